Source: an optimization exercise on an open RTL-to-GDS flow (aim: small area). Production flows keep margins and buffers that such runs may drop. At most, simulation tests tie the RTL to the original design; equivalence was not proved. The runs stand in the order in which they began. Some may have run side by side, so a run need not build on the results above it, and the first need not be the original design. Not every run is shown, and edits may drop behaviour that the tests do not exercise. The RTL of run 3 was laid out without a check of its function. The clock port is modelled as an ideal driver; clocking choices that lean on that would not hold on a real chip. No activity file was given, so power comes from the tool's default toggle rates.

File: flow/config.mk
export PLATFORM = sky130hd
export DESIGN_NAME = PWM_WRAPPER
export DESIGN_NICKNAME = PWM_WRAPPER
export VERILOG_FILES = /design/flow/design.v
export SDC_FILE = /design/flow/constraint.sdc
export NUM_CORES = 4
export LEC_CHECK = 0
export CAP_MARGIN = 20
export CORE_MARGIN = 2
export CORE_UTILIZATION = 40
export SLEW_MARGIN = 20
File: flow/constraint.sdc
create_clock -name core_clock -period 6.0 [get_ports {clk}]
set_input_delay 1.2000 -clock core_clock [delete_from_list [all_inputs] [get_ports {clk}]]
set_output_delay 1.2000 -clock core_clock [all_outputs]
set_load 0.01 [all_outputs]
File: flow/design.v
module minus_one(
input	[15:0]i_operand,
output	[15:0]o_result,
output	o_borrow
);
wire	[15:0]G_0;
assign	G_0=~i_operand;
wire	[15:0]G_1;
assign	G_1[1]=G_0[1]&G_0[0];
assign	G_1[3]=G_0[3]&G_0[2];
assign	G_1[5]=G_0[5]&G_0[4];
assign	G_1[7]=G_0[7]&G_0[6];
assign	G_1[9]=G_0[9]&G_0[8];
assign	G_1[11]=G_0[11]&G_0[10];
assign	G_1[13]=G_0[13]&G_0[12];
assign	G_1[15]=G_0[15]&G_0[14];
assign	G_1[0]=G_0[0];
assign	G_1[2]=G_0[2];
assign	G_1[4]=G_0[4];
assign	G_1[6]=G_0[6];
assign	G_1[8]=G_0[8];
assign	G_1[10]=G_0[10];
assign	G_1[12]=G_0[12];
assign	G_1[14]=G_0[14];
wire	[15:0]G_2;
assign	G_2[3]=G_1[3]&G_1[1];
assign	G_2[5]=G_1[5]&G_1[3];
assign	G_2[7]=G_1[7]&G_1[5];
assign	G_2[9]=G_1[9]&G_1[7];
assign	G_2[11]=G_1[11]&G_1[9];
assign	G_2[13]=G_1[13]&G_1[11];
assign	G_2[15]=G_1[15]&G_1[13];
assign	G_2[0]=G_1[0];
assign	G_2[2]=G_1[2];
assign	G_2[1]=G_1[1];
assign	G_2[4]=G_1[4];
assign	G_2[6]=G_1[6];
assign	G_2[8]=G_1[8];
assign	G_2[10]=G_1[10];
assign	G_2[12]=G_1[12];
assign	G_2[14]=G_1[14];
wire	[15:0]G_3;
assign	G_3[5]=G_2[5]&G_2[1];
assign	G_3[7]=G_2[7]&G_2[3];
assign	G_3[9]=G_2[9]&G_2[5];
assign	G_3[11]=G_2[11]&G_2[7];
assign	G_3[13]=G_2[13]&G_2[9];
assign	G_3[15]=G_2[15]&G_2[11];
assign	G_3[0]=G_2[0];
assign	G_3[2]=G_2[2];
assign	G_3[1]=G_2[1];
assign	G_3[4]=G_2[4];
assign	G_3[3]=G_2[3];
assign	G_3[6]=G_2[6];
assign	G_3[8]=G_2[8];
assign	G_3[10]=G_2[10];
assign	G_3[12]=G_2[12];
assign	G_3[14]=G_2[14];
wire	[15:0]G_4;
assign	G_4[9]=G_3[9]&G_3[1];
assign	G_4[11]=G_3[11]&G_3[3];
assign	G_4[13]=G_3[13]&G_3[5];
assign	G_4[15]=G_3[15]&G_3[7];
assign	G_4[0]=G_3[0];
assign	G_4[2]=G_3[2];
assign	G_4[1]=G_3[1];
assign	G_4[4]=G_3[4];
assign	G_4[3]=G_3[3];
assign	G_4[6]=G_3[6];
assign	G_4[5]=G_3[5];
assign	G_4[8]=G_3[8];
assign	G_4[7]=G_3[7];
assign	G_4[10]=G_3[10];
assign	G_4[12]=G_3[12];
assign	G_4[14]=G_3[14];
wire	[15:0]G_5;
assign	G_5[2]=G_4[2]&G_4[1];
assign	G_5[4]=G_4[4]&G_4[3];
assign	G_5[6]=G_4[6]&G_4[5];
assign	G_5[8]=G_4[8]&G_4[7];
assign	G_5[10]=G_4[10]&G_4[9];
assign	G_5[12]=G_4[12]&G_4[11];
assign	G_5[14]=G_4[14]&G_4[13];
assign	G_5[1]=G_4[1];
assign	G_5[3]=G_4[3];
assign	G_5[5]=G_4[5];
assign	G_5[7]=G_4[7];
assign	G_5[9]=G_4[9];
assign	G_5[11]=G_4[11];
assign	G_5[13]=G_4[13];
assign	G_5[15]=G_4[15];
assign	G_5[0]=G_4[0];
assign	o_result[0]=~i_operand[0];
assign	o_result[15:1]=(G_5[14:0]&(~i_operand[15:1]))|((~G_5[14:0])&i_operand[15:1]);
assign	o_borrow=G_5[15];
endmodule
module	prescaler_tick(
input	i_clk,
input	i_rst,
input	[15:0]i_divisor,
output	o_tick
);
wire	[15:0]divisor;
wire	borrow;
minus_one	minus_one_0(
i_divisor,
divisor,
borrow
);
wire	[15:0]limit;
assign	limit=borrow?16'd0:divisor;
reg	[15:0]ct;
assign	o_tick=(ct>=limit);
always@(posedge i_clk or negedge i_rst)
	if(!i_rst)
		ct<=0;
	else if(o_tick)
		ct<=0;
	else
		ct<=ct+1;
endmodule
module PWM_CORE(
    input           clk,
    input           reset,
    input   [15:0]  period,
    input   [15:0]  duty_cycle,
    input   [15:0]  prescaler,
    input           enable,
    output          pwm_running,
    output          pwm_out
);
wire    tick;
prescaler_tick prescaler_tick_0(
    clk,
    (!reset),
    prescaler,
    tick
);
reg [15:0] counter;
wire [15:0] period_minus_1;
assign period_minus_1 = (period == 0) ? 0 : (period - 1);
assign pwm_running = enable;
assign pwm_out = (counter < duty_cycle) && enable;
always@(posedge clk or posedge reset)
    if(reset) begin
        counter <= 0;
    end
    else begin
        if(enable && tick) begin
            if(counter >= period_minus_1) 
                counter <= 0;
            else 
                counter <= counter + 1;
        end
    end
endmodule
module PWM_CSR(
    input           clk,
    input           reset,
    input           chipselect,
    input           write,
    input           read,
    input   [2:0]   address,
    input   [31:0]  writedata,
    output  [31:0]  readdata,
    output          enable,
    output  [15:0]  period,
    output  [15:0]  duty_cycle,
    output  [15:0]  prescaler,
    input           pwm_running
);
parameter   ADDR_CONTROL=3'd0,
            ADDR_STATUS=3'd1,
            ADDR_PERIOD=3'd2,
            ADDR_DUTY_CYCLE=3'd3,
            ADDR_DIVISOR=3'd4;
reg [31:0]  data_reg;
reg [31:0]  control_reg;
reg [31:0]  status_reg;
reg [15:0]  period_reg;
reg [15:0]  duty_cycle_reg;
reg [15:0]  divisor_reg;
assign enable = control_reg[0];
assign period = period_reg;
assign duty_cycle = duty_cycle_reg;
assign prescaler = divisor_reg;
assign readdata = data_reg;
always @(posedge clk or posedge reset) begin
    if (reset) begin
        control_reg <= 32'h0;
        period_reg <= 16'h0;
        duty_cycle_reg <= 16'h0;
        divisor_reg <= 16'h0;
    end else if (chipselect & write) begin
        case (address)
            ADDR_CONTROL: control_reg <= writedata;
            ADDR_PERIOD: period_reg <= writedata[15:0];
            ADDR_DUTY_CYCLE: duty_cycle_reg <= writedata[15:0];
            ADDR_DIVISOR: divisor_reg <= writedata[15:0];
        endcase
    end else begin
        control_reg <= control_reg;
        period_reg <= period_reg;
        duty_cycle_reg <= duty_cycle_reg;
        divisor_reg <= divisor_reg;
    end
end
always @(posedge clk or posedge reset) begin
    if (reset) begin
        data_reg <= 32'h0;
    end else if (chipselect & read) begin
        case (address)
            ADDR_CONTROL: data_reg <= control_reg;
            ADDR_STATUS: data_reg <= {31'h0, pwm_running};
            ADDR_PERIOD: data_reg <= {16'h0, period_reg};
            ADDR_DUTY_CYCLE: data_reg <= {16'h0, duty_cycle_reg};
            ADDR_DIVISOR: data_reg <= {16'h0, divisor_reg};
            default: data_reg <= 32'h0;
        endcase
    end else begin
        data_reg <= data_reg;
    end
end
endmodule
module PWM_WRAPPER(
    input           clk,
    input           reset,
    input           chipselect,
    input           write,
    input           read,
    input   [2:0]   address,
    input   [31:0]  writedata,
    output  [31:0]  readdata,
    output          pwm_out
);
wire        enable;
wire [15:0] period;
wire [15:0] duty_cycle;
wire [15:0] prescaler;
wire        pwm_running;
PWM_CSR csr_inst (
    .clk            (clk),
    .reset          (reset),
    .chipselect     (chipselect),
    .write          (write),
    .read           (read),
    .address        (address),
    .writedata      (writedata),
    .readdata       (readdata),
    .enable         (enable),
    .period         (period),
    .duty_cycle     (duty_cycle),
    .prescaler      (prescaler),
    .pwm_running    (pwm_running)
);
PWM_CORE core_inst (
    .clk            (clk),
    .reset          (reset),
    .period         (period),
    .duty_cycle     (duty_cycle),
    .prescaler      (prescaler),
    .enable         (enable),
    .pwm_running    (pwm_running),
    .pwm_out        (pwm_out)
);
endmodule
File: flow/run.sh
#!/bin/bash
# synth_recipe.tcl (not shown) runs the flow's synth.tcl, then flattens the netlist and writes it again
# the make line also repeats each setting of config.mk as NAME=value (left out here)
make -C /OpenROAD-flow-scripts/flow DESIGN_CONFIG=/design/flow/config.mk WORK_HOME=/design/flow/orfs CLKGATE_MAP_FILE= SYNTH_SCRIPT=/design/flow/synth_recipe.tcl finish
==> results.txt, run 1 <==
# TYPE chip_impl_metric gauge
chip_impl_info{name="run_status",value="timing/DRC/antenna clean"} 1
chip_impl_metric{name="power.ir.vdd_worst",unit="mV"} 0.191
chip_impl_metric{name="yosysWarnings",unit=""} 3
chip_impl_metric{name="detailroute.via_count",unit=""} 5869
chip_impl_metric{name="maxSlewHeadroom",unit="%"} 34.3
chip_impl_metric{name="via_density_per_instance",unit=""} 5.35
chip_impl_metric{name="cts-buffers-inserted",unit=""} 17
chip_impl_metric{name="routabilityCongestion",unit=""} 0.849
chip_impl_metric{name="clock_power_share",unit="%"} 32.8
chip_impl_metric{name="syn_area",unit="µm²"} 7970
chip_impl_info{name="top_layer",value="met4"} 1
chip_impl_info{name="critical_path.endpoint_type",value="flip-flop"} 1
chip_impl_metric{name="critPathArrivalTime",unit="ns"} 4.74
chip_impl_metric{name="finClkSkew",unit="ns"} 0.0104
chip_impl_info{name="most_frequently_used_flop_master_after_synthesis",value="sky130_fd_sc_hd__dfrtp_1"} 1
chip_impl_info{name="r2r_end",value="core_inst.counter[0]"} 1
chip_impl_metric{name="clock_latency",unit="ns"} 0.43
chip_impl_metric{name="antenna_cells_inserted",unit=""} 0
chip_impl_metric{name="grt_use_total",unit="%"} 18.9
chip_impl_metric{name="area_used_by_multi_input_combinational_logic",unit="µm²"} 4110
chip_impl_info{name="rsz0062_at_grt",value="no"} 1
chip_impl_metric{name="p_int",unit="mW"} 2.10
chip_impl_metric{name="core-area",unit="µm²"} 19500
chip_impl_metric{name="syn-instance-count",unit=""} 749
chip_impl_metric{name="min_path_cells",unit=""} 2
chip_impl_metric{name="route.final.wire_length",unit="mm"} 19.1
chip_impl_metric{name="reg2regPathDepth",unit=""} 15
chip_impl_info{name="critical_path_slowest_stage_cell",value="sky130_fd_sc_hd__nor3b_4"} 1
chip_impl_metric{name="fmax",unit="MHz"} 228
chip_impl_metric{name="drt_first_pass_iters",unit=""} 4
chip_impl_metric{name="initialDrtViolationCount",unit=""} 278
chip_impl_info{name="timing.hold.worst_endpoint",value="csr_inst.data_reg[6]"} 1
chip_impl_metric{name="post-cts-setup-buffer-count",unit=""} 0
chip_impl_metric{name="p_sw",unit="mW"} 1.02
chip_impl_metric{name="clk_pin_slew",unit="ns"} 0.07
chip_impl_info{name="tritoncts",value="done"} 1
chip_impl_metric{name="power_frac_comb",unit="%"} 24.9
chip_impl_metric{name="reg2reg_setup_slack",unit="ns"} 1.62
chip_impl_metric{name="switching_share",unit="%"} 32.6
chip_impl_metric{name="ioPinCount",unit=""} 73
chip_impl_metric{name="post-layout-total-power",unit="mW"} 3.12
chip_impl_metric{name="postSynth.asyncResetShare",unit="%"} 100
chip_impl_info{name="clock-root-buffer",value="sky130_fd_sc_hd__clkbuf_16"} 1
chip_impl_info{name="worst_hold_startpoint",value="csr_inst.data_reg[6]"} 1
chip_impl_metric{name="rows",unit=""} 51
chip_impl_metric{name="final-hold-violation-count",unit=""} 0
chip_impl_metric{name="synth_fp_nets",unit=""} 848
chip_impl_metric{name="fin_cells",unit=""} 1096
chip_impl_metric{name="wl_met1",unit="mm"} 9.14
chip_impl_metric{name="place.port_buffers",unit=""} 72
chip_impl_metric{name="syn_avg_cell_area",unit="µm²"} 10.6
chip_impl_metric{name="cts.sink_count",unit=""} 144
chip_impl_metric{name="final_antenna_net_count",unit=""} 0
chip_impl_metric{name="drive_gt1_share",unit="%"} 17.2
chip_impl_info{name="timing.critical_path.from_type",value="flip-flop"} 1
chip_impl_metric{name="regArea",unit="µm²"} 3600
chip_impl_metric{name="leakage_power_total",unit="nW"} 4.39
chip_impl_metric{name="pwr-share-seq",unit="%"} 42.3
chip_impl_metric{name="synthToLayoutAreaGrowth",unit="%"} 19.8
chip_impl_metric{name="post-route-drc-count",unit=""} 0
chip_impl_metric{name="post_cts_resize_count",unit=""} 0
chip_impl_metric{name="crit_fanout",unit=""} 18
chip_impl_metric{name="power_density",unit="nW/µm²"} 326
chip_impl_info{name="worst_r2r_startpoint",value="csr_inst.divisor_reg[0]"} 1
chip_impl_metric{name="drv.max_cap_violation_count",unit=""} 0
chip_impl_metric{name="cts-htree-levels",unit=""} 4
chip_impl_metric{name="floorplan.initialDensity",unit="%"} 40.8
chip_impl_info{name="min_path_type",value="flip-flop to flip-flop"} 1
chip_impl_metric{name="die_h",unit="µm"} 145
chip_impl_metric{name="wl_met3",unit="µm"} 586
chip_impl_metric{name="timing.final.max_slew_violations",unit=""} 0
chip_impl_info{name="crit_top_cell",value="sky130_fd_sc_hd__ha_1"} 1
chip_impl_metric{name="slowest_delay",unit="ns"} 0.67
chip_impl_metric{name="grt_start_max_net_pins",unit=""} 107
chip_impl_metric{name="fin_nets",unit=""} 917
chip_impl_metric{name="setup_tns",unit="ns"} 0
chip_impl_metric{name="cp.required",unit="ns"} 6.36
chip_impl_metric{name="synth_edf_count",unit=""} 0
chip_impl_metric{name="synth-seq-cells",unit=""} 144
chip_impl_metric{name="die_w",unit="µm"} 145
chip_impl_metric{name="hpwlAfterDp",unit="mm"} 13.7
chip_impl_metric{name="placed_cells",unit=""} 1064
chip_impl_metric{name="grt_pass1_vias",unit=""} 6069
chip_impl_info{name="crit_chain",value="inv_1, ha_1, nor3b_2, and3_2, nand3_2, or3_1, or3_4, and2_4, ha_1, nand2b_1, a31oi_1, o21ai_1, a211o_1, nor3b_4, mux2_2"} 1
chip_impl_metric{name="grt.overflow.total",unit=""} 0
chip_impl_metric{name="grt_antenna_before_repair",unit=""} 0
chip_impl_metric{name="wl_met2",unit="mm"} 9.12
chip_impl_metric{name="fillerInstances",unit=""} 1795
chip_impl_metric{name="clock_tree.buffer_depth",unit=""} 2
chip_impl_metric{name="finalWorstPathRequiredPeriod",unit="ns"} 4.38
chip_impl_metric{name="synth_seq_area_share",unit="%"} 45.2
chip_impl_metric{name="yosys.cell_types.count",unit=""} 53
chip_impl_metric{name="timing.final.setup_violations",unit=""} 0
chip_impl_info{name="path_class",value="flip-flop to flip-flop"} 1
chip_impl_metric{name="dieArea",unit="µm²"} 21100
chip_impl_metric{name="grt_pass1_wl",unit="mm"} 32.1
chip_impl_metric{name="ctsHoldBuffers",unit=""} 0
chip_impl_metric{name="worst_pin_slew",unit="ns"} 0.983
chip_impl_metric{name="post_drt_wl_per_cell",unit="µm"} 17.4
chip_impl_metric{name="post-route-period-util",unit="%"} 73.0
==> synthesized netlist by cell type, types with 6 or more instances <==
cell type                    n  area share (%)
sky130_fd_sc_hd__nor2_1     63             3.0
sky130_fd_sc_hd__nor2b_1     8            0.63
sky130_fd_sc_hd__clkbuf_1   19            0.89
sky130_fd_sc_hd__xnor2_1     7            0.77
sky130_fd_sc_hd__nor4_1      7            0.55
sky130_fd_sc_hd__a21o_1      8            0.75
sky130_fd_sc_hd__a31oi_1    16             1.3
sky130_fd_sc_hd__nor3_1      9            0.57
sky130_fd_sc_hd__nand2_1    56             2.6
sky130_fd_sc_hd__dfrtp_1   144              45
sky130_fd_sc_hd__and3_1      6            0.47
sky130_fd_sc_hd__nand3_1    13            0.82
sky130_fd_sc_hd__o21ai_0    40             2.5
sky130_fd_sc_hd__a22o_1     29             3.2
sky130_fd_sc_hd__a21oi_1    19             1.2
sky130_fd_sc_hd__ha_1       59             9.3
sky130_fd_sc_hd__buf_2       6            0.38
sky130_fd_sc_hd__xor2_1     23             2.5
sky130_fd_sc_hd__nand2b_1    7            0.55
sky130_fd_sc_hd__a22oi_1    10            0.94
sky130_fd_sc_hd__mux2_2     90              13
sky130_fd_sc_hd__mux2i_1     9             1.1
sky130_fd_sc_hd__or2b_1      6            0.57
sky130_fd_sc_hd__inv_1      37             1.7
sky130_fd_sc_hd__nand4_1    14             1.1
==> metal layers <==
| layer | global-route usage [%] | vias to the layer above |
|---|---|---|
| li1 | - | 2821 |
| met1 | 25.7 | 2922 |
| met2 | 30.9 | 104 |
| met3 | 3.77 | 22 |
| met4 | 5.15 | 0 |
| met5 | 0 | - |
==> critical path: cells and delay by family (launching register included) <==
family                     cells  cell delay [ns]
adders and majority gates      2             0.41
and+or+nand+nor                8             2.26
buffers and inverters          1             0.08
AOI/OAI and AO/OA              3             0.90
DFF                            1             0.39
muxes                          1             0.27
==> placed cells by master, fill, tap and decap left out, types with 9 or more instances in the layout <==
cell	netlist	layout
sky130_fd_sc_hd__ha_1	59	59
sky130_fd_sc_hd__mux2i_1	9	9
sky130_fd_sc_hd__a31oi_1	16	16
sky130_fd_sc_hd__mux2_2	90	90
sky130_fd_sc_hd__nor3_1	9	9
sky130_fd_sc_hd__clkbuf_16	0	17
sky130_fd_sc_hd__a22o_1	29	29
sky130_fd_sc_hd__clkdlybuf4s50_1	0	72
sky130_fd_sc_hd__nand4_1	14	14
sky130_fd_sc_hd__inv_1	37	36
sky130_fd_sc_hd__a21oi_1	19	19
sky130_fd_sc_hd__o21ai_0	40	40
sky130_fd_sc_hd__nand3_1	13	13
sky130_fd_sc_hd__nor2_1	63	63
sky130_fd_sc_hd__dfrtp_1	144	144
sky130_fd_sc_hd__buf_4	1	9
sky130_fd_sc_hd__nand2_1	56	56
sky130_fd_sc_hd__a22oi_1	10	10
sky130_fd_sc_hd__xor2_1	23	23
==> final cells by class <==
| cell class | instances | share of cell area [%] |
|---|---|---|
| clock buffer | 17 | 4.45 |
| clock inverter | 15 | 1.52 |
| inverter | 37 | 1.51 |
| multi-input combinational | 537 | 43.1 |
| sequential | 144 | 37.7 |
| tap | 265 | 3.47 |
| timing repair buffer | 81 | 8.25 |
==> power by group through the flow <==
| stage | clock network, mW | logic (mW) | registers [mW] |
|---|---|---|---|
| CTS | 1.04 | 0.785 | 1.32 |
| global route | 1.09 | 0.874 | 1.35 |
| global placement | 0 | 0.745 | 1.33 |
| floorplan | 0 | 0.545 | 1.29 |
| finish | 1.02 | 0.775 | 1.32 |
| detailed placement | 0 | 0.778 | 1.33 |
==> kinds of logic after synthesis <==
kind of cell    Yosys count  synth area share [%]
xor+xnor                 30                  3.30
buf+inv                  68                  3.44
mux                      99                  13.8
flops                   144                  45.2
fa+ha+maj                59                  9.26
compound gates          137                  11.4
simple gates            212                  13.5
==> how the worst max path moves through the flow <==
stage,start,endpoint
after floorplan,reset,core_inst.counter[0]
after global placement,csr_inst.divisor_reg[0],core_inst.counter[0]
after detailed placement,csr_inst.divisor_reg[0],core_inst.counter[0]
after CTS,csr_inst.divisor_reg[0],core_inst.counter[0]
after global routing,csr_inst.divisor_reg[0],core_inst.counter[0]
final,csr_inst.divisor_reg[0],core_inst.counter[0]
==> stage by stage <==
step	util, %	worst slack, ns	cell area, µm²	hold WS (ns)
2_1_floorplan	-	0.934	7970	0.462
3_3_place_gp	46.0	1.80	8980	0.466
3_5_place_dp	46.0	1.60	8980	0.471
4_1_cts	48.9	1.58	9550	0.488
5_1_grt	48.9	1.26	9550	0.499
6_report	48.9	1.62	9550	0.480
==> inputs of run 2 (changes only) <==
==> flow/design.v (replaced) <==
module PWM_WRAPPER(
    input           clk,
    input           reset,
    input           chipselect,
    input           write,
    input           read,
    input   [2:0]   address,
    input   [31:0]  writedata,
    output  [31:0]  readdata,
    output          pwm_out
);
reg [31:0] control_reg;
reg [15:0] period_reg;
reg [15:0] duty_reg;
reg [15:0] div_reg;
reg [31:0] data_reg;
reg [15:0] ct1;
reg [15:0] cnt1;
wire enable = control_reg[0];
function ge16;
    input [15:0] a;
    input [15:0] b;
    integer i;
    reg g;
    begin
        g = 1'b1;
        for (i = 0; i < 16; i = i + 1)
            g = (a[i] & ~b[i]) | ((a[i] | ~b[i]) & g);
        ge16 = g;
    end
endfunction
wire tick = ge16(ct1, div_reg);
wire adv = enable & tick;
wire wrap = ge16(cnt1, period_reg);
assign pwm_out = ge16(duty_reg, cnt1) && enable;
assign readdata = data_reg;
always @(posedge clk or posedge reset)
    if (reset) begin
        control_reg <= 32'h0;
        period_reg  <= 16'h0;
        duty_reg    <= 16'h0;
        div_reg     <= 16'h0;
    end else if (chipselect & write) begin
        case (address)
            3'd0: control_reg <= writedata;
            3'd2: period_reg  <= writedata[15:0];
            3'd3: duty_reg    <= writedata[15:0];
            3'd4: div_reg     <= writedata[15:0];
            default: ;
        endcase
    end
always @(posedge clk or posedge reset)
    if (reset)
        data_reg <= 32'h0;
    else if (chipselect & read)
        case (address)
            3'd0: data_reg <= control_reg;
            3'd1: data_reg <= {31'h0, enable};
            3'd2: data_reg <= {16'h0, period_reg};
            3'd3: data_reg <= {16'h0, duty_reg};
            3'd4: data_reg <= {16'h0, div_reg};
            default: data_reg <= 32'h0;
        endcase
always @(posedge clk or posedge reset)
    if (reset)
        ct1 <= 16'h1;
    else if (tick)
        ct1 <= 16'h1;
    else
        ct1 <= ct1 + 16'h1;
always @(posedge clk or posedge reset)
    if (reset)
        cnt1 <= 16'h1;
    else if (adv) begin
        if (wrap)
            cnt1 <= 16'h1;
        else
            cnt1 <= cnt1 + 16'h1;
    end
endmodule
==> results.txt, run 2 <==
# TYPE chip_impl_metric gauge
chip_impl_info{name="run_status",value="timing/DRC/antenna clean"} 1
chip_impl_metric{name="place.port_buffers",unit=""} 72
chip_impl_info{name="clock-root-buffer",value="sky130_fd_sc_hd__clkbuf_16"} 1
chip_impl_metric{name="final_antenna_net_count",unit=""} 0
chip_impl_metric{name="post-synth-top-area-fraction",unit="%"} 51.7
chip_impl_metric{name="power_density",unit="nW/µm²"} 359
chip_impl_metric{name="ioPinCount",unit=""} 73
chip_impl_metric{name="finClkSkew",unit="ns"} 0.00935
chip_impl_metric{name="detailroute.via_count",unit=""} 5326
chip_impl_metric{name="via_density_per_instance",unit=""} 5.57
chip_impl_info{name="critical_path.endpoint_type",value="output pin"} 1
chip_impl_metric{name="syn_avg_cell_area",unit="µm²"} 10.4
chip_impl_metric{name="clk_pin_slew",unit="ns"} 0.06
chip_impl_metric{name="rows",unit=""} 47
chip_impl_metric{name="grt_pass1_wl",unit="mm"} 28.3
chip_impl_info{name="most_frequently_used_flop_master_after_synthesis",value="sky130_fd_sc_hd__dfrtp_1"} 1
chip_impl_metric{name="grt_antenna_before_repair",unit=""} 0
chip_impl_metric{name="dieArea",unit="µm²"} 18200
chip_impl_metric{name="fin_nets",unit=""} 767
chip_impl_info{name="path_class",value="flip-flop to output pin"} 1
chip_impl_metric{name="antenna_cells_inserted",unit=""} 0
chip_impl_metric{name="synth_edf_count",unit=""} 0
chip_impl_info{name="layout_commonest_cell",value="sky130_fd_sc_hd__dfrtp_1"} 1
chip_impl_metric{name="die_w",unit="µm"} 135
chip_impl_metric{name="syn-instance-count",unit=""} 659
chip_impl_metric{name="post-cts-setup-buffer-count",unit=""} 0
chip_impl_metric{name="yosys.cell_types.count",unit=""} 59
chip_impl_metric{name="synth-seq-cells",unit=""} 144
chip_impl_metric{name="grt_pass1_vias",unit=""} 5201
chip_impl_metric{name="crit_fanout",unit=""} 4
chip_impl_metric{name="die_h",unit="µm"} 135
chip_impl_metric{name="synth_seq_area_share",unit="%"} 52.5
chip_impl_metric{name="post_placement_worst_setup_slack",unit="ns"} 1.95
chip_impl_info{name="yosysTopAreaCell",value="sky130_fd_sc_hd__dfrtp_1"} 1
chip_impl_metric{name="grt.overflow.total",unit=""} 0
chip_impl_info{name="min_path_type",value="flip-flop to flip-flop"} 1
chip_impl_metric{name="postSynth.asyncResetShare",unit="%"} 100
chip_impl_metric{name="post-route-period-util",unit="%"} 67.2
chip_impl_metric{name="ctsHoldBuffers",unit=""} 0
chip_impl_metric{name="clock_tree.buffer_depth",unit=""} 2
chip_impl_info{name="timing.critical_path.from_type",value="flip-flop"} 1
chip_impl_metric{name="least_setup_slack_across_all_paths_after_layout",unit="ns"} 1.97
chip_impl_metric{name="worst_pin_slew",unit="ns"} 1.11
chip_impl_metric{name="post-layout-total-power",unit="mW"} 3.05
chip_impl_metric{name="power.ir.vdd_worst",unit="mV"} 0.225
chip_impl_info{name="yosys.cell_count.top_type",value="sky130_fd_sc_hd__dfrtp_1"} 1
chip_impl_metric{name="floorplan.initialDensity",unit="%"} 41.1
chip_impl_info{name="synth_top_cells_by_area",value="sky130_fd_sc_hd__dfrtp_1 (52%), sky130_fd_sc_hd__mux2_2 (11%), sky130_fd_sc_hd__o21ai_0 (4.4%)"} 1
chip_impl_metric{name="timing.final.max_slew_violations",unit=""} 0
chip_impl_metric{name="cts.sink_count",unit=""} 144
chip_impl_metric{name="hpwlAfterDp",unit="mm"} 12.6
chip_impl_metric{name="clock_latency",unit="ns"} 0.42
chip_impl_info{name="rsz0062_at_grt",value="no"} 1
chip_impl_metric{name="cp.required",unit="ns"} 4.80
chip_impl_metric{name="routabilityCongestion",unit=""} 0.906
chip_impl_metric{name="core-area",unit="µm²"} 16700
chip_impl_metric{name="leakage_power_total",unit="nW"} 3.47
chip_impl_metric{name="final-hold-violation-count",unit=""} 0
chip_impl_metric{name="post_cts_resize_count",unit=""} 0
chip_impl_metric{name="grt_start_max_net_pins",unit=""} 100
chip_impl_metric{name="synthToLayoutAreaGrowth",unit="%"} 23.4
chip_impl_metric{name="fmax",unit="MHz"} 248
chip_impl_info{name="most-common-layout-cells",value="sky130_fd_sc_hd__dfrtp_1 (142), sky130_fd_sc_hd__nand2_1 (76), sky130_fd_sc_hd__clkdlybuf4s50_1 (72)"} 1
chip_impl_metric{name="drv.max_cap_violation_count",unit=""} 0
chip_impl_metric{name="post-route-drc-count",unit=""} 0
chip_impl_metric{name="drive_gt1_share",unit="%"} 15.6
chip_impl_metric{name="timing.final.setup_violations",unit=""} 0
chip_impl_metric{name="route.final.wire_length",unit="mm"} 17.5
chip_impl_metric{name="grt_use_total",unit="%"} 20.2
chip_impl_metric{name="yosysWarnings",unit=""} 1
chip_impl_metric{name="setup_tns",unit="ns"} 0
chip_impl_metric{name="cts-htree-levels",unit=""} 4
chip_impl_info{name="synthTopCellsByCount",value="sky130_fd_sc_hd__dfrtp_1 (142), sky130_fd_sc_hd__nand2_1 (76), sky130_fd_sc_hd__mux2_2 (65)"} 1
chip_impl_metric{name="synth_fp_nets",unit=""} 701
chip_impl_info{name="tritoncts",value="done"} 1
chip_impl_metric{name="finalWorstPathRequiredPeriod",unit="ns"} 4.03
chip_impl_metric{name="critPathArrivalTime",unit="ns"} 2.83
chip_impl_metric{name="cts-buffers-inserted",unit=""} 17
chip_impl_metric{name="maxSlewHeadroom",unit="%"} 25.7
chip_impl_metric{name="drt_first_pass_iters",unit=""} 5
chip_impl_metric{name="initialDrtViolationCount",unit=""} 462
chip_impl_metric{name="post_drt_wl_per_cell",unit="µm"} 18.3
chip_impl_metric{name="syn_area",unit="µm²"} 6870
## run 2: cell count changes after synthesis, moves of 20 or more
| cell | before | now |
|---|---|---|
| sky130_fd_sc_hd__nand2_1 | 56 | 76 |
| sky130_fd_sc_hd__o21ai_0 | 40 | 61 |
| sky130_fd_sc_hd__ha_1 | 59 | 2 |
| sky130_fd_sc_hd__mux2_2 | 90 | 65 |
| sky130_fd_sc_hd__xor2_1 | 23 | 3 |
| sky130_fd_sc_hd__nor2_1 | 63 | 37 |
## run 2: worst max-delay path, cell delays in order, from the launching register on
cell	delay, ns
sky130_fd_sc_hd__dfrtp_1	0.43
sky130_fd_sc_hd__nor2b_1	0.16
sky130_fd_sc_hd__maj3_1	0.35
sky130_fd_sc_hd__maj3_1	0.36
sky130_fd_sc_hd__o21a_1	0.11
sky130_fd_sc_hd__a31oi_1	0.16
sky130_fd_sc_hd__o2111ai_1	0.15
sky130_fd_sc_hd__o211ai_1	0.12
sky130_fd_sc_hd__nand2_1	0.08
sky130_fd_sc_hd__clkdlybuf4s50_1	0.50
## run 2: layer usage
layer	part of all wire [%]	vias to the layer above	wire, µm	global-route usage, %
li1	-	2514	-	-
met1	48	2622	8470	28.4
met2	46	169	7990	31.6
met3	4.6	21	814	3.90
met4	1.4	0	245	6.71
met5	0	-	0	0
## run 2: metrics by stage
step                hold slack (ns)  instance area, µm²  cells  utilization, %
finish                        0.475                8480    957            50.7
global route                  0.511                8480    957            50.7
global placement              0.463                7810    926            46.8
floorplan                     0.458                6870    659               -
detailed placement            0.471                7810    926            46.8
CTS                           0.484                8480    957            50.7
## run 2: cell families after synthesis
| family | count (synthesis) | share of synthesized area [%] |
|---|---|---|
| buf+inv | 66 | 3.66 |
| mux | 67 | 10.9 |
| flops | 144 | 52.5 |
| fa+ha+maj | 7 | 1.09 |
| xor+xnor | 14 | 1.78 |
| compound gates | 169 | 16.8 |
| simple gates | 192 | 13.3 |
## run 2: area by class of cell
class	instances	area [µm²]
fillers	1499	8230
flip-flops and latches	144	3610
multi-input cells	449	3030
repair buffers	77	758
clock buffers	17	425
well taps	220	275
clock inverters	14	239
inverters	36	140
## run 2: power by group
part           switching [mW]  internal (mW)
clock network           0.411          0.777
logic                   0.249          0.277
registers               0.181           1.15
total                   0.841           2.21
## run 2: worst paths after layout
path                               from           end  slack [ns]  cells past startpoint
setup / recovery            duty_reg[7]       pwm_out        1.97                      9
hold / removal             data_reg[31]  data_reg[31]        0.48                      2
setup reg to reg                 ct1[0]       cnt1[9]        2.85                      8
hold reg to reg            data_reg[31]  data_reg[31]        0.48                      2
max in group asynchronous         reset       cnt1[5]        3.48                      3
min in group asynchronous         reset  data_reg[27]        1.32                      2
==> inputs of run 3 (changes only) <==
==> flow/design.v (replaced) <==
module PWM_WRAPPER(
    input           clk,
    input           reset,
    input           chipselect,
    input           write,
    input           read,
    input   [2:0]   address,
    input   [31:0]  writedata,
    output  [31:0]  readdata,
    output          pwm_out
);
reg        enable;           
reg [31:1] control_hi;
reg [15:0] period_reg;
reg [15:0] duty_reg;
reg [15:0] div_reg;
reg        control_v, period_v, duty_v, div_v;
reg [31:0] data_reg;
reg [15:0] ct1;
reg [15:0] cnt1;
function ge16;
    input [15:0] a;
    input [15:0] b;
    integer i;
    reg g;
    begin
        g = 1'b1;
        for (i = 0; i < 16; i = i + 1)
            g = (a[i] & ~b[i]) | ((a[i] | ~b[i]) & g);
        ge16 = g;
    end
endfunction
wire tick = ~div_v | ge16(ct1, div_reg);
wire adv = enable & tick;
wire wrap = ~period_v | ge16(cnt1, period_reg);
assign pwm_out = enable & duty_v & ge16(duty_reg, cnt1);
assign readdata = data_reg;
wire wr = chipselect & write;
wire rd = chipselect & read;
always @(posedge clk or posedge reset)
    if (reset) begin
        enable    <= 1'b0;
        control_v <= 1'b0;
        period_v  <= 1'b0;
        duty_v    <= 1'b0;
        div_v     <= 1'b0;
    end else if (wr) begin
        case (address)
            3'd0: begin enable <= writedata[0]; control_v <= 1'b1; end
            3'd2: period_v <= 1'b1;
            3'd3: duty_v   <= 1'b1;
            3'd4: div_v    <= 1'b1;
            default: ;
        endcase
    end
always @(posedge clk)
    if (wr) begin
        case (address)
            3'd0: control_hi <= writedata[31:1];
            3'd2: period_reg <= writedata[15:0];
            3'd3: duty_reg   <= writedata[15:0];
            3'd4: div_reg    <= writedata[15:0];
            default: ;
        endcase
    end
always @(posedge clk or posedge reset)
    if (reset)
        data_reg <= 32'h0;
    else if (rd)
        case (address)
            3'd0: data_reg <= {control_v ? control_hi : 31'h0, enable};
            3'd1: data_reg <= {31'h0, enable};
            3'd2: data_reg <= {16'h0, period_v ? period_reg : 16'h0};
            3'd3: data_reg <= {16'h0, duty_v ? duty_reg : 16'h0};
            3'd4: data_reg <= {16'h0, div_v ? div_reg : 16'h0};
            default: data_reg <= 32'h0;
        endcase
always @(posedge clk or posedge reset)
    if (reset)
        ct1 <= 16'h1;
    else if (tick)
        ct1 <= 16'h1;
    else
        ct1 <= ct1 + 16'h1;
always @(posedge clk or posedge reset)
    if (reset)
        cnt1 <= 16'h1;
    else if (adv) begin
        if (wrap)
            cnt1 <= 16'h1;
        else
            cnt1 <= cnt1 + 16'h1;
    end
endmodule
==> flow/flow/run.sh (new file) <==
#!/bin/bash
# Standard layout with two changes: the port buffers are the smallest buffer
# (buf_1 instead of the resizer's default pick), and CTS uses clkbuf_8 only
# and inserts no dummy loads.
set -euo pipefail
export BUFFER_PORTS_ARGS="-buffer_cell sky130_fd_sc_hd__buf_1"
export CTS_ARGS="-sink_clustering_enable -repair_clock_nets -buf_list sky130_fd_sc_hd__clkbuf_8 -dont_use_dummy_load"
bash standard.sh > standard.log 2>&1
==> flow/standard.sh (new file) <==
#!/bin/bash
# synth_recipe.tcl (not shown) runs the flow's synth.tcl, then flattens the netlist and writes it again
# the make line also repeats each setting of config.mk as NAME=value (left out here)
make -C /OpenROAD-flow-scripts/flow DESIGN_CONFIG=/design/flow/config.mk WORK_HOME=/design/flow/orfs CLKGATE_MAP_FILE= SYNTH_SCRIPT=/design/flow/synth_recipe.tcl "${@:-finish}"
removed: flow/run.sh
==> results.txt, run 3 <==
# TYPE chip_impl_metric gauge
chip_impl_metric{name="post-route-period-util",unit="%"} 61.2
chip_impl_metric{name="fraction_of_met1_tracks_used_by_global_routing",unit="%"} 23.8
chip_impl_metric{name="grt_pass1_wl",unit="mm"} 25.0
chip_impl_metric{name="final_antenna_net_count",unit=""} 0
chip_impl_metric{name="floorplan.initialDensity",unit="%"} 40.5
chip_impl_info{name="run_status",value="timing/DRC/antenna clean"} 1
chip_impl_metric{name="cts.sink_count",unit=""} 148
chip_impl_info{name="most-common-layout-cells",value="sky130_fd_sc_hd__nand2_1 (79), sky130_fd_sc_hd__edfxtp_1 (79), sky130_fd_sc_hd__buf_1 (72)"} 1
chip_impl_metric{name="synth_seq_area_share",unit="%"} 61.7
chip_impl_metric{name="ioPinCount",unit=""} 73
chip_impl_metric{name="grtUsageMet3",unit="%"} 4.25
chip_impl_metric{name="postPlaceCellArea",unit="µm²"} 7130
chip_impl_metric{name="post_drt_wl_per_cell",unit="µm"} 17.7
chip_impl_metric{name="synth-seq-cells",unit=""} 148
chip_impl_metric{name="clk_pin_slew",unit="ns"} 0.08
chip_impl_metric{name="fmax",unit="MHz"} 272
chip_impl_info{name="min_path_type",value="flip-flop to flip-flop"} 1
chip_impl_metric{name="crit_fanout",unit=""} 5
chip_impl_metric{name="routabilityCongestion",unit=""} 0.845
chip_impl_metric{name="fin_nets",unit=""} 686
chip_impl_metric{name="placed_cells",unit=""} 845
chip_impl_metric{name="post-layout-total-power",unit="mW"} 2.01
chip_impl_metric{name="final-hold-violation-count",unit=""} 0
chip_impl_metric{name="cts-buffers-inserted",unit=""} 17
chip_impl_metric{name="detailroute.via_count",unit=""} 4711
chip_impl_metric{name="dieArea",unit="µm²"} 17700
chip_impl_metric{name="clock_latency",unit="ns"} 0.45
chip_impl_metric{name="drt_first_pass_iters",unit=""} 5
chip_impl_info{name="tritoncts",value="done"} 1
chip_impl_metric{name="critPathArrivalTime",unit="ns"} 2.47
chip_impl_metric{name="post-synth-top-area-fraction",unit="%"} 35.7
chip_impl_metric{name="worst-path-buf-inv",unit=""} 1
chip_impl_metric{name="reg2reg_setup_slack",unit="ns"} 3.37
chip_impl_metric{name="route.final.wire_length",unit="mm"} 15.3
chip_impl_metric{name="initialDrtViolationCount",unit=""} 520
chip_impl_metric{name="antenna_cells_inserted",unit=""} 0
chip_impl_metric{name="setup_tns",unit="ns"} 0
chip_impl_info{name="worst_hold_startpoint",value="data_reg[22]"} 1
chip_impl_metric{name="maxSlewHeadroom",unit="%"} 38.1
chip_impl_metric{name="timing.final.setup_violations",unit=""} 0
chip_impl_info{name="path_class",value="flip-flop to output pin"} 1
chip_impl_metric{name="finClkSkew",unit="ns"} 0.0279
chip_impl_info{name="critical_path.startpoint",value="cnt1[0]"} 1
chip_impl_metric{name="fin_cells",unit=""} 862
chip_impl_metric{name="grt_pass1_vias",unit=""} 4780
chip_impl_metric{name="grt_antenna_before_repair",unit=""} 0
chip_impl_metric{name="post-cts-setup-buffer-count",unit=""} 0
chip_impl_metric{name="postSynth.asyncResetShare",unit="%"} 46.6
chip_impl_info{name="critical_path_slowest_stage_cell",value="sky130_fd_sc_hd__dfstp_2"} 1
chip_impl_metric{name="place.port_buffers",unit=""} 72
chip_impl_info{name="synthTopCellsByCount",value="sky130_fd_sc_hd__edfxtp_1 (79), sky130_fd_sc_hd__nand2_1 (79), sky130_fd_sc_hd__dfrtp_1 (67)"} 1
chip_impl_metric{name="yosysWarnings",unit=""} 1
chip_impl_metric{name="post_cts_resize_count",unit=""} 0
chip_impl_metric{name="power.ir.vdd_worst",unit="mV"} 0.134
chip_impl_metric{name="power_density",unit="nW/µm²"} 272
chip_impl_metric{name="slowest_delay",unit="ns"} 0.57
chip_impl_info{name="worst_r2r_startpoint",value="ct1[14]"} 1
chip_impl_metric{name="rows",unit=""} 47
chip_impl_info{name="most_frequently_used_flop_master_after_synthesis",value="sky130_fd_sc_hd__edfxtp_1"} 1
chip_impl_metric{name="finalWorstPathRequiredPeriod",unit="ns"} 3.67
chip_impl_info{name="crit_chain",value="nand2b_1, maj3_1, maj3_1, a2bb2oi_1, o2111ai_1, nand2_1, o2111ai_1, nand2_1, buf_1"} 1
chip_impl_metric{name="grt.overflow.total",unit=""} 0
chip_impl_metric{name="hpwlAfterDp",unit="mm"} 10.8
chip_impl_metric{name="leakage_power_total",unit="nW"} 2.67
chip_impl_metric{name="drive_gt1_share",unit="%"} 8.57
chip_impl_metric{name="fin_util",unit="%"} 44.9
chip_impl_metric{name="grt_start_max_net_pins",unit=""} 70
chip_impl_metric{name="regArea",unit="µm²"} 4100
chip_impl_metric{name="worst_pin_slew",unit="ns"} 0.928
chip_impl_info{name="clock-root-buffer",value="sky130_fd_sc_hd__clkbuf_8"} 1
chip_impl_metric{name="via_density_per_instance",unit=""} 5.47
chip_impl_metric{name="die_h",unit="µm"} 133
chip_impl_info{name="critical_path.endpoint_type",value="output pin"} 1
chip_impl_info{name="globalRoute.busiestLayer",value="met2"} 1
chip_impl_metric{name="area_used_by_multi_input_combinational_logic",unit="µm²"} 2290
chip_impl_metric{name="ctsHoldBuffers",unit=""} 0
chip_impl_metric{name="cp.required",unit="ns"} 4.80
chip_impl_metric{name="largest_register_ffs",unit=""} 32
chip_impl_metric{name="syn-instance-count",unit=""} 570
chip_impl_info{name="yosysTopAreaCell",value="sky130_fd_sc_hd__edfxtp_1"} 1
chip_impl_metric{name="synth_fp_nets",unit=""} 612
chip_impl_metric{name="fillerInstances",unit=""} 1541
chip_impl_metric{name="synthToLayoutAreaGrowth",unit="%"} 10.9
chip_impl_metric{name="post-route-drc-count",unit=""} 0
chip_impl_info{name="path_delay_family",value="adder cells"} 1
chip_impl_info{name="timing.critical_path.from_type",value="flip-flop"} 1
chip_impl_metric{name="core-area",unit="µm²"} 16400
chip_impl_metric{name="syn_area",unit="µm²"} 6650
chip_impl_metric{name="die_w",unit="µm"} 133
chip_impl_metric{name="grt_use_total",unit="%"} 18.3
chip_impl_metric{name="syn_avg_cell_area",unit="µm²"} 11.7
chip_impl_metric{name="drv.max_cap_violation_count",unit=""} 0
chip_impl_metric{name="area_of_all_placed_cells_without_fillers",unit="µm²"} 7370
chip_impl_metric{name="yosys.cell_types.count",unit=""} 71
chip_impl_metric{name="grt_util_met2",unit="%"} 29.8
chip_impl_metric{name="timing.final.max_slew_violations",unit=""} 0
chip_impl_info{name="synth_top_cells_by_area",value="sky130_fd_sc_hd__edfxtp_1 (36%), sky130_fd_sc_hd__dfrtp_1 (25%), sky130_fd_sc_hd__nand2_1 (4.5%)"} 1
chip_impl_info{name="rsz0062_at_grt",value="no"} 1
chip_impl_metric{name="cts-htree-levels",unit=""} 4
chip_impl_metric{name="clock_tree.buffer_depth",unit=""} 2
chip_impl_metric{name="synth_edf_count",unit=""} 79
## run 3: cell count changes after synthesis, sizes merged, moves of 6 or more
cell,change
clkbuf,-9
edfxtp,+79
nor2,-8
a21boi,+17
a22o,-16
nor3,-6
dfrtp,-75
mux2,-63
o21ai,-10
a221oi,-14
a222oi,+18
## run 3: final timing paths
kind / cells after the start / endpoint
hold reg to reg: 2 / data_reg[22]
min in group asynchronous: 3 / data_reg[2]
setup reg to reg: 8 / cnt1[14]
hold / removal: 2 / data_reg[22]
max in group asynchronous: 3 / control_v
setup / recovery: 9 / pwm_out
## run 3: cell families after synthesis
| family | Yosys count | share of synthesized area, % |
|---|---|---|
| simple gates | 185 | 13.4 |
| mux | 4 | 0.640 |
| buf+inv | 62 | 4.09 |
| compound gates | 140 | 15.7 |
| xor+xnor | 19 | 2.50 |
| flops | 148 | 61.7 |
| fa+ha+maj | 12 | 1.94 |
## run 3: area by class of cell
class | instances | area share (%)
Sequential cell | 148 | 55.7
Inverter | 38 | 1.94
Clock buffer | 17 | 3.18
Tap cell | 220 | 3.74
Multi-Input combinational cell | 360 | 31.1
Timing Repair Buffer | 79 | 4.38
## run 3: report_power, final
group | internal, mW | switching (mW) | leakage, nW | total, mW
combinational | 0.100 | 0.150 | 0.905 | 0.251
sequential | 1.14 | 0.0574 | 1.64 | 1.19
clock | 0.249 | 0.311 | 0.122 | 0.561
total | 1.49 | 0.519 | 2.67 | 2.01
## run 3: worst reg2reg max path: cells and delay by family, from the launching register on
family | cells | cell delay (ns)
AOI/OAI and AO/OA | 4 | 1.16
xor gates and xnor gates | 1 | 0.23
DFF | 1 | 0.40
and+or+nand+nor | 3 | 0.70
## run 3: stage by stage
stage / worst slack, ns / hold slack, ns
floorplan: 0.773 / 0.430
global placement: 2.79 / 0.449
detailed placement: 2.79 / 0.465
CTS: 2.27 / 0.487
global route: 2.18 / 0.502
finish: 2.33 / 0.482
## run 3: per-layer routing
layer	wire, µm	up-vias	share of wire, %
met3	643	29	4.2
met2	7230	132	47
met5	0	-	0
li1	-	2209	-
met4	346	0	2.3
met1	7030	2341	46
==> inputs of run 4 (changes only) <==
--- a/flow/design.v
+++ b/flow/design.v
@@ -26,7 +26,7 @@
     begin
         g = 1'b1;
         for (i = 0; i < 16; i = i + 1)
-            g = (a[i] & ~b[i]) | ((a[i] | ~b[i]) & g);
+            g = (a[i] ~^ b[i]) ? g : a[i];
         ge16 = g;
     end
 endfunction
==> results.txt, run 4 <==
# TYPE chip_impl_metric gauge
chip_impl_metric{name="place.port_buffers",unit=""} 72
chip_impl_metric{name="post-cts-setup-buffer-count",unit=""} 0
chip_impl_metric{name="drv.max_cap_violation_count",unit=""} 0
chip_impl_metric{name="area_used_by_multi_input_combinational_logic",unit="µm²"} 2250
chip_impl_metric{name="leakage_power_total",unit="nW"} 2.70
chip_impl_metric{name="floorplan.initialDensity",unit="%"} 41.1
chip_impl_metric{name="reg2regPathDepth",unit=""} 8
chip_impl_metric{name="least_setup_slack_across_all_paths_after_layout",unit="ns"} 2.18
chip_impl_metric{name="grt_antenna_before_repair",unit=""} 0
chip_impl_metric{name="drive_gt1_share",unit="%"} 6.46
chip_impl_metric{name="worst-path-buf-inv",unit=""} 1
chip_impl_metric{name="postPlaceCellArea",unit="µm²"} 7050
chip_impl_metric{name="clk_pin_slew",unit="ns"} 0.07
chip_impl_info{name="run_status",value="timing/DRC/antenna clean"} 1
chip_impl_metric{name="ioPinCount",unit=""} 73
chip_impl_metric{name="fillerInstances",unit=""} 1491
chip_impl_info{name="synth_top_cells_by_area",value="sky130_fd_sc_hd__edfxtp_1 (36%), sky130_fd_sc_hd__dfrtp_1 (26%), sky130_fd_sc_hd__nand2_1 (4.0%)"} 1
chip_impl_metric{name="largest_register_ffs",unit=""} 32
chip_impl_info{name="yosys.cell_count.top_type",value="sky130_fd_sc_hd__edfxtp_1"} 1
chip_impl_metric{name="final-hold-violation-count",unit=""} 0
chip_impl_metric{name="post-synth-top-area-fraction",unit="%"} 36.2
chip_impl_info{name="path_delay_family",value="compound AO/OA/AOI/OAI gates"} 1
chip_impl_metric{name="critPathArrivalTime",unit="ns"} 2.62
chip_impl_metric{name="die_w",unit="µm"} 132
chip_impl_metric{name="initialDrtViolationCount",unit=""} 304
chip_impl_metric{name="finalWorstPathRequiredPeriod",unit="ns"} 3.82
chip_impl_info{name="globalRoute.busiestLayer",value="met2"} 1
chip_impl_metric{name="power_density",unit="nW/µm²"} 274
chip_impl_metric{name="synthToLayoutAreaGrowth",unit="%"} 11.1
chip_impl_metric{name="finClkSkew",unit="ns"} 0.0124
chip_impl_metric{name="post-route-drc-count",unit=""} 0
chip_impl_metric{name="route.final.wire_length",unit="mm"} 15.4
chip_impl_metric{name="power.ir.vdd_worst",unit="mV"} 0.145
chip_impl_metric{name="synth_seq_area_share",unit="%"} 62.5
chip_impl_metric{name="cts-htree-levels",unit=""} 4
chip_impl_metric{name="maxSlewHeadroom",unit="%"} 38.9
chip_impl_metric{name="grt_start_max_net_pins",unit=""} 70
chip_impl_metric{name="routabilityCongestion",unit=""} 0.845
chip_impl_info{name="crit_top_cell",value="sky130_fd_sc_hd__maj3_1"} 1
chip_impl_metric{name="post_cts_resize_count",unit=""} 0
chip_impl_metric{name="antenna_cells_inserted",unit=""} 0
chip_impl_info{name="layout_commonest_cell",value="sky130_fd_sc_hd__edfxtp_1"} 1
chip_impl_metric{name="synth_fp_nets",unit=""} 608
chip_impl_metric{name="detailroute.via_count",unit=""} 4576
chip_impl_metric{name="yosysWarnings",unit=""} 1
chip_impl_metric{name="cts-buffers-inserted",unit=""} 17
chip_impl_info{name="yosysTopAreaCell",value="sky130_fd_sc_hd__edfxtp_1"} 1
chip_impl_metric{name="finalHoldWorstSlack",unit="ns"} 0.480
chip_impl_metric{name="area_of_all_placed_cells_without_fillers",unit="µm²"} 7290
chip_impl_metric{name="cp.required",unit="ns"} 4.80
chip_impl_info{name="rsz0062_at_grt",value="no"} 1
chip_impl_info{name="timing.critical_path.from_type",value="flip-flop"} 1
chip_impl_metric{name="worst_pin_slew",unit="ns"} 0.916
chip_impl_metric{name="crit_fanout",unit=""} 7
chip_impl_metric{name="clock_tree.buffer_depth",unit=""} 2
chip_impl_metric{name="post_drt_wl_per_cell",unit="µm"} 18.1
chip_impl_info{name="critical_path.endpoint_type",value="output pin"} 1
chip_impl_metric{name="ctsHoldBuffers",unit=""} 0
chip_impl_info{name="path_class",value="flip-flop to output pin"} 1
chip_impl_metric{name="synth_edf_count",unit=""} 79
chip_impl_metric{name="dieArea",unit="µm²"} 17400
chip_impl_metric{name="post-route-period-util",unit="%"} 63.7
chip_impl_metric{name="min_path_cells",unit=""} 1
chip_impl_metric{name="crit_cells",unit=""} 8
chip_impl_metric{name="grt_pass1_vias",unit=""} 4499
chip_impl_metric{name="syn-instance-count",unit=""} 566
chip_impl_metric{name="syn_avg_cell_area",unit="µm²"} 11.6
chip_impl_metric{name="syn_area",unit="µm²"} 6560
chip_impl_metric{name="timing.final.setup_violations",unit=""} 0
chip_impl_metric{name="timing.final.max_slew_violations",unit=""} 0
chip_impl_info{name="crit_chain",value="nand2b_1, maj3_1, a211o_1, a31oi_1, maj3_1, and3_1, o31ai_1, buf_1"} 1
chip_impl_info{name="critical_path_slowest_stage_cell",value="sky130_fd_sc_hd__dfstp_2"} 1
chip_impl_metric{name="grt_util_met2",unit="%"} 29.2
chip_impl_info{name="most_frequently_used_flop_master_after_synthesis",value="sky130_fd_sc_hd__edfxtp_1"} 1
chip_impl_metric{name="rows",unit=""} 46
chip_impl_metric{name="hpwlAfterDp",unit="mm"} 10.6
chip_impl_metric{name="grtUsageMet3",unit="%"} 4.15
chip_impl_metric{name="fin_cells",unit=""} 851
chip_impl_metric{name="setup_tns",unit="ns"} 0
chip_impl_info{name="most-common-layout-cells",value="sky130_fd_sc_hd__edfxtp_1 (79), sky130_fd_sc_hd__buf_1 (72), sky130_fd_sc_hd__nand2_1 (70)"} 1
chip_impl_metric{name="drt_first_pass_iters",unit=""} 5
chip_impl_info{name="tritoncts",value="done"} 1
chip_impl_metric{name="clock_latency",unit="ns"} 0.45
chip_impl_metric{name="cts.sink_count",unit=""} 148
chip_impl_metric{name="fmax",unit="MHz"} 262
chip_impl_metric{name="post_placement_worst_setup_slack",unit="ns"} 2.67
chip_impl_metric{name="fin_nets",unit=""} 679
chip_impl_metric{name="slowest_delay",unit="ns"} 0.60
chip_impl_metric{name="final_antenna_net_count",unit=""} 0
chip_impl_metric{name="fraction_of_met1_tracks_used_by_global_routing",unit="%"} 25.3
chip_impl_metric{name="grt_use_total",unit="%"} 18.4
chip_impl_metric{name="die_h",unit="µm"} 132
chip_impl_metric{name="grt.overflow.total",unit=""} 0
chip_impl_metric{name="grt_pass1_wl",unit="mm"} 24.6
chip_impl_metric{name="postSynth.asyncResetShare",unit="%"} 46.6
chip_impl_metric{name="fin_util",unit="%"} 45.7
chip_impl_metric{name="placed_cells",unit=""} 834
chip_impl_info{name="min_path_type",value="flip-flop to flip-flop"} 1
chip_impl_metric{name="regArea",unit="µm²"} 4100
chip_impl_metric{name="via_density_per_instance",unit=""} 5.38
chip_impl_metric{name="core-area",unit="µm²"} 15900
chip_impl_metric{name="synth-seq-cells",unit=""} 148
chip_impl_info{name="clock-root-buffer",value="sky130_fd_sc_hd__clkbuf_8"} 1
chip_impl_metric{name="post-layout-total-power",unit="mW"} 2.00
chip_impl_metric{name="yosys.cell_types.count",unit=""} 58
chip_impl_info{name="synthTopCellsByCount",value="sky130_fd_sc_hd__edfxtp_1 (79), sky130_fd_sc_hd__nand2_1 (70), sky130_fd_sc_hd__dfrtp_1 (67)"} 1
[run 4: cell types whose count changed in the layout (fill, tap and decap cells not counted), sizes merged, moves of 6 or more]
| cell | change |
|---|---|
| nand3 | -6 |
| a21boi | -16 |
| a221oi | +16 |
| a22o | +26 |
| a222oi | -18 |
| nand2 | -10 |
| inv | -9 |
| xnor2 | -9 |
| nor2b | +12 |
[run 4: layer usage]
| layer | wire [µm] | share of wire, % |
|---|---|---|
| met4 | 172 | 1.1 |
| met5 | 0 | 0 |
| met1 | 7070 | 46 |
| met3 | 818 | 5.3 |
| met2 | 7340 | 48 |
[run 4: worst paths after layout]
| kind | startpoint | end | slack, ns |
|---|---|---|---|
| min in group asynchronous | reset | data_reg[29] | 1.02 |
| max | cnt1[0] | pwm_out | 2.18 |
| max in group asynchronous | reset | div_v | 4.39 |
| max reg2reg | div_reg[13] | cnt1[7] | 3.15 |
| min | control_v | control_v | 0.48 |
| min reg2reg | control_v | control_v | 0.48 |
[run 4: layout make-up]
cell class,count,area share (%)
timing repair buffer,79,4.43
inverter,29,1.49
clock buffer,17,3.21
tap,216,3.71
sequential,148,56.3
multi-input combinational,362,30.9
[run 4: power by group]
part           switching [mW]  internal, mW  total (mW)  leakage (nW)
logic                   0.136        0.0992       0.235         0.936
registers              0.0638          1.14        1.20          1.64
clock network           0.311         0.249       0.561         0.122
total                   0.511          1.48        2.00          2.70
[run 4: logic make-up (layout without fill, tap and decap cells)]
logic type | Yosys count | after routing | share of synthesized area (%)
flops | 148 | 148 | 62.5
mux | 1 | 1 | 0.172
buf+inv | 56 | 125 | 3.47
compound gates | 145 | 145 | 15.6
fa+ha+maj | 14 | 14 | 2.23
xor+xnor | 13 | 13 | 1.74
simple gates | 189 | 189 | 14.2
==> inputs of run 5 (changes only) <==
==> flow/flow/run.sh (replaced) <==
#!/bin/bash
# Standard layout with three changes:
#  - after the standard synthesis, its combinational logic is mapped again by
#    ABC for area (resyn.abc); every flip-flop cell keeps its name and type;
#  - the port buffers are the smallest buffer (buf_1);
#  - CTS uses clkbuf_8 only and inserts no dummy loads.
set -euo pipefail
export BUFFER_PORTS_ARGS="-buffer_cell sky130_fd_sc_hd__buf_1"
export CTS_ARGS="-sink_clustering_enable -repair_clock_nets -buf_list sky130_fd_sc_hd__clkbuf_8 -dont_use_dummy_load"

bash standard.sh synth > synth.log 2>&1

RES=orfs/results/$FLOW_PLATFORM/PWM_WRAPPER/base
LIB=$FLOW_HOME/platforms/$FLOW_PLATFORM/lib/sky130_fd_sc_hd__tt_025C_1v80.lib
cp $RES/1_2_yosys.v 1_2_yosys.standard.v
DONT_USE=""
for c in $(sed -n '/^export DONT_USE_CELLS/,/^$/p' $FLOW_HOME/platforms/$FLOW_PLATFORM/config.mk | grep -o 'sky130_fd_sc_hd__[a-z0-9_]*'); do
  DONT_USE="$DONT_USE -dont_use $c"
done
cat > resyn.ys <<EOS
read_liberty -ignore_miss_func $LIB
read_verilog 1_2_yosys.standard.v
hierarchy -top $FLOW_TOP
setattr -mod -set keep_hierarchy 1 sky130_fd_sc_hd__df* sky130_fd_sc_hd__edf* sky130_fd_sc_hd__sdf* sky130_fd_sc_hd__dl* sky130_fd_sc_hd__conb*
flatten
rename -hide $FLOW_TOP/w:*.*
opt_clean -purge
abc -liberty $LIB -script flow/resyn.abc $DONT_USE
opt_clean -purge
splitnets
opt_clean -purge
hilomap -singleton -hicell sky130_fd_sc_hd__conb_1 HI -locell sky130_fd_sc_hd__conb_1 LO
insbuf -buf sky130_fd_sc_hd__buf_4 A X
rename -hide $FLOW_TOP/w:_*
stat -liberty $LIB
select $FLOW_TOP
write_verilog -noattr -noexpr -nohex -nodec -selected 1_2_yosys.resyn.v
EOS
yosys -s resyn.ys > resyn.log 2>&1
cp 1_2_yosys.resyn.v $RES/1_2_yosys.v
rm -f $RES/1_synth.odb $RES/1_synth.sdc

bash standard.sh > finish.log 2>&1
==> flow/flow/resyn.abc (new file) <==
strash
&get -n
&deepsyn -T 20
&put
dch -f
map -a
==> results.txt, run 5 <==
# TYPE chip_impl_metric gauge
chip_impl_metric{name="initialDrtViolationCount",unit=""} 242
chip_impl_metric{name="least_setup_slack_across_all_paths_after_layout",unit="ns"} 1.04
chip_impl_metric{name="worst_pin_slew",unit="ns"} 0.995
chip_impl_metric{name="floorplan.initialDensity",unit="%"} 40.5
chip_impl_metric{name="power.ir.vdd_worst",unit="mV"} 0.183
chip_impl_metric{name="post-route-drc-count",unit=""} 0
chip_impl_metric{name="route.final.wire_length",unit="mm"} 13.6
chip_impl_info{name="min_path_type",value="flip-flop to flip-flop"} 1
chip_impl_info{name="path_delay_family",value="simple AND/OR/NAND/NOR gates"} 1
chip_impl_metric{name="timing.final.setup_violations",unit=""} 0
chip_impl_metric{name="post-layout-total-power",unit="mW"} 1.86
chip_impl_metric{name="clk_pin_slew",unit="ns"} 0.07
chip_impl_metric{name="timing.final.max_slew_violations",unit=""} 0
chip_impl_metric{name="reg2regPathDepth",unit=""} 31
chip_impl_info{name="endpoint",value="cnt1[14]"} 1
chip_impl_metric{name="grt_use_total",unit="%"} 18.3
chip_impl_info{name="clock-root-buffer",value="sky130_fd_sc_hd__clkbuf_8"} 1
chip_impl_metric{name="place.port_buffers",unit=""} 72
chip_impl_metric{name="fin_nets",unit=""} 621
chip_impl_metric{name="ctsHoldBuffers",unit=""} 0
chip_impl_metric{name="die_w",unit="µm"} 125
chip_impl_info{name="run_status",value="timing/DRC/antenna clean"} 1
chip_impl_metric{name="setup_tns",unit="ns"} 0
chip_impl_metric{name="pwr-share-seq",unit="%"} 62.2
chip_impl_metric{name="yosysWarnings",unit=""} 1
chip_impl_metric{name="cts-buffers-inserted",unit=""} 17
chip_impl_metric{name="crit_cells",unit=""} 31
chip_impl_metric{name="power_frac_comb",unit="%"} 7.7
chip_impl_metric{name="syn_avg_cell_area",unit="µm²"} 12.2
chip_impl_metric{name="grt.overflow.total",unit=""} 0
chip_impl_info{name="timing.critical_path.from_type",value="flip-flop"} 1
chip_impl_metric{name="fmax",unit="MHz"} 202
chip_impl_metric{name="power_density",unit="nW/µm²"} 279
chip_impl_metric{name="final_antenna_net_count",unit=""} 0
chip_impl_metric{name="fillerInstances",unit=""} 1330
chip_impl_metric{name="cts.sink_count",unit=""} 148
chip_impl_metric{name="dieArea",unit="µm²"} 15600
chip_impl_metric{name="crit_fanout",unit=""} 15
chip_impl_info{name="path_class",value="flip-flop to flip-flop"} 1
chip_impl_metric{name="post_placement_worst_setup_slack",unit="ns"} 1.07
chip_impl_metric{name="rows",unit=""} 44
chip_impl_metric{name="post-cts-setup-buffer-count",unit=""} 0
chip_impl_info{name="critical_path.endpoint_type",value="flip-flop"} 1
chip_impl_metric{name="finalWorstPathRequiredPeriod",unit="ns"} 4.96
chip_impl_info{name="tritoncts",value="done"} 1
chip_impl_metric{name="post_cts_resize_count",unit=""} 0
chip_impl_metric{name="post-route-period-util",unit="%"} 82.6
chip_impl_metric{name="die_h",unit="µm"} 125
chip_impl_metric{name="p_int",unit="mW"} 1.43
chip_impl_metric{name="syn-instance-count",unit=""} 481
chip_impl_metric{name="drv.max_cap_violation_count",unit=""} 0
chip_impl_info{name="worst_r2r_startpoint",value="ct1[0]"} 1
chip_impl_info{name="rsz0062_at_grt",value="no"} 1
chip_impl_info{name="critical_path_slowest_stage_cell",value="sky130_fd_sc_hd__dfstp_2"} 1
chip_impl_metric{name="slowest_delay",unit="ns"} 0.55
chip_impl_metric{name="synthToLayoutAreaGrowth",unit="%"} 14.1
chip_impl_metric{name="ioPinCount",unit=""} 73
chip_impl_metric{name="reg2reg_setup_slack",unit="ns"} 1.04
chip_impl_metric{name="via_density_per_instance",unit=""} 5.37
chip_impl_metric{name="finClkSkew",unit="ns"} 0.0223
chip_impl_metric{name="routabilityCongestion",unit=""} 0.851
chip_impl_metric{name="clock_tree.buffer_depth",unit=""} 2
chip_impl_info{name="most-common-layout-cells",value="sky130_fd_sc_hd__edfxtp_1 (79), sky130_fd_sc_hd__buf_1 (72), sky130_fd_sc_hd__dfrtp_1 (67)"} 1
chip_impl_info{name="layout_commonest_cell",value="sky130_fd_sc_hd__edfxtp_1"} 1
chip_impl_metric{name="clock_power_share",unit="%"} 30.1
chip_impl_metric{name="drt_first_pass_iters",unit=""} 4
chip_impl_metric{name="final-hold-violation-count",unit=""} 0
chip_impl_metric{name="detailroute.via_count",unit=""} 4094
chip_impl_metric{name="grt_pass1_vias",unit=""} 4090
chip_impl_metric{name="core-area",unit="µm²"} 14400
chip_impl_metric{name="syn_area",unit="µm²"} 5850
chip_impl_metric{name="maxSlewHeadroom",unit="%"} 33.4
chip_impl_metric{name="largest_register_ffs",unit=""} 32
chip_impl_metric{name="grt_antenna_before_repair",unit=""} 0
chip_impl_info{name="critical_path.startpoint",value="ct1[0]"} 1
chip_impl_metric{name="grt_pass1_wl",unit="mm"} 21.8
chip_impl_metric{name="antenna_cells_inserted",unit=""} 0
chip_impl_metric{name="post_drt_wl_per_cell",unit="µm"} 17.9
chip_impl_info{name="crit_top_cell",value="sky130_fd_sc_hd__nand2_1"} 1
chip_impl_metric{name="drive_gt1_share",unit="%"} 9.50
chip_impl_metric{name="clock_latency",unit="ns"} 0.44
chip_impl_metric{name="grt_start_max_net_pins",unit=""} 70
chip_impl_metric{name="critPathArrivalTime",unit="ns"} 5.23
chip_impl_info{name="r2r_end",value="cnt1[14]"} 1
chip_impl_metric{name="p_sw",unit="µW"} 433
chip_impl_metric{name="hpwlAfterDp",unit="mm"} 9.14
chip_impl_metric{name="cp.required",unit="ns"} 6.27
chip_impl_metric{name="synth_fp_nets",unit=""} 521
chip_impl_metric{name="switching_share",unit="%"} 23.3
chip_impl_metric{name="cts-htree-levels",unit=""} 4
chip_impl_metric{name="worst-path-buf-inv",unit=""} 2
chip_impl_metric{name="leakage_power_total",unit="nW"} 2.43
==> run 5: through the flow <==
stage	std cells	hold WS, ns	util, %	cell area, µm²
floorplan	481	0.440	-	5850
global placement	746	0.451	44.6	6430
detailed placement	746	0.455	44.6	6430
CTS	763	0.472	46.2	6670
global route	763	0.488	46.2	6670
finish	763	0.468	46.2	6670
==> run 5: layout make-up <==
cell class / count / area [µm²] / area share (%)
multi-input combinational: 268 / 1520 / 22.8
inverter: 65 / 245 / 3.68
clock buffer: 17 / 234 / 3.51
tap: 184 / 230 / 3.45
sequential: 148 / 4100 / 61.5
timing repair buffer: 81 / 338 / 5.07
==> run 5: power by group through the flow <==
stage	Combinational [mW]	Sequential, mW	Clock, mW
2_1_floorplan	0.0810	1.18	0
3_3_place_gp	0.142	1.17	0
3_5_place_dp	0.146	1.18	0
4_1_cts	0.147	1.16	0.578
5_1_grt	0.162	1.16	0.618
6_report	0.143	1.16	0.561
==> run 5: layer usage <==
metal | global-route usage [%] | vias to the layer above | routed length (µm)
li1 | - | 1954 | -
met1 | 24.4 | 2006 | 6280
met2 | 29.2 | 121 | 6520
met3 | 4.77 | 13 | 647
met4 | 6.41 | 0 | 197
met5 | 0 | - | 0
==> run 5: worst reg2reg max path: cells and delay by family, from the launching register on <==
kind            cells  cell delay [ns]
compound gates      9             1.12
buf+inv             2             0.32
flops               1             0.55
simple gates       20             2.82
==> run 5: worst min path at each step <==
stage | from | end | cells past startpoint
2_1_floorplan | control_v | control_v | 1
3_3_place_gp | control_hi[17] | data_reg[17] | 1
3_5_place_dp | control_hi[28] | data_reg[28] | 1
4_1_cts | control_hi[26] | data_reg[26] | 1
5_1_grt | control_hi[23] | data_reg[23] | 1
6_report | control_hi[26] | data_reg[26] | 1
==> inputs of run 6 (changes only) <==
==> flow/design.v (replaced) <==
module PWM_WRAPPER(
    input           clk,
    input           reset,
    input           chipselect,
    input           write,
    input           read,
    input   [2:0]   address,
    input   [31:0]  writedata,
    output  [31:0]  readdata,
    output          pwm_out
);
reg [31:0] control_reg;
reg [15:0] period_reg;
reg [15:0] duty_reg;
reg [15:0] div_reg;
reg        control_v, period_v, duty_v, div_v;
reg [31:0] data_reg;
reg [15:0] ct1;
reg [15:0] cnt1;
wire enable = control_v & control_reg[0];
function ge16;
    input [15:0] a;
    input [15:0] b;
    integer i;
    reg g;
    begin
        g = 1'b1;
        for (i = 0; i < 16; i = i + 1)
            g = (a[i] ~^ b[i]) ? g : a[i];
        ge16 = g;
    end
endfunction
wire tick = ~div_v | ge16(ct1, div_reg);
wire adv = enable & tick;
wire wrap = ~period_v | ge16(cnt1, period_reg);
assign pwm_out = enable & duty_v & ge16(duty_reg, cnt1);
assign readdata = data_reg;
wire wr = chipselect & write;
wire rd = chipselect & read;
always @(posedge clk or posedge reset)
    if (reset) begin
        control_v <= 1'b0;
        period_v  <= 1'b0;
        duty_v    <= 1'b0;
        div_v     <= 1'b0;
    end else if (wr) begin
        case (address)
            3'd0: control_v <= 1'b1;
            3'd2: period_v  <= 1'b1;
            3'd3: duty_v    <= 1'b1;
            3'd4: div_v     <= 1'b1;
            default: ;
        endcase
    end
always @(posedge clk)
    if (wr) begin
        case (address)
            3'd0: control_reg <= writedata;
            3'd2: period_reg  <= writedata[15:0];
            3'd3: duty_reg    <= writedata[15:0];
            3'd4: div_reg     <= writedata[15:0];
            default: ;
        endcase
    end
always @(posedge clk or posedge reset)
    if (reset)
        data_reg <= 32'h0;
    else if (rd)
        case (address)
            3'd0: data_reg <= control_v ? control_reg : 32'h0;
            3'd1: data_reg <= {31'h0, enable};
            3'd2: data_reg <= {16'h0, period_v ? period_reg : 16'h0};
            3'd3: data_reg <= {16'h0, duty_v ? duty_reg : 16'h0};
            3'd4: data_reg <= {16'h0, div_v ? div_reg : 16'h0};
            default: data_reg <= 32'h0;
        endcase
always @(posedge clk)
    if (tick)
        ct1 <= 16'h1;
    else
        ct1 <= ct1 + 16'h1;
always @(posedge clk)
    if (~control_v | (adv & wrap))
        cnt1 <= 16'h1;
    else if (adv)
        cnt1 <= cnt1 + 16'h1;
endmodule
==> flow/flow/resyn.abc (replaced) <==
strash
&get -n
&deepsyn -T 60
&put
dch -f
&get -n
&nf -a -R 1000
&put
==> results.txt, run 6 <==
# TYPE chip_impl_metric gauge
chip_impl_metric{name="area_of_all_placed_cells_without_fillers",unit="µm²"} 6410
chip_impl_metric{name="routabilityCongestion",unit=""} 0.815
chip_impl_info{name="path_class",value="flip-flop to flip-flop"} 1
chip_impl_metric{name="clock_latency",unit="ns"} 0.43
chip_impl_metric{name="crit_fanout",unit=""} 18
chip_impl_info{name="rsz0062_at_grt",value="no"} 1
chip_impl_metric{name="final_antenna_net_count",unit=""} 0
chip_impl_metric{name="power_density",unit="nW/µm²"} 295
chip_impl_metric{name="least_setup_slack_across_all_paths_after_layout",unit="ns"} 1.20
chip_impl_metric{name="switching_share",unit="%"} 23.4
chip_impl_metric{name="floorplan.initialDensity",unit="%"} 40.7
chip_impl_metric{name="cts-htree-levels",unit=""} 4
chip_impl_metric{name="finalWorstPathRequiredPeriod",unit="ns"} 4.80
chip_impl_metric{name="final-hold-violation-count",unit=""} 0
chip_impl_info{name="critical_path.endpoint_type",value="flip-flop"} 1
chip_impl_metric{name="regArea",unit="µm²"} 3940
chip_impl_metric{name="finClkSkew",unit="ns"} 0.0256
chip_impl_metric{name="grt_use_total",unit="%"} 17.3
chip_impl_metric{name="fin_util",unit="%"} 46.5
chip_impl_metric{name="pwr-share-seq",unit="%"} 61.6
chip_impl_metric{name="syn-instance-count",unit=""} 423
chip_impl_metric{name="die_h",unit="µm"} 122
chip_impl_metric{name="antenna_cells_inserted",unit=""} 0
chip_impl_metric{name="die_w",unit="µm"} 122
chip_impl_info{name="timing.hold.worst_endpoint",value="data_reg[27]"} 1
chip_impl_metric{name="drv.max_cap_violation_count",unit=""} 0
chip_impl_metric{name="detailroute.via_count",unit=""} 3808
chip_impl_metric{name="yosysWarnings",unit=""} 1
chip_impl_info{name="tritoncts",value="done"} 1
chip_impl_metric{name="area_used_by_multi_input_combinational_logic",unit="µm²"} 1550
chip_impl_metric{name="place.port_buffers",unit=""} 72
chip_impl_metric{name="grt_start_max_net_pins",unit=""} 37
chip_impl_metric{name="fraction_of_met1_tracks_used_by_global_routing",unit="%"} 23.2
chip_impl_info{name="timing.critical_path.from_type",value="flip-flop"} 1
chip_impl_info{name="critical_path.startpoint",value="ct1[1]"} 1
chip_impl_metric{name="post-cts-setup-buffer-count",unit=""} 0
chip_impl_metric{name="finalHoldWorstSlack",unit="ns"} 0.459
chip_impl_metric{name="grt.overflow.total",unit=""} 0
chip_impl_metric{name="fmax",unit="MHz"} 209
chip_impl_metric{name="syn_avg_cell_area",unit="µm²"} 13.3
chip_impl_metric{name="ioPinCount",unit=""} 73
chip_impl_metric{name="power_frac_comb",unit="%"} 9.6
chip_impl_info{name="layout_commonest_cell",value="sky130_fd_sc_hd__edfxtp_1"} 1
chip_impl_metric{name="leakage_power_total",unit="nW"} 2.30
chip_impl_metric{name="rows",unit=""} 43
chip_impl_metric{name="synthToLayoutAreaGrowth",unit="%"} 14.3
chip_impl_info{name="worst_r2r_startpoint",value="ct1[1]"} 1
chip_impl_metric{name="cts.sink_count",unit=""} 148
chip_impl_metric{name="p_int",unit="mW"} 1.45
chip_impl_metric{name="drive_gt1_share",unit="%"} 5.18
chip_impl_metric{name="worst_pin_slew",unit="ns"} 1.01
chip_impl_metric{name="min_path_cells",unit=""} 1
chip_impl_metric{name="syn_area",unit="µm²"} 5610
chip_impl_metric{name="synth_fp_nets",unit=""} 463
chip_impl_metric{name="p_sw",unit="µW"} 444
chip_impl_metric{name="grt_util_met2",unit="%"} 27.4
chip_impl_metric{name="fillerInstances",unit=""} 1251
chip_impl_metric{name="power.ir.vdd_worst",unit="mV"} 0.110
chip_impl_metric{name="ctsHoldBuffers",unit=""} 0
chip_impl_metric{name="postPlaceCellArea",unit="µm²"} 6180
chip_impl_metric{name="clock_power_share",unit="%"} 28.8
chip_impl_metric{name="cts-buffers-inserted",unit=""} 17
chip_impl_metric{name="post-route-drc-count",unit=""} 0
chip_impl_metric{name="drt_first_pass_iters",unit=""} 5
chip_impl_metric{name="post_cts_resize_count",unit=""} 0
chip_impl_info{name="clock-root-buffer",value="sky130_fd_sc_hd__clkbuf_8"} 1
chip_impl_metric{name="maxSlewHeadroom",unit="%"} 33.0
chip_impl_metric{name="reg2regPathDepth",unit=""} 25
chip_impl_metric{name="grt_pass1_wl",unit="mm"} 19.5
chip_impl_info{name="worst_hold_startpoint",value="control_reg[27]"} 1
chip_impl_metric{name="grtUsageMet3",unit="%"} 4.18
chip_impl_metric{name="post_placement_worst_setup_slack",unit="ns"} 1.30
chip_impl_metric{name="core-area",unit="µm²"} 13800
chip_impl_metric{name="clk_pin_slew",unit="ns"} 0.08
chip_impl_metric{name="via_density_per_instance",unit=""} 5.43
chip_impl_metric{name="initialDrtViolationCount",unit=""} 303
chip_impl_metric{name="post-route-period-util",unit="%"} 79.9
chip_impl_metric{name="critPathArrivalTime",unit="ns"} 5.14
chip_impl_info{name="globalRoute.busiestLayer",value="met2"} 1
chip_impl_metric{name="fin_nets",unit=""} 563
chip_impl_metric{name="clock_tree.buffer_depth",unit=""} 2
chip_impl_metric{name="timing.final.setup_violations",unit=""} 0
chip_impl_metric{name="hpwlAfterDp",unit="mm"} 8.36
chip_impl_info{name="most-common-layout-cells",value="sky130_fd_sc_hd__edfxtp_1 (80), sky130_fd_sc_hd__buf_1 (72), sky130_fd_sc_hd__dfrtp_1 (36)"} 1
chip_impl_metric{name="dieArea",unit="µm²"} 15000
chip_impl_info{name="min_path_type",value="flip-flop to flip-flop"} 1
chip_impl_metric{name="cp.required",unit="ns"} 6.35
chip_impl_metric{name="post_drt_wl_per_cell",unit="µm"} 17.7
chip_impl_metric{name="setup_tns",unit="ns"} 0
chip_impl_metric{name="grt_antenna_before_repair",unit=""} 0
chip_impl_info{name="r2r_end",value="cnt1[15]"} 1
chip_impl_metric{name="timing.final.max_slew_violations",unit=""} 0
chip_impl_metric{name="grt_pass1_vias",unit=""} 3798
chip_impl_info{name="run_status",value="timing/DRC/antenna clean"} 1
chip_impl_metric{name="reg2reg_setup_slack",unit="ns"} 1.20
chip_impl_metric{name="route.final.wire_length",unit="mm"} 12.4
## run 6: through the flow
stage	instances	total power, mW
detailed placement	684	1.37
global route	701	1.98
floorplan	423	1.30
finish	701	1.89
CTS	701	1.92
global placement	684	1.36
## run 6: critical path, stage by stage, from the launching register on
cell	delay, ns
sky130_fd_sc_hd__dfxtp_1	0.37
sky130_fd_sc_hd__clkinv_1	0.12
sky130_fd_sc_hd__o211ai_1	0.18
sky130_fd_sc_hd__a21oi_1	0.10
sky130_fd_sc_hd__o2bb2ai_1	0.13
sky130_fd_sc_hd__o221ai_1	0.12
sky130_fd_sc_hd__a31oi_1	0.16
sky130_fd_sc_hd__a221oi_1	0.07
sky130_fd_sc_hd__o2bb2ai_1	0.15
sky130_fd_sc_hd__a221oi_1	0.09
sky130_fd_sc_hd__o2bb2ai_1	0.15
sky130_fd_sc_hd__a221oi_1	0.09
sky130_fd_sc_hd__o221ai_1	0.18
sky130_fd_sc_hd__buf_4	0.26
sky130_fd_sc_hd__nand2_1	0.13
sky130_fd_sc_hd__nor4_1	0.38
sky130_fd_sc_hd__and2_0	0.30
sky130_fd_sc_hd__and3_1	0.23
sky130_fd_sc_hd__and2_0	0.25
sky130_fd_sc_hd__and3_1	0.22
sky130_fd_sc_hd__and2_0	0.24
sky130_fd_sc_hd__and3_1	0.23
sky130_fd_sc_hd__and2_0	0.25
sky130_fd_sc_hd__and3_1	0.21
sky130_fd_sc_hd__nor2_1	0.04
sky130_fd_sc_hd__nor2_1	0.07
## run 6: how the worst max path moves through the flow
stage | slack, ns | endpoint | cells past startpoint
floorplan | 1.04 | control_reg[0] | 1
global placement | 1.44 | cnt1[15] | 25
detailed placement | 1.30 | cnt1[15] | 25
CTS | 1.23 | cnt1[15] | 25
global route | 0.53 | cnt1[15] | 25
finish | 1.20 | cnt1[15] | 25
## run 6: routing by layer
metal	wire, µm	vias up
met2	6080	94
li1	-	1827
met1	5580	1876
met4	165	0
met5	0	-
met3	583	11
## run 6: cell type report
type	count	area share [%]
inverters	33	1.93
multi-input cells	242	24.1
repair buffers	81	5.27
clock buffers	17	3.65
flip-flops and latches	148	61.5
well taps	180	3.51
## run 6: power groups by stage
stage	combinational, mW	sequential [mW]	clock (mW)
3_5_place_dp	0.183	1.19	0
3_3_place_gp	0.179	1.18	0
5_1_grt	0.205	1.17	0.601
2_1_floorplan	0.111	1.18	0
6_report	0.182	1.17	0.546
4_1_cts	0.184	1.17	0.568
==> inputs of run 7 (changes only) <==
--- a/flow/flow/run.sh
+++ b/flow/flow/run.sh
@@ -6,7 +6,7 @@
 #  - CTS uses clkbuf_8 only and inserts no dummy loads.
 set -euo pipefail
 export BUFFER_PORTS_ARGS="-buffer_cell sky130_fd_sc_hd__buf_1"
-export CTS_ARGS="-sink_clustering_enable -repair_clock_nets -buf_list sky130_fd_sc_hd__clkbuf_8 -dont_use_dummy_load"
+export CTS_ARGS="-sink_clustering_enable -repair_clock_nets -buf_list {sky130_fd_sc_hd__clkbuf_4 sky130_fd_sc_hd__clkbuf_8} -sink_clustering_max_diameter 40 -dont_use_dummy_load"
 
 bash standard.sh synth > synth.log 2>&1
 
--- a/flow/config.mk
+++ b/flow/config.mk
@@ -5,7 +5,7 @@
 export SDC_FILE = /design/flow/constraint.sdc
 export NUM_CORES = 4
 export LEC_CHECK = 0
-export CAP_MARGIN = 20
+export CAP_MARGIN = 0
 export CORE_MARGIN = 2
 export CORE_UTILIZATION = 40
-export SLEW_MARGIN = 20
+export SLEW_MARGIN = 0
==> results.txt, run 7 <==
# TYPE chip_impl_metric gauge
chip_impl_metric{name="clock_tree.buffer_depth",unit=""} 2
chip_impl_metric{name="post-layout-total-power",unit="mW"} 1.89
chip_impl_info{name="rsz0062_at_grt",value="no"} 1
chip_impl_metric{name="worst_pin_slew",unit="ns"} 1.01
chip_impl_metric{name="finClkSkew",unit="ns"} 0.0256
chip_impl_info{name="min_path_type",value="flip-flop to flip-flop"} 1
chip_impl_info{name="timing.critical_path.from_type",value="flip-flop"} 1
chip_impl_metric{name="yosysWarnings",unit=""} 1
chip_impl_metric{name="critPathArrivalTime",unit="ns"} 5.14
chip_impl_info{name="worst_hold_startpoint",value="control_reg[27]"} 1
chip_impl_metric{name="grt_use_total",unit="%"} 17.3
chip_impl_metric{name="crit_fanout",unit=""} 18
chip_impl_metric{name="power_density",unit="nW/µm²"} 295
chip_impl_metric{name="rows",unit=""} 43
chip_impl_info{name="clock-root-buffer",value="sky130_fd_sc_hd__clkbuf_8"} 1
chip_impl_metric{name="drt_first_pass_iters",unit=""} 5
chip_impl_metric{name="syn_area",unit="µm²"} 5610
chip_impl_metric{name="power.ir.vdd_worst",unit="mV"} 0.110
chip_impl_metric{name="via_density_per_instance",unit=""} 5.43
chip_impl_info{name="layout_commonest_cell",value="sky130_fd_sc_hd__edfxtp_1"} 1
chip_impl_metric{name="route.final.wire_length",unit="mm"} 12.4
chip_impl_info{name="run_status",value="timing/DRC/antenna clean"} 1
chip_impl_metric{name="syn-instance-count",unit=""} 423
chip_impl_metric{name="clk_pin_slew",unit="ns"} 0.08
chip_impl_metric{name="fmax",unit="MHz"} 209
chip_impl_metric{name="ctsHoldBuffers",unit=""} 0
chip_impl_metric{name="final_antenna_net_count",unit=""} 0
chip_impl_metric{name="cts-buffers-inserted",unit=""} 17
chip_impl_metric{name="initialDrtViolationCount",unit=""} 303
chip_impl_metric{name="timing.final.max_slew_violations",unit=""} 0
chip_impl_metric{name="leakage_power_total",unit="nW"} 2.30
chip_impl_metric{name="detailroute.via_count",unit=""} 3808
chip_impl_metric{name="cp.required",unit="ns"} 6.35
chip_impl_metric{name="place.port_buffers",unit=""} 72
chip_impl_metric{name="fin_nets",unit=""} 563
chip_impl_metric{name="ioPinCount",unit=""} 73
chip_impl_info{name="r2r_end",value="cnt1[15]"} 1
chip_impl_metric{name="floorplan.initialDensity",unit="%"} 40.7
chip_impl_metric{name="antenna_cells_inserted",unit=""} 0
chip_impl_metric{name="drv.max_cap_violation_count",unit=""} 0
chip_impl_metric{name="drive_gt1_share",unit="%"} 5.18
chip_impl_metric{name="hpwlAfterDp",unit="mm"} 8.36
chip_impl_metric{name="cts-htree-levels",unit=""} 4
chip_impl_info{name="worst_r2r_startpoint",value="ct1[1]"} 1
chip_impl_metric{name="grt_pass1_wl",unit="mm"} 19.5
chip_impl_metric{name="clock_latency",unit="ns"} 0.43
chip_impl_metric{name="maxSlewHeadroom",unit="%"} 33.0
chip_impl_metric{name="post-route-drc-count",unit=""} 0
chip_impl_info{name="most-common-layout-cells",value="sky130_fd_sc_hd__edfxtp_1 (80), sky130_fd_sc_hd__buf_1 (72), sky130_fd_sc_hd__dfrtp_1 (36)"} 1
chip_impl_metric{name="routabilityCongestion",unit=""} 0.815
chip_impl_metric{name="grt.overflow.total",unit=""} 0
chip_impl_metric{name="die_w",unit="µm"} 122
chip_impl_metric{name="post_drt_wl_per_cell",unit="µm"} 17.7
chip_impl_metric{name="reg2regPathDepth",unit=""} 25
chip_impl_metric{name="grt_start_max_net_pins",unit=""} 37
chip_impl_metric{name="finalWorstPathRequiredPeriod",unit="ns"} 4.80
chip_impl_metric{name="final-hold-violation-count",unit=""} 0
chip_impl_metric{name="post-cts-setup-buffer-count",unit=""} 0
chip_impl_metric{name="core-area",unit="µm²"} 13800
chip_impl_metric{name="synthToLayoutAreaGrowth",unit="%"} 14.3
chip_impl_metric{name="synth_fp_nets",unit=""} 463
chip_impl_metric{name="timing.final.setup_violations",unit=""} 0
chip_impl_metric{name="cts.sink_count",unit=""} 148
chip_impl_metric{name="dieArea",unit="µm²"} 15000
chip_impl_metric{name="min_path_cells",unit=""} 1
chip_impl_metric{name="grt_antenna_before_repair",unit=""} 0
chip_impl_metric{name="post_cts_resize_count",unit=""} 0
chip_impl_info{name="path_class",value="flip-flop to flip-flop"} 1
chip_impl_info{name="timing.hold.worst_endpoint",value="data_reg[27]"} 1
chip_impl_metric{name="post-route-period-util",unit="%"} 79.9
chip_impl_info{name="critical_path.endpoint_type",value="flip-flop"} 1
chip_impl_metric{name="die_h",unit="µm"} 122
chip_impl_metric{name="reg2reg_setup_slack",unit="ns"} 1.20
chip_impl_metric{name="syn_avg_cell_area",unit="µm²"} 13.3
chip_impl_info{name="tritoncts",value="done"} 1
chip_impl_metric{name="grt_pass1_vias",unit=""} 3798
chip_impl_metric{name="setup_tns",unit="ns"} 0
-- run 7: cell counts in the layout (fill, tap and decap cells not counted) --
Identical to the previous run, type by type.
-- run 7: report_power, final --
part	total [mW]	leakage [nW]	internal, mW	switching (mW)
combinational	0.182	0.719	0.0737	0.108
sequential	1.17	1.46	1.13	0.0397
clock	0.546	0.122	0.250	0.296
total	1.89	2.30	1.45	0.444
-- run 7: worst max path at each step --
stage / cells past startpoint / startpoint / slack [ns] / to
6_report: 25 / ct1[1] / 1.20 / cnt1[15]
5_1_grt: 25 / ct1[1] / 0.53 / cnt1[15]
4_1_cts: 25 / ct1[1] / 1.23 / cnt1[15]
3_5_place_dp: 25 / ct1[1] / 1.30 / cnt1[15]
3_3_place_gp: 25 / ct1[1] / 1.44 / cnt1[15]
2_1_floorplan: 1 / address[0] / 1.04 / control_reg[0]
-- run 7: area by class of cell --
type                    instances  area [µm²]
clock buffers                  17         234
inverters                      33         124
multi-input cells             242        1550
flip-flops and latches        148        3940
well taps                     180         225
repair buffers                 81         338
fillers                      1251        7360
-- run 7: worst max-delay path: stages (launching register included) --
cell                        delay, ns
sky130_fd_sc_hd__dfxtp_1         0.37
sky130_fd_sc_hd__clkinv_1        0.12
sky130_fd_sc_hd__o211ai_1        0.18
sky130_fd_sc_hd__a21oi_1         0.10
sky130_fd_sc_hd__o2bb2ai_1       0.13
sky130_fd_sc_hd__o221ai_1        0.12
sky130_fd_sc_hd__a31oi_1         0.16
sky130_fd_sc_hd__a221oi_1        0.07
sky130_fd_sc_hd__o2bb2ai_1       0.15
sky130_fd_sc_hd__a221oi_1        0.09
sky130_fd_sc_hd__o2bb2ai_1       0.15
sky130_fd_sc_hd__a221oi_1        0.09
sky130_fd_sc_hd__o221ai_1        0.18
sky130_fd_sc_hd__buf_4           0.26
sky130_fd_sc_hd__nand2_1         0.13
sky130_fd_sc_hd__nor4_1          0.38
sky130_fd_sc_hd__and2_0          0.30
sky130_fd_sc_hd__and3_1          0.23
sky130_fd_sc_hd__and2_0          0.25
sky130_fd_sc_hd__and3_1          0.22
sky130_fd_sc_hd__and2_0          0.24
sky130_fd_sc_hd__and3_1          0.23
sky130_fd_sc_hd__and2_0          0.25
sky130_fd_sc_hd__and3_1          0.21
sky130_fd_sc_hd__nor2_1          0.04
sky130_fd_sc_hd__nor2_1          0.07
-- run 7: routing by layer --
metal	up-vias	GRT usage [%]	part of all wire (%)
met5	-	0	0
met4	0	6.82	1.3
met3	11	4.18	4.7
met2	94	27.4	49
met1	1876	23.2	45
li1	1827	-	-
-- run 7: through the flow --
| stage | hold WS [ns] | utilization, % | area (µm²) | setup slack, ns | std cells |
|---|---|---|---|---|---|
| 2_1_floorplan | 0.443 | - | 5610 | 1.04 | 423 |
| 3_3_place_gp | 0.448 | 44.8 | 6180 | 1.44 | 684 |
| 3_5_place_dp | 0.451 | 44.8 | 6180 | 1.30 | 684 |
| 4_1_cts | 0.459 | 46.5 | 6410 | 1.23 | 701 |
| 5_1_grt | 0.478 | 46.5 | 6410 | 0.525 | 701 |
| 6_report | 0.459 | 46.5 | 6410 | 1.20 | 701 |
==> inputs of run 8 (changes only) <==
--- a/flow/design.v
+++ b/flow/design.v
@@ -15,8 +15,10 @@
 reg [15:0] div_reg;
 reg        control_v, period_v, duty_v, div_v;
 reg [31:0] data_reg;
-reg [15:0] ct1;
-reg [15:0] cnt1;
+reg [15:0] ct1_n;
+reg [15:0] cnt1_n;
+wire [15:0] ct1 = ~ct1_n;
+wire [15:0] cnt1 = ~cnt1_n;
 wire enable = control_v & control_reg[0];
 function ge16;
     input [15:0] a;
@@ -76,12 +78,12 @@
         endcase
 always @(posedge clk)
     if (tick)
-        ct1 <= 16'h1;
+        ct1_n <= ~16'h1;
     else
-        ct1 <= ct1 + 16'h1;
+        ct1_n <= ~(ct1 + 16'h1);
 always @(posedge clk)
     if (~control_v | (adv & wrap))
-        cnt1 <= 16'h1;
+        cnt1_n <= ~16'h1;
     else if (adv)
-        cnt1 <= cnt1 + 16'h1;
+        cnt1_n <= ~(cnt1 + 16'h1);
 endmodule
==> flow/flow/run.sh (replaced) <==
#!/bin/bash
# Standard layout with these changes:
#  - after the standard synthesis, its combinational logic is mapped again by
#    ABC for area (resyn.abc, run with four random seeds; the smallest result
#    is kept); every flip-flop cell keeps its name and type;
#  - the port buffers are the smallest buffer (buf_1);
#  - CTS builds the tree from clkbuf_4 without dummy loads, then post_cts.tcl
#    upsizes to clkbuf_8 the clock buffers whose flip-flop clock pins have the
#    slowest slew.
set -euo pipefail
export BUFFER_PORTS_ARGS="-buffer_cell sky130_fd_sc_hd__buf_1"
export CTS_ARGS="-sink_clustering_enable -repair_clock_nets -buf_list sky130_fd_sc_hd__clkbuf_4 -dont_use_dummy_load"
export POST_CTS_TCL=$PWD/flow/post_cts.tcl

bash standard.sh synth > synth.log 2>&1

RES=orfs/results/$FLOW_PLATFORM/PWM_WRAPPER/base
LIB=$FLOW_HOME/platforms/$FLOW_PLATFORM/lib/sky130_fd_sc_hd__tt_025C_1v80.lib
YOSYS=yosys
cp $RES/1_2_yosys.v 1_2_yosys.standard.v
DONT_USE=""
for c in $(sed -n '/^export DONT_USE_CELLS/,/^$/p' $FLOW_HOME/platforms/$FLOW_PLATFORM/config.mk | grep -o 'sky130_fd_sc_hd__[a-z0-9_]*'); do
  DONT_USE="$DONT_USE -dont_use $c"
done
for S in 1 2 3 4; do
  sed "s/&deepsyn -T 60/\&deepsyn -T 60 -S $S/" flow/resyn.abc > resyn_$S.abc
  cat > resyn_$S.ys <<EOS
read_liberty -ignore_miss_func $LIB
read_verilog 1_2_yosys.standard.v
hierarchy -top $FLOW_TOP
setattr -mod -set keep_hierarchy 1 sky130_fd_sc_hd__df* sky130_fd_sc_hd__edf* sky130_fd_sc_hd__sdf* sky130_fd_sc_hd__dl* sky130_fd_sc_hd__conb*
flatten
rename -hide $FLOW_TOP/w:*.*
opt_clean -purge
abc -liberty $LIB -script resyn_$S.abc $DONT_USE
opt_clean -purge
splitnets
opt_clean -purge
hilomap -singleton -hicell sky130_fd_sc_hd__conb_1 HI -locell sky130_fd_sc_hd__conb_1 LO
insbuf -buf sky130_fd_sc_hd__buf_4 A X
rename -hide $FLOW_TOP/w:_*
stat -liberty $LIB
select $FLOW_TOP
write_verilog -noattr -noexpr -nohex -nodec -selected 1_2_yosys.resyn_$S.v
EOS
  $YOSYS -s resyn_$S.ys > resyn_$S.log 2>&1 &
done
wait
best=""; best_area=""
for S in 1 2 3 4; do
  a=$(grep "Chip area for top module" resyn_$S.log | awk '{print $NF}' || true)
  echo "seed $S: area $a" >> resyn_pick.log
  if [[ -n "$a" && -s 1_2_yosys.resyn_$S.v ]]; then
    if [[ -z "$best" ]] || awk -v a="$a" -v b="$best_area" 'BEGIN{exit !(a < b)}'; then best=$S; best_area=$a; fi
  fi
done
echo "picked seed $best ($best_area)" >> resyn_pick.log
if [[ -n "$best" ]]; then
  cp 1_2_yosys.resyn_$best.v $RES/1_2_yosys.v
  rm -f $RES/1_synth.odb $RES/1_synth.sdc
fi

bash standard.sh > finish.log 2>&1
==> flow/flow/post_cts.tcl (new file) <==
# Upsize the clock buffers whose flip-flop clock pins see the slowest slew.
estimate_parasitics -placement
set limit 0.110
for {set pass 0} {$pass < 3} {incr pass} {
  set bufs {}
  foreach inst [get_cells *] {
    if {[string match "*__df*" [get_property $inst ref_name]] || [string match "*__edf*" [get_property $inst ref_name]]} {
      set pin [get_pins [get_full_name $inst]/CLK]
      if {[get_property $pin slew_max] > $limit} {
        set net [get_nets -of_objects $pin]
        foreach drv [get_pins -of_objects $net -filter "direction==output"] {
          set c [get_cells -of_objects $drv]
          if {[get_property $c ref_name] eq "sky130_fd_sc_hd__clkbuf_4"} { lappend bufs [get_full_name $c] }
        }
      }
    }
  }
  set bufs [lsort -unique $bufs]
  puts "post_cts pass $pass: upsizing [llength $bufs] clock buffers"
  if {[llength $bufs] == 0} { break }
  foreach b $bufs { replace_cell [get_cells $b] [get_lib_cells sky130_fd_sc_hd__clkbuf_8] }
  detailed_placement
  estimate_parasitics -placement
}
--- a/flow/config.mk
+++ b/flow/config.mk
@@ -5,7 +5,7 @@
 export SDC_FILE = /design/flow/constraint.sdc
 export NUM_CORES = 4
 export LEC_CHECK = 0
-export CAP_MARGIN = 0
+export CAP_MARGIN = 20
 export CORE_MARGIN = 2
 export CORE_UTILIZATION = 40
-export SLEW_MARGIN = 0
+export SLEW_MARGIN = 20
==> results.txt, run 8 <==
# TYPE chip_impl_metric gauge
chip_impl_metric{name="place.port_buffers",unit=""} 72
chip_impl_metric{name="fillerInstances",unit=""} 1246
chip_impl_metric{name="critPathArrivalTime",unit="ns"} 5.07
chip_impl_metric{name="syn_area",unit="µm²"} 5500
chip_impl_metric{name="maxSlewHeadroom",unit="%"} 34.5
chip_impl_info{name="timing.critical_path.from_type",value="flip-flop"} 1
chip_impl_metric{name="setup_tns",unit="ns"} 0
chip_impl_metric{name="drv.max_cap_violation_count",unit=""} 0
chip_impl_metric{name="slowest_delay",unit="ns"} 0.43
chip_impl_metric{name="post-route-period-util",unit="%"} 77.6
chip_impl_metric{name="drt_first_pass_iters",unit=""} 6
chip_impl_metric{name="power.ir.vdd_worst",unit="mV"} 0.153
chip_impl_metric{name="grt_pass1_vias",unit=""} 3779
chip_impl_info{name="path_delay_family",value="simple AND/OR/NAND/NOR gates"} 1
chip_impl_metric{name="synth_fp_nets",unit=""} 439
chip_impl_metric{name="clock_power_share",unit="%"} 25.5
chip_impl_metric{name="postPlaceCellArea",unit="µm²"} 6050
chip_impl_metric{name="grtUsageMet3",unit="%"} 5.22
chip_impl_metric{name="grt_antenna_before_repair",unit=""} 0
chip_impl_metric{name="post_drt_wl_per_cell",unit="µm"} 18.7
chip_impl_metric{name="via_density_per_instance",unit=""} 5.72
chip_impl_metric{name="cts.sink_count",unit=""} 148
chip_impl_metric{name="fin_cells",unit=""} 672
chip_impl_metric{name="grt_util_met2",unit="%"} 27.7
chip_impl_metric{name="final_antenna_net_count",unit=""} 0
chip_impl_metric{name="finalWorstPathRequiredPeriod",unit="ns"} 4.66
chip_impl_metric{name="die_w",unit="µm"} 121
chip_impl_metric{name="final-hold-violation-count",unit=""} 0
chip_impl_metric{name="core-area",unit="µm²"} 13300
chip_impl_metric{name="hpwlAfterDp",unit="mm"} 8.21
chip_impl_metric{name="drive_gt1_share",unit="%"} 5.44
chip_impl_metric{name="routabilityCongestion",unit=""} 0.820
chip_impl_metric{name="fin_nets",unit=""} 538
chip_impl_metric{name="rows",unit=""} 42
chip_impl_info{name="critical_path.endpoint_type",value="flip-flop"} 1
chip_impl_metric{name="crit_fanout",unit=""} 17
chip_impl_metric{name="placed_cells",unit=""} 655
chip_impl_metric{name="switching_share",unit="%"} 24.3
chip_impl_info{name="run_status",value="timing/DRC/antenna clean"} 1
chip_impl_metric{name="pwr-share-seq",unit="%"} 65.6
chip_impl_metric{name="grt_use_total",unit="%"} 18.2
chip_impl_metric{name="power_frac_comb",unit="%"} 9.0
chip_impl_metric{name="post-layout-total-power",unit="mW"} 1.79
chip_impl_metric{name="route.final.wire_length",unit="mm"} 12.6
chip_impl_metric{name="syn-instance-count",unit=""} 399
chip_impl_metric{name="post_placement_worst_setup_slack",unit="ns"} 1.15
chip_impl_metric{name="worst_pin_slew",unit="ns"} 0.983
chip_impl_metric{name="finClkSkew",unit="ns"} 0.0317
chip_impl_metric{name="leakage_power_total",unit="nW"} 2.22
chip_impl_metric{name="cp.required",unit="ns"} 6.41
chip_impl_metric{name="fmax",unit="MHz"} 215
chip_impl_metric{name="detailroute.via_count",unit=""} 3845
chip_impl_metric{name="dieArea",unit="µm²"} 14700
chip_impl_info{name="path_class",value="flip-flop to flip-flop"} 1
chip_impl_metric{name="die_h",unit="µm"} 121
chip_impl_metric{name="fin_util",unit="%"} 46.6
chip_impl_metric{name="grt_pass1_wl",unit="mm"} 20.1
chip_impl_metric{name="clock_latency",unit="ns"} 0.55
chip_impl_metric{name="yosysWarnings",unit=""} 1
chip_impl_metric{name="ioPinCount",unit=""} 73
chip_impl_metric{name="area_of_all_placed_cells_without_fillers",unit="µm²"} 6220
chip_impl_metric{name="initialDrtViolationCount",unit=""} 360
chip_impl_info{name="most-common-layout-cells",value="sky130_fd_sc_hd__edfxtp_1 (80), sky130_fd_sc_hd__buf_1 (72), sky130_fd_sc_hd__nand2_1 (42)"} 1
chip_impl_metric{name="synthToLayoutAreaGrowth",unit="%"} 13.1
chip_impl_info{name="tritoncts",value="done"} 1
chip_impl_metric{name="syn_avg_cell_area",unit="µm²"} 13.8
chip_impl_metric{name="power_density",unit="nW/µm²"} 288
chip_impl_metric{name="grt.overflow.total",unit=""} 0
chip_impl_info{name="min_path_type",value="flip-flop to flip-flop"} 1
chip_impl_metric{name="post-route-drc-count",unit=""} 0
chip_impl_metric{name="p_sw",unit="µW"} 435
chip_impl_metric{name="grt_start_max_net_pins",unit=""} 37
chip_impl_info{name="crit_chain",value="a22oi_1, o21ai_0, o221ai_1, a21oi_1, a221oi_1, o21ai_0, o21ai_0, a21oi_1, a221oi_1, o21ai_0, o221ai_1, a21oi_2, nand2b_1, and2_0, or3_1, or3_1, or3_1, or2_0, or3_1, nand2_1, nand2_1"} 1
chip_impl_metric{name="antenna_cells_inserted",unit=""} 0
chip_impl_metric{name="p_int",unit="mW"} 1.35
chip_impl_info{name="layout_commonest_cell",value="sky130_fd_sc_hd__edfxtp_1"} 1
chip_impl_metric{name="finalHoldWorstSlack",unit="ns"} 0.459
chip_impl_info{name="globalRoute.busiestLayer",value="met2"} 1
chip_impl_metric{name="fraction_of_met1_tracks_used_by_global_routing",unit="%"} 24.9
chip_impl_metric{name="timing.final.setup_violations",unit=""} 0
chip_impl_metric{name="least_setup_slack_across_all_paths_after_layout",unit="ns"} 1.34
chip_impl_metric{name="worst-path-buf-inv",unit=""} 0
chip_impl_info{name="rsz0062_at_grt",value="no"} 1
chip_impl_metric{name="clk_pin_slew",unit="ns"} 0.10
chip_impl_info{name="critical_path_slowest_stage_cell",value="sky130_fd_sc_hd__edfxtp_1"} 1
chip_impl_metric{name="floorplan.initialDensity",unit="%"} 41.2
chip_impl_metric{name="timing.final.max_slew_violations",unit=""} 0
-- run 8: power groups by stage --
stage	sequential, mW	combinational [mW]	clock [mW]
floorplan	1.19	0.0939	0
global placement	1.19	0.158	0
detailed placement	1.19	0.162	0
global route	1.18	0.183	0.516
finish	1.17	0.161	0.455
-- run 8: layer usage --
| layer | up-vias | routed length (µm) | share of wire (%) |
|---|---|---|---|
| li1 | 1797 | - | - |
| met2 | 134 | 5840 | 46 |
| met3 | 15 | 891 | 7.1 |
| met4 | 0 | 195 | 1.6 |
| met5 | - | 0 | 0 |
| met1 | 1899 | 5640 | 45 |
-- run 8: worst paths after layout --
| path | cells past startpoint | slack, ns | start | to |
|---|---|---|---|---|
| min in group asynchronous | 3 | 0.74 | reset | data_reg[0] |
| max in group asynchronous | 3 | 4.88 | reset | data_reg[3] |
| worst min-delay path | 2 | 0.46 | control_reg[4] | data_reg[4] |
| worst max register to register | 21 | 1.34 | div_reg[1] | cnt1_n[15] |
| worst max-delay path | 21 | 1.34 | div_reg[1] | cnt1_n[15] |
| worst min register to register | 2 | 0.46 | control_reg[4] | data_reg[4] |
-- run 8: final cells by class --
type	instances	area, µm²	area share [%]
Inverter	1	3.75	0.0604
Tap cell	176	220	3.54
Timing Repair Buffer	80	330	5.31
Multi-Input combinational cell	250	1560	25.1
Sequential cell	148	3940	63.4
Clock buffer	17	159	2.56
-- run 8: tightest hold or removal path, stage by stage (launching register included) --
cell and delay (ns):
sky130_fd_sc_hd__edfxtp_1 0.32, sky130_fd_sc_hd__a22oi_1 0.08, sky130_fd_sc_hd__nand2_1 0.06
==> inputs of run 9 (changes only) <==
==> flow/config.mk (replaced) <==
export PLATFORM = sky130hd
export DESIGN_NAME = PWM_WRAPPER
export DESIGN_NICKNAME = PWM_WRAPPER
export VERILOG_FILES = /design/flow/design.v
export SDC_FILE = /design/flow/constraint.sdc
export NUM_CORES = 4
export LEC_CHECK = 0
export CAP_MARGIN = 0
export CORE_MARGIN = 2
export CORE_UTILIZATION = 60
export GPL_TIMING_DRIVEN = 0
export SLEW_MARGIN = 0
==> results.txt, run 9 <==
# TYPE chip_impl_metric gauge
chip_impl_info{name="run_status",value="timing/DRC/antenna clean"} 1
chip_impl_metric{name="clk_pin_slew",unit="ns"} 0.09
chip_impl_info{name="min_path_type",value="flip-flop to flip-flop"} 1
chip_impl_info{name="layout_commonest_cell",value="sky130_fd_sc_hd__edfxtp_1"} 1
chip_impl_info{name="tritoncts",value="done"} 1
chip_impl_metric{name="syn_area",unit="µm²"} 5500
chip_impl_info{name="r2r_end",value="cnt1_n[15]"} 1
chip_impl_info{name="timing.critical_path.from_type",value="flip-flop"} 1
chip_impl_metric{name="ioPinCount",unit=""} 73
chip_impl_info{name="critical_path.endpoint_type",value="flip-flop"} 1
chip_impl_metric{name="min_path_cells",unit=""} 1
chip_impl_metric{name="worst_pin_slew",unit="ns"} 1.37
chip_impl_metric{name="cts.sink_count",unit=""} 148
chip_impl_metric{name="timing.final.max_slew_violations",unit=""} 0
chip_impl_metric{name="post-layout-total-power",unit="mW"} 1.77
chip_impl_metric{name="post-route-drc-count",unit=""} 0
chip_impl_metric{name="power.ir.vdd_worst",unit="mV"} 0.189
chip_impl_info{name="timing.hold.worst_endpoint",value="data_reg[23]"} 1
chip_impl_metric{name="fin_nets",unit=""} 536
chip_impl_metric{name="fmax",unit="MHz"} 196
chip_impl_metric{name="crit_fanout",unit=""} 17
chip_impl_metric{name="synthToLayoutAreaGrowth",unit="%"} 11.5
chip_impl_metric{name="drive_gt1_share",unit="%"} 5.87
chip_impl_metric{name="reg2reg_setup_slack",unit="ns"} 0.90
chip_impl_metric{name="die_w",unit="µm"} 99.7
chip_impl_metric{name="route.final.wire_length",unit="mm"} 11.8
chip_impl_info{name="most-common-layout-cells",value="sky130_fd_sc_hd__edfxtp_1 (80), sky130_fd_sc_hd__buf_1 (72), sky130_fd_sc_hd__nand2_1 (42)"} 1
chip_impl_metric{name="rows",unit=""} 34
chip_impl_metric{name="syn-instance-count",unit=""} 399
chip_impl_metric{name="routabilityCongestion",unit=""} 0.850
chip_impl_metric{name="dieArea",unit="µm²"} 9940
chip_impl_metric{name="syn_avg_cell_area",unit="µm²"} 13.8
chip_impl_metric{name="floorplan.initialDensity",unit="%"} 62.4
chip_impl_metric{name="power_density",unit="nW/µm²"} 289
chip_impl_metric{name="post-route-period-util",unit="%"} 85.0
chip_impl_metric{name="initialDrtViolationCount",unit=""} 282
chip_impl_metric{name="place.port_buffers",unit=""} 72
chip_impl_metric{name="die_h",unit="µm"} 99.7
chip_impl_metric{name="grt_pass1_wl",unit="mm"} 18.9
chip_impl_metric{name="yosysWarnings",unit=""} 1
chip_impl_metric{name="timing.final.setup_violations",unit=""} 0
chip_impl_metric{name="clock_latency",unit="ns"} 0.52
chip_impl_metric{name="reg2regPathDepth",unit=""} 21
chip_impl_metric{name="synth_fp_nets",unit=""} 439
chip_impl_metric{name="critPathArrivalTime",unit="ns"} 5.48
chip_impl_metric{name="cp.required",unit="ns"} 6.37
chip_impl_metric{name="grt.overflow.total",unit=""} 0
chip_impl_metric{name="final-hold-violation-count",unit=""} 0
chip_impl_metric{name="detailroute.via_count",unit=""} 3787
chip_impl_info{name="rsz0062_at_grt",value="no"} 1
chip_impl_info{name="path_class",value="flip-flop to flip-flop"} 1
chip_impl_metric{name="via_density_per_instance",unit=""} 6.29
chip_impl_metric{name="finalWorstPathRequiredPeriod",unit="ns"} 5.10
chip_impl_metric{name="setup_tns",unit="ns"} 0
chip_impl_metric{name="antenna_cells_inserted",unit=""} 0
chip_impl_metric{name="drt_first_pass_iters",unit=""} 5
chip_impl_metric{name="grt_pass1_vias",unit=""} 3735
chip_impl_metric{name="final_antenna_net_count",unit=""} 0
chip_impl_metric{name="drv.max_cap_violation_count",unit=""} 0
chip_impl_metric{name="hpwlAfterDp",unit="mm"} 7.72
chip_impl_metric{name="leakage_power_total",unit="nW"} 2.21
chip_impl_metric{name="core-area",unit="µm²"} 8810
chip_impl_metric{name="grt_antenna_before_repair",unit=""} 0
chip_impl_metric{name="finClkSkew",unit="ns"} 0.0280
chip_impl_metric{name="maxSlewHeadroom",unit="%"} 8.39
chip_impl_info{name="worst_hold_startpoint",value="control_reg[23]"} 1
chip_impl_metric{name="grt_use_total",unit="%"} 25.4
chip_impl_info{name="worst_r2r_startpoint",value="div_reg[2]"} 1
chip_impl_metric{name="grt_start_max_net_pins",unit=""} 37
chip_impl_metric{name="post_drt_wl_per_cell",unit="µm"} 19.6
run 9: power breakdown:
part | internal, mW | switching, mW
clock network | 0.157 | 0.283
logic | 0.0652 | 0.0926
registers | 1.12 | 0.0474
total | 1.35 | 0.423
run 9: metrics by stage:
| stage | hold WS [ns] | setup slack [ns] | area (µm²) | utilization [%] | instances |
|---|---|---|---|---|---|
| after global routing | 0.475 | 0.367 | 6130 | 69.6 | 602 |
| after detailed placement | 0.459 | 0.905 | 5970 | 67.8 | 585 |
| after global placement | 0.446 | -1.08 | 5900 | 67.0 | 579 |
| final | 0.443 | 0.899 | 6130 | 69.6 | 602 |
| after floorplan | 0.443 | 1.04 | 5500 | - | 399 |
run 9: worst max path at each step:
stage | depth (start not counted) | endpoint | start
2_1_floorplan | 1 | control_reg[0] | address[2]
3_3_place_gp | 2 | control_reg[8] | address[0]
3_5_place_dp | 21 | cnt1_n[15] | div_reg[2]
5_1_grt | 21 | cnt1_n[15] | div_reg[0]
6_report | 21 | cnt1_n[15] | div_reg[2]
run 9: cell type report:
| class | instances | area, µm² |
|---|---|---|
| tap | 108 | 135 |
| fill | 672 | 2680 |
| inverter | 1 | 5.00 |
| multi-input combinational | 250 | 1560 |
| clock buffer | 17 | 153 |
| sequential | 148 | 3940 |
| timing repair buffer | 78 | 330 |
run 9: worst max-delay path: stages (launching register included):
cell and delay [ns]:
sky130_fd_sc_hd__edfxtp_1 0.45, sky130_fd_sc_hd__a22oi_1 0.19, sky130_fd_sc_hd__o21ai_0 0.10, sky130_fd_sc_hd__o221ai_1 0.09, sky130_fd_sc_hd__a21oi_1 0.10, sky130_fd_sc_hd__a221oi_1 0.21, sky130_fd_sc_hd__o21ai_0 0.12, sky130_fd_sc_hd__o21ai_0 0.12
sky130_fd_sc_hd__a21oi_1 0.11, sky130_fd_sc_hd__a221oi_1 0.27, sky130_fd_sc_hd__o21ai_0 0.18, sky130_fd_sc_hd__o221ai_1 0.10, sky130_fd_sc_hd__a21oi_1 0.39, sky130_fd_sc_hd__nand2b_1 0.34, sky130_fd_sc_hd__and2_0 0.24, sky130_fd_sc_hd__or3_1 0.43
sky130_fd_sc_hd__or3_1 0.40, sky130_fd_sc_hd__or3_1 0.37, sky130_fd_sc_hd__or2_0 0.29, sky130_fd_sc_hd__or3_1 0.36, sky130_fd_sc_hd__nand2_1 0.08, sky130_fd_sc_hd__nand2_1 0.05
run 9: routing by layer:
layer	wire (µm)	track usage, %	share of wire (%)
met5	0	0	0
met4	104	6.64	0.88
met3	787	6.32	6.7
met2	5540	40.7	47
met1	5360	35.1	45
==> inputs of run 10 (changes only) <==
--- a/flow/flow/post_cts.tcl
+++ b/flow/flow/post_cts.tcl
@@ -1,6 +1,6 @@
 # Upsize the clock buffers whose flip-flop clock pins see the slowest slew.
 estimate_parasitics -placement
-set limit 0.110
+set limit 0.120
 for {set pass 0} {$pass < 3} {incr pass} {
   set bufs {}
   foreach inst [get_cells *] {
==> flow/config.mk (replaced) <==
export PLATFORM = sky130hd
export DESIGN_NAME = PWM_WRAPPER
export DESIGN_NICKNAME = PWM_WRAPPER
export VERILOG_FILES = /design/flow/design.v
export SDC_FILE = /design/flow/constraint.sdc
export NUM_CORES = 4
export LEC_CHECK = 0
export CAP_MARGIN = 20
export CORE_MARGIN = 2
export CORE_UTILIZATION = 40
export SLEW_MARGIN = 20
==> results.txt, run 10 <==
# TYPE chip_impl_metric gauge
chip_impl_info{name="run_status",value="timing/DRC/antenna clean"} 1
chip_impl_info{name="critical_path.endpoint_type",value="flip-flop"} 1
chip_impl_metric{name="die_h",unit="µm"} 121
chip_impl_metric{name="grt_pass1_vias",unit=""} 3767
chip_impl_metric{name="switching_share",unit="%"} 24.5
chip_impl_metric{name="drive_gt1_share",unit="%"} 5.44
chip_impl_metric{name="grt_antenna_before_repair",unit=""} 0
chip_impl_metric{name="power_density",unit="nW/µm²"} 283
chip_impl_metric{name="synth_fp_nets",unit=""} 439
chip_impl_info{name="min_path_type",value="flip-flop to flip-flop"} 1
chip_impl_metric{name="finalWorstPathRequiredPeriod",unit="ns"} 4.68
chip_impl_metric{name="worst_pin_slew",unit="ns"} 0.990
chip_impl_metric{name="dieArea",unit="µm²"} 14700
chip_impl_info{name="path_class",value="flip-flop to flip-flop"} 1
chip_impl_metric{name="hpwlAfterDp",unit="mm"} 8.21
chip_impl_metric{name="routabilityCongestion",unit=""} 0.820
chip_impl_metric{name="post-route-period-util",unit="%"} 78.0
chip_impl_metric{name="rows",unit=""} 42
chip_impl_metric{name="fin_cells",unit=""} 672
chip_impl_metric{name="ioPinCount",unit=""} 73
chip_impl_metric{name="maxSlewHeadroom",unit="%"} 34.0
chip_impl_metric{name="pwr-share-seq",unit="%"} 66.8
chip_impl_metric{name="p_sw",unit="µW"} 429
chip_impl_metric{name="antenna_cells_inserted",unit=""} 0
chip_impl_metric{name="reg2reg_setup_slack",unit="ns"} 1.32
chip_impl_info{name="timing.critical_path.from_type",value="flip-flop"} 1
chip_impl_metric{name="min_path_cells",unit=""} 1
chip_impl_metric{name="floorplan.initialDensity",unit="%"} 41.2
chip_impl_info{name="r2r_end",value="cnt1_n[15]"} 1
chip_impl_info{name="timing.hold.worst_endpoint",value="data_reg[23]"} 1
chip_impl_metric{name="clk_pin_slew",unit="ns"} 0.11
chip_impl_metric{name="timing.final.max_slew_violations",unit=""} 0
chip_impl_metric{name="initialDrtViolationCount",unit=""} 404
chip_impl_metric{name="leakage_power_total",unit="nW"} 2.21
chip_impl_metric{name="cts.sink_count",unit=""} 148
chip_impl_info{name="most-common-layout-cells",value="sky130_fd_sc_hd__edfxtp_1 (80), sky130_fd_sc_hd__buf_1 (72), sky130_fd_sc_hd__nand2_1 (42)"} 1
chip_impl_info{name="critical_path.startpoint",value="div_reg[2]"} 1
chip_impl_info{name="rsz0062_at_grt",value="no"} 1
chip_impl_metric{name="finalHoldWorstSlack",unit="ns"} 0.445
chip_impl_metric{name="fmax",unit="MHz"} 214
chip_impl_metric{name="drv.max_cap_violation_count",unit=""} 0
chip_impl_metric{name="cp.required",unit="ns"} 6.39
chip_impl_metric{name="setup_tns",unit="ns"} 0
chip_impl_metric{name="grt.overflow.total",unit=""} 0
chip_impl_metric{name="die_w",unit="µm"} 121
chip_impl_metric{name="syn-instance-count",unit=""} 399
chip_impl_metric{name="drt_first_pass_iters",unit=""} 6
chip_impl_metric{name="final-hold-violation-count",unit=""} 0
chip_impl_metric{name="route.final.wire_length",unit="mm"} 12.6
chip_impl_metric{name="place.port_buffers",unit=""} 72
chip_impl_metric{name="synthToLayoutAreaGrowth",unit="%"} 12.6
chip_impl_metric{name="grt_pass1_wl",unit="mm"} 20.0
chip_impl_info{name="worst_r2r_startpoint",value="div_reg[2]"} 1
chip_impl_metric{name="core-area",unit="µm²"} 13300
chip_impl_metric{name="p_int",unit="mW"} 1.33
chip_impl_metric{name="fin_util",unit="%"} 46.4
chip_impl_metric{name="power_frac_comb",unit="%"} 9.2
chip_impl_metric{name="grt_use_total",unit="%"} 18.2
chip_impl_metric{name="clock_power_share",unit="%"} 24.0
chip_impl_metric{name="via_density_per_instance",unit=""} 5.72
chip_impl_metric{name="yosysWarnings",unit=""} 1
chip_impl_metric{name="placed_cells",unit=""} 655
chip_impl_metric{name="post-route-drc-count",unit=""} 0
chip_impl_info{name="worst_hold_startpoint",value="control_reg[23]"} 1
chip_impl_metric{name="critPathArrivalTime",unit="ns"} 5.07
chip_impl_metric{name="syn_avg_cell_area",unit="µm²"} 13.8
chip_impl_metric{name="final_antenna_net_count",unit=""} 0
chip_impl_metric{name="power.ir.vdd_worst",unit="mV"} 0.149
chip_impl_metric{name="syn_area",unit="µm²"} 5500
chip_impl_metric{name="post_drt_wl_per_cell",unit="µm"} 18.7
chip_impl_metric{name="clock_latency",unit="ns"} 0.54
chip_impl_metric{name="fin_nets",unit=""} 538
chip_impl_info{name="tritoncts",value="done"} 1
chip_impl_metric{name="finClkSkew",unit="ns"} 0.0320
chip_impl_metric{name="detailroute.via_count",unit=""} 3845
chip_impl_metric{name="crit_fanout",unit=""} 17
chip_impl_metric{name="grt_start_max_net_pins",unit=""} 37
chip_impl_metric{name="timing.final.setup_violations",unit=""} 0
chip_impl_info{name="layout_commonest_cell",value="sky130_fd_sc_hd__edfxtp_1"} 1
chip_impl_metric{name="reg2regPathDepth",unit=""} 21
==> run 10: cell type report <==
type                       count  area, µm²
fill                        1252       7160
clock buffer                  17        134
inverter                       1       3.75
tap                          176        220
timing repair buffer          80        330
sequential                   148       3940
multi-input combinational    250       1560
==> run 10: how the worst max path moves through the flow <==
stage	cells after the start	slack, ns	to
after floorplan	1	1.04	control_reg[0]
after global placement	21	1.28	cnt1_n[15]
after detailed placement	21	1.15	cnt1_n[15]
after global routing	21	0.77	cnt1_n[15]
final	21	1.32	cnt1_n[15]
==> run 10: per-layer routing <==
| metal | wire [µm] | up-vias | track usage, % |
|---|---|---|---|
| li1 | - | 1797 | - |
| met1 | 5620 | 1881 | 24.9 |
| met2 | 5860 | 154 | 27.5 |
| met3 | 896 | 13 | 5.22 |
| met4 | 178 | 0 | 6.82 |
| met5 | 0 | - | 0 |
==> run 10: worst max-delay path, stage by stage (launching register included) <==
cell	delay, ns
sky130_fd_sc_hd__edfxtp_1	0.44
sky130_fd_sc_hd__a22oi_1	0.19
sky130_fd_sc_hd__o21ai_0	0.11
sky130_fd_sc_hd__o221ai_1	0.08
sky130_fd_sc_hd__a21oi_1	0.10
sky130_fd_sc_hd__a221oi_1	0.20
sky130_fd_sc_hd__o21ai_0	0.12
sky130_fd_sc_hd__o21ai_0	0.11
sky130_fd_sc_hd__a21oi_1	0.10
sky130_fd_sc_hd__a221oi_1	0.21
sky130_fd_sc_hd__o21ai_0	0.15
sky130_fd_sc_hd__o221ai_1	0.10
sky130_fd_sc_hd__a21oi_2	0.24
sky130_fd_sc_hd__nand2b_1	0.25
sky130_fd_sc_hd__and2_0	0.21
sky130_fd_sc_hd__or3_1	0.41
sky130_fd_sc_hd__or3_1	0.40
sky130_fd_sc_hd__or3_1	0.36
sky130_fd_sc_hd__or2_0	0.28
sky130_fd_sc_hd__or3_1	0.35
sky130_fd_sc_hd__nand2_1	0.08
sky130_fd_sc_hd__nand2_1	0.05
==> run 10: metrics by stage <==
stage               area (µm²)  power [mW]  setup WS, ns
floorplan                 5500        1.28          1.04
global placement          6050        1.35          1.28
detailed placement        6050        1.36          1.15
global route              6190        1.85         0.770
finish                    6190        1.75          1.32
==> run 10: power groups by stage <==
stage | Sequential (mW) | Combinational, mW | Clock, mW
6_report | 1.17 | 0.161 | 0.422
5_1_grt | 1.18 | 0.183 | 0.484
3_5_place_dp | 1.19 | 0.162 | 0
3_3_place_gp | 1.19 | 0.158 | 0
2_1_floorplan | 1.19 | 0.0939 | 0
==> inputs of run 11 (changes only) <==
--- a/flow/flow/run.sh
+++ b/flow/flow/run.sh
@@ -1,8 +1,8 @@
 #!/bin/bash
 # Standard layout with these changes:
 #  - after the standard synthesis, its combinational logic is mapped again by
-#    ABC for area (resyn.abc, run with four random seeds; the smallest result
-#    is kept); every flip-flop cell keeps its name and type;
+#    ABC for area (resyn.abc and resyn2.abc, each run with four random seeds;
+#    the smallest result is kept); every flip-flop cell keeps its name and type;
 #  - the port buffers are the smallest buffer (buf_1);
 #  - CTS builds the tree from clkbuf_4 without dummy loads, then post_cts.tcl
 #    upsizes to clkbuf_8 the clock buffers whose flip-flop clock pins have the
@@ -22,8 +22,9 @@
 for c in $(sed -n '/^export DONT_USE_CELLS/,/^$/p' $FLOW_HOME/platforms/$FLOW_PLATFORM/config.mk | grep -o 'sky130_fd_sc_hd__[a-z0-9_]*'); do
   DONT_USE="$DONT_USE -dont_use $c"
 done
-for S in 1 2 3 4; do
-  sed "s/&deepsyn -T 60/\&deepsyn -T 60 -S $S/" flow/resyn.abc > resyn_$S.abc
+run_one() {
+  S=$1
+  sed "s/&deepsyn -T 60/\&deepsyn -T 60 -S ${S#*_}/" flow/resyn${S%_*}.abc > resyn_$S.abc
   cat > resyn_$S.ys <<EOS
 read_liberty -ignore_miss_func $LIB
 read_verilog 1_2_yosys.standard.v
@@ -43,18 +44,22 @@
 select $FLOW_TOP
 write_verilog -noattr -noexpr -nohex -nodec -selected 1_2_yosys.resyn_$S.v
 EOS
-  $YOSYS -s resyn_$S.ys > resyn_$S.log 2>&1 &
-done
+  $YOSYS -s resyn_$S.ys > resyn_$S.log 2>&1
+}
+CANDS="_1 _2 _3 _4 2_1 2_2 2_3 2_4"
+for S in _1 _2 _3 _4; do run_one $S & done
+wait
+for S in 2_1 2_2 2_3 2_4; do run_one $S & done
 wait
 best=""; best_area=""
-for S in 1 2 3 4; do
+for S in $CANDS; do
   a=$(grep "Chip area for top module" resyn_$S.log | awk '{print $NF}' || true)
-  echo "seed $S: area $a" >> resyn_pick.log
+  echo "candidate $S: area $a" >> resyn_pick.log
   if [[ -n "$a" && -s 1_2_yosys.resyn_$S.v ]]; then
     if [[ -z "$best" ]] || awk -v a="$a" -v b="$best_area" 'BEGIN{exit !(a < b)}'; then best=$S; best_area=$a; fi
   fi
 done
-echo "picked seed $best ($best_area)" >> resyn_pick.log
+echo "picked candidate $best ($best_area)" >> resyn_pick.log
 if [[ -n "$best" ]]; then
   cp 1_2_yosys.resyn_$best.v $RES/1_2_yosys.v
   rm -f $RES/1_synth.odb $RES/1_synth.sdc
==> flow/flow/resyn2.abc (new file) <==
strash
&get -n
&deepsyn -T 60
&dch -f
&nf -a -R 1000
&put
strash
&get -n
&dch -f
&nf -a -R 1000
&put
==> results.txt, run 11 <==
# TYPE chip_impl_metric gauge
chip_impl_metric{name="synth_fp_nets",unit=""} 437
chip_impl_metric{name="syn_area",unit="µm²"} 5480
chip_impl_metric{name="place.port_buffers",unit=""} 72
chip_impl_metric{name="finalWorstPathRequiredPeriod",unit="ns"} 4.39
chip_impl_metric{name="power.ir.vdd_worst",unit="mV"} 0.126
chip_impl_metric{name="setup_tns",unit="ns"} 0
chip_impl_metric{name="post_drt_wl_per_cell",unit="µm"} 18.6
chip_impl_info{name="endpoint",value="pwm_out"} 1
chip_impl_metric{name="power_density",unit="nW/µm²"} 286
chip_impl_metric{name="drive_gt1_share",unit="%"} 5.47
chip_impl_metric{name="cts.sink_count",unit=""} 148
chip_impl_metric{name="clock_latency",unit="ns"} 0.55
chip_impl_metric{name="floorplan.initialDensity",unit="%"} 41.2
chip_impl_metric{name="critPathArrivalTime",unit="ns"} 3.19
chip_impl_metric{name="slowest_delay",unit="ns"} 0.45
chip_impl_metric{name="detailroute.via_count",unit=""} 3799
chip_impl_metric{name="grt_pass1_vias",unit=""} 3693
chip_impl_metric{name="rows",unit=""} 42
chip_impl_info{name="worst_r2r_startpoint",value="div_reg[2]"} 1
chip_impl_metric{name="route.final.wire_length",unit="mm"} 12.4
chip_impl_metric{name="finalHoldWorstSlack",unit="ns"} 0.456
chip_impl_metric{name="pwr-share-seq",unit="%"} 66.7
chip_impl_metric{name="grt_start_max_net_pins",unit=""} 37
chip_impl_metric{name="cp.required",unit="ns"} 4.80
chip_impl_metric{name="reg2reg_setup_slack",unit="ns"} 1.70
chip_impl_metric{name="post-route-drc-count",unit=""} 0
chip_impl_info{name="timing.critical_path.from_type",value="flip-flop"} 1
chip_impl_metric{name="crit_cells",unit=""} 13
chip_impl_info{name="min_path_type",value="flip-flop to flip-flop"} 1
chip_impl_metric{name="grt_use_total",unit="%"} 17.9
chip_impl_metric{name="die_w",unit="µm"} 121
chip_impl_metric{name="timing.final.max_slew_violations",unit=""} 0
chip_impl_info{name="layout_commonest_cell",value="sky130_fd_sc_hd__edfxtp_1"} 1
chip_impl_metric{name="fin_nets",unit=""} 536
chip_impl_info{name="run_status",value="timing/DRC/antenna clean"} 1
chip_impl_metric{name="post-route-period-util",unit="%"} 73.2
chip_impl_metric{name="maxSlewHeadroom",unit="%"} 33.1
chip_impl_metric{name="synthToLayoutAreaGrowth",unit="%"} 12.8
chip_impl_metric{name="switching_share",unit="%"} 24.6
chip_impl_info{name="path_delay_family",value="compound AO/OA/AOI/OAI gates"} 1
chip_impl_info{name="critical_path.startpoint",value="duty_reg[1]"} 1
chip_impl_metric{name="hpwlAfterDp",unit="mm"} 8.30
chip_impl_metric{name="final_antenna_net_count",unit=""} 0
chip_impl_info{name="path_class",value="flip-flop to output pin"} 1
chip_impl_info{name="rsz0062_at_grt",value="no"} 1
chip_impl_metric{name="timing.final.setup_violations",unit=""} 0
chip_impl_metric{name="p_sw",unit="µW"} 434
chip_impl_metric{name="drt_first_pass_iters",unit=""} 5
chip_impl_metric{name="final-hold-violation-count",unit=""} 0
chip_impl_metric{name="syn-instance-count",unit=""} 397
chip_impl_metric{name="power_frac_comb",unit="%"} 8.9
chip_impl_metric{name="finClkSkew",unit="ns"} 0.0275
chip_impl_info{name="critical_path_slowest_stage_cell",value="sky130_fd_sc_hd__edfxtp_1"} 1
chip_impl_metric{name="reg2regPathDepth",unit=""} 20
chip_impl_info{name="r2r_end",value="cnt1_n[14]"} 1
chip_impl_metric{name="worst_pin_slew",unit="ns"} 1.00
chip_impl_metric{name="die_h",unit="µm"} 121
chip_impl_metric{name="fin_util",unit="%"} 46.5
chip_impl_metric{name="initialDrtViolationCount",unit=""} 370
chip_impl_metric{name="dieArea",unit="µm²"} 14600
chip_impl_metric{name="fmax",unit="MHz"} 228
chip_impl_metric{name="grt_antenna_before_repair",unit=""} 0
chip_impl_metric{name="clock_power_share",unit="%"} 24.4
chip_impl_metric{name="via_density_per_instance",unit=""} 5.67
chip_impl_metric{name="grt.overflow.total",unit=""} 0
chip_impl_metric{name="clk_pin_slew",unit="ns"} 0.10
chip_impl_info{name="critical_path.endpoint_type",value="output pin"} 1
chip_impl_metric{name="core-area",unit="µm²"} 13300
chip_impl_info{name="crit_chain",value="o22ai_1, a31oi_1, a221oi_1, nor2_1, a221oi_1, o21ai_0, o21ai_0, a21oi_1, a221oi_1, o21ai_0, a222oi_1, nor3_1, buf_1"} 1
chip_impl_metric{name="fin_cells",unit=""} 670
chip_impl_metric{name="fillerInstances",unit=""} 1220
chip_impl_metric{name="p_int",unit="mW"} 1.33
chip_impl_metric{name="drv.max_cap_violation_count",unit=""} 0
chip_impl_metric{name="antenna_cells_inserted",unit=""} 0
chip_impl_metric{name="ioPinCount",unit=""} 73
chip_impl_metric{name="leakage_power_total",unit="nW"} 2.16
chip_impl_metric{name="yosysWarnings",unit=""} 1
chip_impl_info{name="tritoncts",value="done"} 1
chip_impl_metric{name="worst-path-buf-inv",unit=""} 1
chip_impl_metric{name="placed_cells",unit=""} 653
chip_impl_metric{name="grt_pass1_wl",unit="mm"} 19.7
chip_impl_info{name="most-common-layout-cells",value="sky130_fd_sc_hd__edfxtp_1 (80), sky130_fd_sc_hd__buf_1 (72), sky130_fd_sc_hd__nand2_1 (41)"} 1
chip_impl_metric{name="syn_avg_cell_area",unit="µm²"} 13.8
chip_impl_metric{name="crit_fanout",unit=""} 3
chip_impl_metric{name="routabilityCongestion",unit=""} 0.765
run 11: per-stage QoR:
step | worst slack, ns | area (µm²) | total power, mW
2_1_floorplan | 1.91 | 5480 | 1.29
3_3_place_gp | 1.90 | 6040 | 1.35
3_5_place_dp | 1.76 | 6040 | 1.36
5_1_grt | 1.25 | 6180 | 1.86
6_report | 1.61 | 6180 | 1.77
run 11: area by class of cell:
class                   instances  area, µm²  share of cell area [%]
repair buffers                 80        330                    5.35
clock buffers                  17        140                    2.27
well taps                     176        220                    3.57
multi-input cells             247       1530                    24.8
inverters                       2       7.51                   0.122
flip-flops and latches        148       3940                    63.9
run 11: layer usage:
metal / vias to the layer above / track usage [%] / routed length [µm]
met4: 0 / 6.32 / 174
met3: 15 / 5.26 / 835
met5: - / 0 / 0
met1: 1866 / 24.7 / 5890
met2: 126 / 27.1 / 5530
li1: 1792 / - / -
run 11: worst min path at each step:
stage / from / to / slack (ns) / cells past startpoint
2_1_floorplan: control_reg[16] / data_reg[16] / 0.44 / 1
3_3_place_gp: control_reg[19] / data_reg[19] / 0.45 / 1
3_5_place_dp: control_reg[29] / data_reg[29] / 0.45 / 1
5_1_grt: control_reg[19] / data_reg[19] / 0.48 / 1
6_report: control_reg[19] / data_reg[19] / 0.46 / 1
run 11: power groups by stage:
stage	clock network [mW]	logic [mW]	registers, mW
global placement	0	0.154	1.20
finish	0.431	0.157	1.18
floorplan	0	0.0924	1.20
global route	0.490	0.178	1.19
detailed placement	0	0.158	1.20
==> inputs of run 12 (changes only) <==
--- a/flow/flow/run.sh
+++ b/flow/flow/run.sh
@@ -3,7 +3,8 @@
 #  - after the standard synthesis, its combinational logic is mapped again by
 #    ABC for area (resyn.abc and resyn2.abc, each run with four random seeds;
 #    the smallest result is kept); every flip-flop cell keeps its name and type;
-#  - the port buffers are the smallest buffer (buf_1);
+#  - the port buffers are the smallest buffer (buf_1), and the resizer's
+#    fanout buffers are at most buf_2;
 #  - CTS builds the tree from clkbuf_4 without dummy loads, then post_cts.tcl
 #    upsizes to clkbuf_8 the clock buffers whose flip-flop clock pins have the
 #    slowest slew.
@@ -65,4 +66,6 @@
   rm -f $RES/1_synth.odb $RES/1_synth.sdc
 fi
 
+# layout: the resizer may not use buffers above buf_2 for fanout repair
+export DONT_USE_CELLS="sky130_fd_sc_hd__buf_4 sky130_fd_sc_hd__buf_6 sky130_fd_sc_hd__buf_8 sky130_fd_sc_hd__buf_12 sky130_fd_sc_hd__buf_16"
 bash standard.sh > finish.log 2>&1
==> results.txt, run 12 <==
# TYPE chip_impl_metric gauge
chip_impl_info{name="run_status",value="timing/DRC/antenna clean"} 1
chip_impl_metric{name="cp.required",unit="ns"} 4.80
chip_impl_metric{name="placed_cells",unit=""} 653
chip_impl_metric{name="clk_pin_slew",unit="ns"} 0.10
chip_impl_metric{name="worst_pin_slew",unit="ns"} 1.00
chip_impl_metric{name="clock_latency",unit="ns"} 0.55
chip_impl_metric{name="final-hold-violation-count",unit=""} 0
chip_impl_metric{name="power_density",unit="nW/µm²"} 286
chip_impl_metric{name="via_density_per_instance",unit=""} 5.67
chip_impl_metric{name="route.final.wire_length",unit="mm"} 12.4
chip_impl_metric{name="setup_tns",unit="ns"} 0
chip_impl_metric{name="floorplan.initialDensity",unit="%"} 41.2
chip_impl_info{name="path_class",value="flip-flop to output pin"} 1
chip_impl_metric{name="fillerInstances",unit=""} 1220
chip_impl_metric{name="crit_fanout",unit=""} 3
chip_impl_metric{name="initialDrtViolationCount",unit=""} 370
chip_impl_metric{name="hpwlAfterDp",unit="mm"} 8.30
chip_impl_metric{name="ioPinCount",unit=""} 73
chip_impl_metric{name="maxSlewHeadroom",unit="%"} 33.1
chip_impl_metric{name="leakage_power_total",unit="nW"} 2.16
chip_impl_metric{name="fin_cells",unit=""} 670
chip_impl_metric{name="power.ir.vdd_worst",unit="mV"} 0.126
chip_impl_metric{name="syn_area",unit="µm²"} 5480
chip_impl_metric{name="synthToLayoutAreaGrowth",unit="%"} 12.8
chip_impl_metric{name="core-area",unit="µm²"} 13300
chip_impl_metric{name="p_int",unit="mW"} 1.33
chip_impl_metric{name="syn_avg_cell_area",unit="µm²"} 13.8
chip_impl_info{name="layout_commonest_cell",value="sky130_fd_sc_hd__edfxtp_1"} 1
chip_impl_metric{name="grt_use_total",unit="%"} 17.9
chip_impl_metric{name="rows",unit=""} 42
chip_impl_metric{name="drv.max_cap_violation_count",unit=""} 0
chip_impl_metric{name="clock_power_share",unit="%"} 24.4
chip_impl_metric{name="post-route-period-util",unit="%"} 73.2
chip_impl_metric{name="post_drt_wl_per_cell",unit="µm"} 18.6
chip_impl_metric{name="fmax",unit="MHz"} 228
chip_impl_metric{name="power_frac_comb",unit="%"} 8.9
chip_impl_metric{name="final_antenna_net_count",unit=""} 0
chip_impl_metric{name="die_h",unit="µm"} 121
chip_impl_metric{name="yosysWarnings",unit=""} 1
chip_impl_metric{name="drive_gt1_share",unit="%"} 5.47
chip_impl_metric{name="detailroute.via_count",unit=""} 3799
chip_impl_metric{name="grt.overflow.total",unit=""} 0
chip_impl_metric{name="grt_pass1_vias",unit=""} 3693
chip_impl_metric{name="post-route-drc-count",unit=""} 0
chip_impl_info{name="timing.critical_path.from_type",value="flip-flop"} 1
chip_impl_metric{name="syn-instance-count",unit=""} 397
chip_impl_info{name="tritoncts",value="done"} 1
chip_impl_metric{name="grt_pass1_wl",unit="mm"} 19.7
chip_impl_metric{name="p_sw",unit="µW"} 434
chip_impl_metric{name="fin_nets",unit=""} 536
chip_impl_metric{name="die_w",unit="µm"} 121
chip_impl_metric{name="routabilityCongestion",unit=""} 0.765
chip_impl_metric{name="grt_antenna_before_repair",unit=""} 0
chip_impl_info{name="min_path_type",value="flip-flop to flip-flop"} 1
chip_impl_metric{name="min_path_cells",unit=""} 1
chip_impl_metric{name="antenna_cells_inserted",unit=""} 0
chip_impl_info{name="rsz0062_at_grt",value="no"} 1
chip_impl_metric{name="switching_share",unit="%"} 24.6
chip_impl_metric{name="synth_fp_nets",unit=""} 437
chip_impl_metric{name="drt_first_pass_iters",unit=""} 5
chip_impl_metric{name="grt_start_max_net_pins",unit=""} 37
chip_impl_metric{name="reg2regPathDepth",unit=""} 20
chip_impl_metric{name="dieArea",unit="µm²"} 14600
chip_impl_metric{name="place.port_buffers",unit=""} 72
chip_impl_info{name="most-common-layout-cells",value="sky130_fd_sc_hd__edfxtp_1 (80), sky130_fd_sc_hd__buf_1 (72), sky130_fd_sc_hd__nand2_1 (41)"} 1
chip_impl_metric{name="critPathArrivalTime",unit="ns"} 3.19
chip_impl_info{name="critical_path.endpoint_type",value="output pin"} 1
chip_impl_metric{name="finalWorstPathRequiredPeriod",unit="ns"} 4.39
chip_impl_metric{name="cts.sink_count",unit=""} 148
chip_impl_metric{name="finClkSkew",unit="ns"} 0.0275
chip_impl_metric{name="pwr-share-seq",unit="%"} 66.7
chip_impl_metric{name="timing.final.setup_violations",unit=""} 0
chip_impl_metric{name="timing.final.max_slew_violations",unit=""} 0
-- run 12: metal layers --
metal	track usage, %	vias up	part of all wire [%]
met5	0	-	0
met1	24.7	1866	47
li1	-	1792	-
met3	5.26	15	6.7
met4	6.32	0	1.4
met2	27.1	126	44
-- run 12: worst paths after layout --
| check | to | startpoint | slack (ns) |
|---|---|---|---|
| max | pwm_out | duty_reg[1] | 1.61 |
| min | data_reg[19] | control_reg[19] | 0.46 |
| max reg2reg | cnt1_n[14] | div_reg[2] | 1.70 |
| min reg2reg | data_reg[19] | control_reg[19] | 0.46 |
| max in group asynchronous | data_reg[28] | reset | 4.88 |
| min in group asynchronous | data_reg[0] | reset | 0.73 |
-- run 12: worst max-delay path: stages (launching register included) --
cell                       delay (ns)
sky130_fd_sc_hd__edfxtp_1        0.45
sky130_fd_sc_hd__o22ai_1         0.18
sky130_fd_sc_hd__a31oi_1         0.12
sky130_fd_sc_hd__a221oi_1        0.24
sky130_fd_sc_hd__nor2_1          0.08
sky130_fd_sc_hd__a221oi_1        0.21
sky130_fd_sc_hd__o21ai_0         0.13
sky130_fd_sc_hd__o21ai_0         0.12
sky130_fd_sc_hd__a21oi_1         0.10
sky130_fd_sc_hd__a221oi_1        0.22
sky130_fd_sc_hd__o21ai_0         0.18
sky130_fd_sc_hd__a222oi_1        0.35
sky130_fd_sc_hd__nor3_1          0.11
sky130_fd_sc_hd__buf_1           0.15
-- run 12: through the flow --
stage	hold WS [ns]	setup WS [ns]	util [%]	instance area (µm²)	power, mW
after detailed placement	0.449	1.76	45.4	6040	1.36
final	0.456	1.61	46.5	6180	1.77
after global placement	0.447	1.90	45.4	6040	1.35
after global routing	0.477	1.25	46.5	6180	1.86
after floorplan	0.443	1.91	-	5480	1.29
-- run 12: layout make-up --
cell class / count / area, µm² / share of cell area, %
flip-flops and latches: 148 / 3940 / 63.9
multi-input cells: 247 / 1530 / 24.8
repair buffers: 80 / 330 / 5.35
well taps: 176 / 220 / 3.57
clock buffers: 17 / 140 / 2.27
inverters: 2 / 7.51 / 0.122
-- run 12: power groups by stage --
stage | clock [mW] | combinational, mW | sequential [mW]
3_3_place_gp | 0 | 0.154 | 1.20
5_1_grt | 0.490 | 0.178 | 1.19
6_report | 0.431 | 0.157 | 1.18
3_5_place_dp | 0 | 0.158 | 1.20
2_1_floorplan | 0 | 0.0924 | 1.20

-- what the ideal ports hide --
In the flow no input, the clock included, has a driving cell. The finished layouts below were timed again as built, in two steps. Step 1: set_driving_cell puts a clkbuf_16 on clk and a buf_2 on each other input, an assumption about the parent block. Step 2 also shifts input and output timing later by t, the mid clock arrival at the registers, as if the neighbouring blocks saw the same clock. a / b / c = ideal / step 1 / step 2; a / b = the first two.
run	t (ns)	slack for setup (ns)	latest minus earliest clock arrival (ns)	slew at the worst register clock pin (ns)	cell pins on the clock port's net
run 1	0.472	1.621 / 1.608 / 1.621	0.011 / 0.012	0.07 / 0.07	1
run 2	0.463	1.965 / 1.923 / 1.873	0.010 / 0.009	0.06 / 0.06	1
run 3	0.472	2.326 / 2.288 / 2.759	0.028 / 0.029	0.08 / 0.08	1
run 4	0.477	2.180 / 2.143 / 2.621	0.015 / 0.015	0.07 / 0.07	1
run 5	0.465	1.044 / 1.044 / 1.044	0.023 / 0.022	0.08 / 0.08	1
run 6	0.451	1.205 / 1.205 / 1.205	0.028 / 0.028	0.08 / 0.08	1
run 7	0.451	1.205 / 1.205 / 1.205	0.028 / 0.028	0.08 / 0.08	1
run 8	0.567	1.341 / 1.341 / 1.341	0.032 / 0.032	0.10 / 0.10	1
run 9	0.538	0.899 / 0.899 / 0.899	0.029 / 0.028	0.10 / 0.10	1
run 10	0.552	1.318 / 1.318 / 1.318	0.033 / 0.033	0.11 / 0.11	1
run 11	0.565	1.606 / 1.573 / 1.702	0.033 / 0.033	0.11 / 0.11	1
run 12	0.565	1.606 / 1.573 / 1.702	0.033 / 0.033	0.11 / 0.11	1
After both steps setup and hold are still met in every run listed. The setup slack of run 2, which loses most, moves by -0.042 ns with the drivers and by -0.092 ns with both steps.
